What follows belongs to an exercise in optimizing a design on an open flow for small area; a production flow would make more cautious choices.
The RTL was checked by simulation tests, not by an equivalence proof against the original design.
Runs are listed by start time; runs that overlapped did not see each other's results, and the first one shown may already differ from the original design.
Not every run is shown, and edits may drop behaviour that the tests do not exercise.
Power figures rest on the tool's default switching activity, not on a simulated workload.

[flow/config.mk]
export PLATFORM = sky130hd
export DESIGN_NAME = router_top
export DESIGN_NICKNAME = router_top
export VERILOG_FILES = /design/flow/design.v
export SDC_FILE = /design/flow/constraint.sdc
export NUM_CORES = 4
export LEC_CHECK = 0
export CAP_MARGIN = 20
export CORE_MARGIN = 2
export CORE_UTILIZATION = 40
export SLEW_MARGIN = 20
[flow/constraint.sdc]
create_clock -name core_clock -period 5.0 [get_ports {clock}]
set_input_delay 1.0000 -clock core_clock [delete_from_list [all_inputs] [get_ports {clock}]]
set_output_delay 1.0000 -clock core_clock [all_outputs]
set_load 0.01 [all_outputs]
[flow/design.v]
module router_fsm(input clock, resetn, pkt_valid, parity_done, soft_reset_0, soft_reset_1, soft_reset_2,
                        fifo_full, low_pkt_valid, fifo_empty_0, fifo_empty_1, fifo_empty_2,
                  input [1:0] data_in,
                  output busy, detect_add, ld_state, laf_state, full_state, write_enb_reg, rst_int_reg, lfd_state);
parameter Decode_Address = 3'b000, 
          Load_First_Data = 3'b001,
          Wait_Till_Empty = 3'b010,
          Load_Data = 3'b011,
          Check_Parity_Error = 3'b100,
          Load_Parity = 3'b101,
          Fifo_Full_State = 3'b110,
          Load_After_Full = 3'b111;
reg [2:0] state, next_state;
always @(posedge clock) begin
    if (!resetn) state <= Decode_Address;
    else if((soft_reset_0 && (data_in[1:0] == 0)) | (soft_reset_1 && (data_in[1:0] == 1)) | (soft_reset_2 && (data_in[1:0] == 2))) state <= Decode_Address;
    else state <= next_state; 
end
always @(*) begin
    case(state)
    Decode_Address : begin  
        if(pkt_valid & (data_in[1:0] == 0 & fifo_empty_0 | data_in[1:0] == 1 & fifo_empty_1 | data_in[1:0] == 2 & fifo_empty_2))
        begin
            next_state = Load_First_Data;
        end
        else if(pkt_valid & (data_in[1:0] == 0 & !fifo_empty_0 | data_in[1:0] == 1 & !fifo_empty_1 | data_in[1:0] == 2 & !fifo_empty_2))
        begin
            next_state = Wait_Till_Empty;
        end
        else next_state = Decode_Address;
    end
    Load_First_Data : next_state = Load_Data;  
    Wait_Till_Empty : begin  
        if( (fifo_empty_0 && (data_in[1:0] == 0)) || (fifo_empty_1 && (data_in[1:0] == 1)) || (fifo_empty_2 && (data_in[1:0] == 2)) ) begin
            next_state = Load_First_Data;
        end
        else next_state = Wait_Till_Empty;
    end
    Load_Data : begin  
        if(fifo_full) next_state = Fifo_Full_State;
        else if (!fifo_full & !pkt_valid) next_state = Load_Parity;
        else next_state = Load_Data;
    end
    Fifo_Full_State : begin  
        if(!fifo_full) next_state = Load_After_Full;
        else next_state = Fifo_Full_State;
    end
    Load_Parity : next_state = Check_Parity_Error;  
    Check_Parity_Error : begin  
        if(fifo_full) next_state= Fifo_Full_State;
        else next_state = Decode_Address;
    end
    Load_After_Full : begin  
        if (parity_done) next_state = Decode_Address;
        else if(low_pkt_valid) next_state = Load_Parity;
        else next_state = Load_Data;
    end
    endcase
end
assign detect_add = (state == Decode_Address);
assign lfd_state = (state == Load_First_Data);
assign busy = (state == Load_First_Data) || (state == Load_Parity) || (state == Fifo_Full_State) || (state == Load_After_Full) || (state == Wait_Till_Empty) || (state == Check_Parity_Error);
assign ld_state = (state == Load_Data)||(state == Load_Parity) ;
assign write_enb_reg = (state == Load_First_Data)|(state == Load_Data)||(state == Load_Parity);
assign full_state = (state == Fifo_Full_State);
assign laf_state = (state == Load_After_Full);  
assign rst_int_reg = (state == Check_Parity_Error);
endmodule
module router_reg(input clock, resetn, pkt_valid, fifo_full, rst_int_reg, detect_add, 
                        ld_state, laf_state, full_state, lfd_state, 
                  output reg parity_done, low_pkt_valid, err, 
                  input [7:0] data_in, output reg [7:0] dout);
reg [7:0] a,c,d,e;
reg [8:0] b [31:0];
reg [4:0] count_b,count_a ;
always@(posedge clock) begin
    if(!resetn) begin
        dout <= 8'd0;
        parity_done <= 1'b0;
        low_pkt_valid <= 1'b0;
        err <= 1'b0;
        count_b <= 0;
        count_a <= 0;
        c <= 8'd0;
        d <= 8'd0;
    end
    else begin
    parity_done <= ((ld_state & !fifo_full & !pkt_valid) | (laf_state & low_pkt_valid & !parity_done)) & !detect_add;
    low_pkt_valid <= (ld_state & !pkt_valid);
        if(pkt_valid) begin
            if(detect_add) begin
                dout <= data_in;
                c <= data_in;
            end
            else if(ld_state||lfd_state) begin
                if(full_state) begin
                    b[count_b] <= data_in;
                    count_b <= count_b + 1;
                end
                else if(!full_state) begin
                    if(laf_state) begin
                        dout <= b[count_a];
                        count_a <= count_a + 1;
                    end
                    else begin
                        c <= c^data_in;
                        dout <= data_in;
                    end
                end 
            end 
        end
        else begin
            d <= data_in;
            dout <= data_in;
        end
    end
err <= (c==d) ? 0 : 1 ;
end
endmodule
module router_sync(input detect_add, write_enb_reg, clock, resetn, 
                         read_enb_0, read_enb_1, read_enb_2,
                         empty_0, empty_1, empty_2, 
                         full_0, full_1, full_2, 
                   input [1:0] data_in,
                   output reg vld_out_0, vld_out_1, vld_out_2,
                   output reg soft_reset_0, soft_reset_1, soft_reset_2, 
                   output reg fifo_full,
                   output reg [2:0] write_enb);
reg [1:0] q;
reg [4:0] count0,count1,count2;
always@(posedge clock)begin
    if(detect_add) q <= data_in;
end
always@(*)begin
    vld_out_0 <= !empty_0;
    vld_out_1 <= !empty_1;
    vld_out_2 <= !empty_2;
    case(q)
    2'b00 : begin
            fifo_full = full_0;
            write_enb = {2'b00, write_enb_reg};
            end 
    2'b01 : begin
            fifo_full = full_1;
            write_enb = {1'b0, write_enb_reg,1'b0};
            end
    2'b10 : begin
            fifo_full = full_2;
            write_enb = {write_enb_reg, 2'b00};
            end
    default : begin
                fifo_full = 0;
                write_enb = 3'd0;
    end
    endcase
end
always@(posedge clock) begin
    if(!resetn)begin
        count0<=5'd0;
        count1<=5'd0;
        count2<=5'd0;
        soft_reset_0 <= 1'b0;
        soft_reset_1 <= 1'b0;
        soft_reset_2 <= 1'b0;
    end
    else begin
        soft_reset_0 <= 1'b0;
        soft_reset_1 <= 1'b0;
        soft_reset_2 <= 1'b0;
        if (vld_out_0 && !read_enb_0) begin
            if (count0 == 5'b11101) begin
                soft_reset_0 <= 1'b1;
                count0 <= 5'd0;
            end
            else count0 <= count0 + 1'b1;
        end
        else count0 <= 5'd0;
        if (vld_out_1 && !read_enb_1) begin
            if (count1 == 5'b11101) begin
                soft_reset_1 <= 1'b1;
                count1 <= 5'd0;
            end
            else count1 <= count1 + 1'b1;
        end
        else count1 <= 5'd0;
        if (vld_out_2 && !read_enb_2) begin
            if (count2 == 5'b11101) begin
                soft_reset_2 <= 1'b1;
                count2 <= 5'd0;
            end
            else count2 <= count2 + 1'b1;
        end
        else count2 <= 5'd0;
    end
end
endmodule
module router_fifo(input clock, resetn, write_enb, read_enb, soft_reset, lfd_state,
                   input [7:0] data_in, output full, empty, output [7:0] data_out);
reg [8:0] mem [0:15];
reg [3:0] rd_pointer, wr_pointer;
reg [8:0] packet_out;
wire [8:0]packet;
reg [6:0] length;
reg [4:0] status_count;
assign empty = (status_count == 0 ) ? 1'b1 : 1'b0 ;
assign full = (status_count == 5'd16) ? 1'b1 : 1'b0 ;
assign packet[7:0] = data_in[7:0];
assign packet[8] = lfd_state;
assign data_out = resetn ?  packet_out[7:0] : 8'd0;
always@(posedge clock) begin
    if(!resetn || soft_reset) status_count <= 5'd0;
    else if(full == 1'b0 && write_enb & empty == 1'b0 && read_enb) status_count <= status_count;
    else if (full == 1'b0 && write_enb) status_count <= status_count + 1'b1;
    else if(empty == 1'b0 && read_enb ) status_count <= status_count - 1'b1;
    else status_count <= status_count;
end
always@(posedge clock) begin
    if(!resetn || soft_reset) begin  
        wr_pointer <= 4'd0;
    end
    else if(full == 1'b0 && write_enb) begin  
            mem[wr_pointer[3:0]] <= packet;
            wr_pointer <= wr_pointer + 1'b1;
    end
end
always@(posedge clock) begin
    if(!resetn || soft_reset) begin  
        rd_pointer <= 4'd0;
        packet_out <= 9'd0;
    end
    else begin 
        if(empty == 1'b0 && read_enb ) begin  
                packet_out <= mem[rd_pointer[3:0]];
                rd_pointer <= rd_pointer + 1'b1;
        end
        if (length == 0 && (empty || !mem[rd_pointer[3:0]][8])) packet_out <= 9'd0;
    end
end
always@(posedge clock)begin
    if (!resetn || soft_reset) begin
        length <= 0;
    end
    else if(empty == 1'b0 && read_enb ) begin
        if(mem[rd_pointer[3:0]][8])begin
                length <= mem[rd_pointer[3:0]][7:2] + 1'b1;
        end
        else if (length != 0)  begin
                length <= length - 1'b1;
        end
    end
end
endmodule
module router_top(input clock, resetn, read_enb_0, read_enb_1, read_enb_2, pkt_valid,
                  input [7:0] data_in, output [7:0] data_out_0, data_out_1, data_out_2,
                  output valid_out_0, valid_out_1, valid_out_2, error, busy);
wire parity_done,detect_add;
wire ld_state, laf_state, full_state, write_enb_reg, rst_int_reg, lfd_state;
wire [2:0] fifo_empty, full,w_enb, write_enb, soft_reset_temp;
wire fifo_full,low_pkt_valid,soft_reset_0,soft_reset_1,soft_reset_2;
wire [7:0] dout;
wire read_enb_temp[2:0];
wire [7:0] data_out_temp[2:0];
assign soft_reset_temp[0] = soft_reset_0;
assign soft_reset_temp[1] = soft_reset_1;
assign soft_reset_temp[2] = soft_reset_2;
assign read_enb_temp[0] = read_enb_0;
assign read_enb_temp[1] = read_enb_1;
assign read_enb_temp[2] = read_enb_2;
assign data_out_0 = data_out_temp[0];
assign data_out_1 = data_out_temp[1];
assign data_out_2 = data_out_temp[2];
router_fsm dut1(.clock(clock),
                .resetn(resetn),
                .pkt_valid(pkt_valid),
                .parity_done(parity_done),
                .soft_reset_0(soft_reset_0),
                .soft_reset_1(soft_reset_1),
                .soft_reset_2(soft_reset_2),
                .fifo_full(fifo_full),
                .low_pkt_valid(low_pkt_valid),
                .fifo_empty_0(fifo_empty[0]),
                .fifo_empty_1(fifo_empty[1]),
                .fifo_empty_2(fifo_empty[2]),
                .data_in(data_in[1:0]),
                .busy(busy),
                .detect_add(detect_add),
                .ld_state(ld_state),
                .laf_state(laf_state),
                .full_state(full_state),
                .write_enb_reg(write_enb_reg),
                .rst_int_reg(rst_int_reg),
                .lfd_state(lfd_state));
router_reg dut2(.clock(clock),
                .resetn(resetn),
                .pkt_valid(pkt_valid),
                .fifo_full(fifo_full),
                .detect_add(detect_add),
                .ld_state(ld_state),
                .laf_state(laf_state),
                .full_state(full_state),
                .rst_int_reg(rst_int_reg),
                .lfd_state(lfd_state),
                .parity_done(parity_done),
                .low_pkt_valid(low_pkt_valid),
                .err(error),
                .data_in(data_in),
                .dout(dout));
router_sync dut3(.clock(clock),
                .resetn(resetn),
                .detect_add(detect_add),
                .read_enb_0(read_enb_0),
                .read_enb_1(read_enb_1),
                .read_enb_2(read_enb_2),
                .write_enb_reg(write_enb_reg),
                .empty_0(fifo_empty[0]),
                .empty_1(fifo_empty[1]),
                .empty_2(fifo_empty[2]),
                .full_0(full[0]),
                .full_1(full[1]),
                .full_2(full[2]),
                .data_in(data_in[1:0]),
                .vld_out_0(valid_out_0),
                .vld_out_1(valid_out_1),
                .vld_out_2(valid_out_2),
                .soft_reset_0(soft_reset_0),
                .soft_reset_1(soft_reset_1),
                .soft_reset_2(soft_reset_2),
                .fifo_full(fifo_full),
                .write_enb(w_enb));
genvar x;
generate for (x= 0 ; x<3 ; x = x+1)
begin:fifo
	router_fifo f(.clock(clock),
                  .resetn(resetn), 
                  .soft_reset(soft_reset_temp[x]),
	              .lfd_state(lfd_state),
                  .write_enb(w_enb[x]),
                  .data_in(dout), 
                  .read_enb(read_enb_temp[x]),
	              .full(full[x]), 
                  .empty(fifo_empty[x]), 
                  .data_out(data_out_temp[x]));
end
endgenerate	
endmodule
[flow/run.sh]
#!/bin/bash
# synth_recipe.tcl (not shown) runs the flow's synth.tcl, then flattens the netlist and writes it again
# the make line also repeats each setting of config.mk as NAME=value (left out here)
make -C /OpenROAD-flow-scripts/flow DESIGN_CONFIG=/design/flow/config.mk WORK_HOME=/design/flow/orfs CLKGATE_MAP_FILE= SYNTH_SCRIPT=/design/flow/synth_recipe.tcl finish
==> flow_summary.ini, run 1 <==
[placement]
dp_hpwl_um = 33850
place_congestion = 0.8331
portBuffers = 42
placed_cells = 2343

[sta]
relSlewSlack = 0.2490
finalCriticalPeriod_ns = 3.802
rsz0062_at_grt = false
finClkSkew_ns = 0.02029
period_share = 0.7604
tightest_slew_ns = 1.124
setup-tns-final_ns = 0
hold_viol = 0
setup_viol = 0
fmax_ghz = 0.2630
slew_violations = 0

[floorplan]
dieArea_um2 = 61750
core_um2 = 59020
io_pins = 43
rows = 89
die_w_um = 248.5
initial_core_util = 0.4052
fp.dieH_um = 248.5

[finish]
layout_common_cells = 434 x edfxtp_1, 139 x nor2_1, 138 x nand2_1, 132 x dfxtp_1, 84 x mux4_2
fin_nets = 1686
fin_cells = 2451
area_growth_pct = 13.94
drive_gt1_frac = 0.1436
antenna_cells = 0
mostFrequentLayoutCell = edfxtp_1
fillers = 5095

[global_route]
grt_start_max_net_pins = 50
grt_antenna_before_repair = 3
grt_overflow = 0
track_usage = 0.1706
first_global_vias = 13740
gr-max-usage-layer = met2
grt_first_pass_wirelength_um = 81440
grt_util_met3 = 0.03235
use_met1 = 0.2208
met2_usage = 0.2826

[route]
ant_nets = 0
routedWlPerCell_um = 21.67
drc = 0
dr_total_vias = 13480
vias_per_cell = 5.499
drtPass1Iterations = 7
drtIter0Drc = 1096
totalWireLength_um = 53110

[synth]
syn_avg_cell_area_um2 = 15.27
synth_nets = 1622
syn_inst = 1566
synth_cell_types = 73
ys_warn_count = 5
ys_ff_latch = 578
synthesis.area_um2 = 23910
synth_edf_count = 434
synth-main-ff-cell = edfxtp_1
yosysSeqAreaShare = 0.6656
async_flop_share = 0

[worst_setup_path]
crit_type = reg2reg
required_ns = 5.52
cp_max_fo = 14
crit_path_end_kind = flop
cp-start-kind = flop
worstPathArrival_ns = 4.32
r2r_cells = 9

[flow_run]
drv_cap = 0

[min_path]
hold-path-cell-count = 2
hp-class = reg2reg

[clock_network]
post_cts_resized = 0
htreeDepth = 2
cts_hold_buf = 0
cts_buffers = 58
clk_latency_ns = 0.61
clkSinkCount = 578
cts_tree = done
clk_pin_slew_worst_paths_ns = 0.06
clockBufferDepth = 3
root_buffer = clkbuf_16
post_cts_buffers = 0

[pwr]
powerDensity_nw_per_um2 = 511.2
finalPower_mw = 13.93
p_leak_nw = 9.036
ir_drop_mv = 0.3534

[status]
outcome = no timing/DRC/antenna violations
==> routing by layer <==
layer | vias to the layer above | share of wire | wire length (um)
met3 | 101 | 0.056 | 2964
met1 | 6856 | 0.42 | 22400
met4 | 2 | 0.035 | 1885
met5 | - | 0.00013 | 7
li1 | 6134 | - | -
met2 | 384 | 0.49 | 25850
==> report_power, final <==
| group | internal [mW] | total [mW] | switching (mW) |
|---|---|---|---|
| Combinational | 1.43 | 3.11 | 1.68 |
| Sequential | 5.56 | 6.13 | 0.571 |
| Clock | 2.88 | 4.69 | 1.81 |
==> cell usage after synthesis, drive strengths merged (19+ instances only) <==
master,count,share of area
dfxtp,144,0.12
clkbuf,32,0.0054
a22oi,34,0.011
ha,39,0.020
nor2,139,0.022
xnor2,27,0.0099
a21oi,54,0.011
nor3,20,0.0042
mux4,117,0.12
and2,37,0.0097
nand2,139,0.022
buf,35,0.011
inv,36,0.0057
mux2i,23,0.0098
edfxtp,434,0.54
nand3,40,0.0084
xor2,40,0.015
o21ai,19,0.0040
==> worst max-delay path, cell delays in order (launching register included) <==
cell and delay [ns]:
dfxtp_1 0.59, a21bo_2 0.32, a2111oi_2 1.00, inv_1 0.30, fa_1 0.50, a21o_1 0.18, a21o_1 0.18, or3_1 0.32
and3_1 0.18, nor3_1 0.15
==> cell families after synthesis <==
kind of cell,share of synthesized area
AO/OA/AOI/OAI,0.05039
XOR/XNOR,0.02454
adder cells (fa/ha/maj),0.02292
buffers and inverters,0.02213
flip-flops,0.6656
multiplexers,0.1280
AND/OR/NAND/NOR,0.08649
==> registers in the layout (all words and copies together) (netlist names), 2 cells and up, named ones only <==
| signal | flops |
|---|---|
| dut2.c | 8 |
| fifo.f.rd_pointer | 12 |
| fifo.f.wr_pointer | 12 |
| dut3.count1 | 5 |
| fifo.f.packet_out | 24 |
| fifo.f.length | 21 |
| dut2.d | 8 |
| fifo.f.status_count | 15 |
| fifo.f.mem | 432 |
| dut2.dout | 8 |
| dut3.count2 | 5 |
| dut3.q | 2 |
| dut1.state | 3 |
| dut3.count0 | 5 |
==> layout make-up <==
cell class / count / area [um^2] / area share
flip-flops and latches: 578 / 15950 / 0.5853
multi-input cells: 884 / 7482 / 0.2746
clock buffers: 66 / 1501 / 0.05510
well taps: 773 / 967.2 / 0.03550
repair buffers: 71 / 633.1 / 0.02324
clock inverters: 42 / 576.8 / 0.02117
inverters: 37 / 138.9 / 0.005097
==> path summary, 6_finish.rpt <==
path / startpoint / endpoint / slack [ns]
worst max-delay path: dut1.state[0] / fifo[1].f.status_count[4] / 1.20
worst min-delay path: fifo[2].f.packet_out[4] / fifo[2].f.packet_out[4] / 0.45
worst max register to register: dut1.state[0] / fifo[1].f.status_count[4] / 1.20
worst min register to register: fifo[2].f.packet_out[4] / fifo[2].f.packet_out[4] / 0.45
==> stage by stage <==
step / area (um^2) / utilization / worst slack [ns] / hold WS, ns
floorplan: 23910 / - / 1.998 / 0.4317
global placement: 25150 / 0.4262 / 1.391 / 0.4408
detailed placement: 25150 / 0.4262 / 1.335 / 0.4448
CTS: 27230 / 0.4614 / 1.303 / 0.4533
global route: 27250 / 0.4617 / 1.044 / 0.4658
finish: 27250 / 0.4617 / 1.198 / 0.4510
==> inputs of run 2 (changes only) <==
==> flow/design.v (replaced) <==
module router_fifo(input clock, input [15:0] ld, sh, hd, input [8:0] din_x,
                   output [8:0] row0);
reg [8:0] row [0:15];
assign row0 = row[0];
genvar g;
generate for (g = 0; g < 16; g = g + 1) begin : rows
    wire [8:0] above = (g == 15) ? 9'd0 : row[(g + 1) % 16];
    always @(posedge clock)
        row[g] <= ~((din_x & {9{ld[g]}}) | (above & {9{sh[g]}}) | (row[g] & {9{hd[g]}}));
end endgenerate
endmodule
module router_top(input clock, resetn, read_enb_0, read_enb_1, read_enb_2, pkt_valid,
                  input [7:0] data_in, output [7:0] data_out_0, data_out_1, data_out_2,
                  output valid_out_0, valid_out_1, valid_out_2, error, busy);
localparam Decode_Address     = 3'b000,
           Load_First_Data    = 3'b001,
           Wait_Till_Empty    = 3'b010,
           Load_Data          = 3'b011,
           Check_Parity_Error = 3'b100,
           Load_Parity        = 3'b101,
           Fifo_Full_State    = 3'b110,
           Load_After_Full    = 3'b111;
reg [2:0] state, next_state;
wire [1:0] addr = data_in[1:0];
wire detect_add = (state == Decode_Address);
wire lfd_state  = (state == Load_First_Data);
wire ld_state   = (state == Load_Data) || (state == Load_Parity);
wire laf_state  = (state == Load_After_Full);
wire write_enb_reg = lfd_state || ld_state;
assign busy = !(detect_add || state == Load_Data);
wire [2:0] empty, full;      
assign valid_out_0 = !empty[0];
assign valid_out_1 = !empty[1];
assign valid_out_2 = !empty[2];
reg [1:0] q;
always @(posedge clock) if (detect_add) q <= addr;
wire fifo_full = (q == 2'd0) ? full[0] : (q == 2'd1) ? full[1] : (q == 2'd2) ? full[2] : 1'b0;
wire [2:0] write_enb = {write_enb_reg && q == 2'd2, write_enb_reg && q == 2'd1, write_enb_reg && q == 2'd0};
reg [4:0] cnt0, cnt1, cnt2;
wire soft_reset_0 = (cnt0 == 5'd30);
wire soft_reset_1 = (cnt1 == 5'd30);
wire soft_reset_2 = (cnt2 == 5'd30);
function [4:0] next_count(input [4:0] c, input stall);
    if (!stall) next_count = 5'd0;
    else if (c == 5'd30) next_count = 5'd1;
    else next_count = c + 1'b1;
endfunction
always @(posedge clock) begin
    if (!resetn) begin
        cnt0 <= 5'd0; cnt1 <= 5'd0; cnt2 <= 5'd0;
    end
    else begin
        cnt0 <= next_count(cnt0, !empty[0] && !read_enb_0);
        cnt1 <= next_count(cnt1, !empty[1] && !read_enb_1);
        cnt2 <= next_count(cnt2, !empty[2] && !read_enb_2);
    end
end
reg parity_done, low_pkt_valid;
wire addr_empty = (addr == 2'd0) ? empty[0] : (addr == 2'd1) ? empty[1] : (addr == 2'd2) ? empty[2] : 1'b0;
always @(posedge clock) begin
    if (!resetn) state <= Decode_Address;
    else if ((soft_reset_0 && addr == 2'd0) || (soft_reset_1 && addr == 2'd1) || (soft_reset_2 && addr == 2'd2))
        state <= Decode_Address;
    else state <= next_state;
end
always @(*) begin
    case (state)
    Decode_Address:     next_state = !pkt_valid || addr == 2'd3 ? Decode_Address :
                                     addr_empty ? Load_First_Data : Wait_Till_Empty;
    Load_First_Data:    next_state = Load_Data;
    Wait_Till_Empty:    next_state = addr_empty ? Load_First_Data : Wait_Till_Empty;
    Load_Data:          next_state = fifo_full ? Fifo_Full_State : !pkt_valid ? Load_Parity : Load_Data;
    Fifo_Full_State:    next_state = fifo_full ? Fifo_Full_State : Load_After_Full;
    Load_Parity:        next_state = Check_Parity_Error;
    Check_Parity_Error: next_state = fifo_full ? Fifo_Full_State : Decode_Address;
    default:            next_state = parity_done ? Decode_Address : low_pkt_valid ? Load_Parity : Load_Data;
    endcase
end
reg [7:0] dout, c, d;
reg err;
assign error = err;
always @(posedge clock) begin
    if (!resetn) begin
        parity_done <= 1'b0;
        low_pkt_valid <= 1'b0;
        dout <= 8'd0;
        c <= 8'd0;
        d <= 8'd0;
    end
    else begin
        parity_done <= (ld_state && !fifo_full && !pkt_valid) || (laf_state && low_pkt_valid && !parity_done);
        low_pkt_valid <= ld_state && !pkt_valid;
        if (!pkt_valid || detect_add || write_enb_reg) dout <= data_in;
        if (pkt_valid && detect_add) c <= data_in;
        else if (pkt_valid && write_enb_reg) c <= c ^ data_in;
        if (!pkt_valid) d <= data_in;
    end
    err <= (c != d);
end
reg ph;
always @(posedge clock) begin
    if (!resetn) ph <= 1'b0;
    else ph <= !ph;
end
wire [8:0] din_x = {lfd_state, dout} ^ {9{ph}};
wire [2:0] soft_reset = {soft_reset_2, soft_reset_1, soft_reset_0};
wire [2:0] read_enb = {read_enb_2, read_enb_1, read_enb_0};
wire [7:0] data_out [0:2];
assign data_out_0 = data_out[0];
assign data_out_1 = data_out[1];
assign data_out_2 = data_out[2];
genvar k, g;
generate for (k = 0; k < 3; k = k + 1) begin : fifo
    reg  [4:0] n;            
    assign empty[k] = (n == 5'd0);
    assign full[k] = n[4];
    reg  [7:0] packet_out;
    reg        lz;           
    reg  [5:0] lm;           
    wire rst = !resetn || soft_reset[k];
    wire r = !empty[k] && read_enb[k];
    wire w = !full[k] && write_enb[k];
    wire [8:0] row0;
    wire [8:0] head = row0 ^ {9{ph}};
    wire hdr = head[8];
    wire [4:0] t = n - {4'd0, r};
    wire [15:0] ld, sh, hd;
    for (g = 0; g < 16; g = g + 1) begin : sel
        assign ld[g] = (t == g);
        assign sh[g] = r && !ld[g];
        assign hd[g] = !r && !ld[g];
    end
    router_fifo mem(.clock(clock), .ld(ld), .sh(sh), .hd(hd), .din_x(din_x), .row0(row0));
    assign data_out[k] = resetn ? packet_out : 8'd0;
    always @(posedge clock) begin
        if (rst) n <= 5'd0;
        else if (w && !r) n <= n + 1'b1;
        else if (!w && r) n <= n - 1'b1;
    end
    always @(posedge clock) begin
        if (rst) packet_out <= 8'd0;
        else if (lz && (empty[k] || !hdr)) packet_out <= 8'd0;
        else if (r) packet_out <= head[7:0];
    end
    always @(posedge clock) begin
        if (rst) lz <= 1'b1;
        else if (r) begin
            if (hdr) begin
                lz <= 1'b0;
                lm <= head[7:2];
            end
            else if (!lz) begin
                if (lm == 6'd0) lz <= 1'b1;
                lm <= lm - 1'b1;
            end
        end
    end
end endgenerate
endmodule
--- a/flow/config.mk
+++ b/flow/config.mk
@@ -9,3 +9,4 @@
 export CORE_MARGIN = 2
 export CORE_UTILIZATION = 40
 export SLEW_MARGIN = 20
+export SYNTH_HIERARCHICAL = 1
==> flow_summary.ini, run 2 <==
[sta]
hold_viol = 0
relSlewSlack = 0.3446
slew_violations = 0
rsz0062_at_grt = false
finClkSkew_ns = 0.02833
setup-tns-final_ns = 0
setup_viol = 0
finalCriticalPeriod_ns = 3.933
fmax_ghz = 0.2543
setup_slack_ns = 1.067
period_share = 0.7865
tightest_slew_ns = 0.9771
holdWs_ns = 0.4266

[clock_network]
clkSinkCount = 540
root_buffer = clkbuf_16
cts_buffers = 53
cts_tree = done
clk_pin_slew_worst_paths_ns = 0.06
post_cts_resized = 0
clk_latency_ns = 0.60
clockBufferDepth = 3
htreeDepth = 2
post_cts_buffers = 0
cts_hold_buf = 0

[pwr]
powerDensity_nw_per_um2 = 819.7
p_leak_nw = 8.548
finalPower_mw = 18.95
ir_drop_mv = 0.3611

[worst_setup_path]
reg2reg_from = fifo[0].n[4]
crit_path_end_kind = flop
required_ns = 5.49
cp-startpoint = read_enb_0
crit_type = in2reg
worstPathArrival_ns = 4.42
cp_max_fo = 11
cp-start-kind = input port

[synth]
synthesis.area_um2 = 20690
ys_warn_count = 9
synth_nets = 1967
syn_inst = 1924
syn_avg_cell_area_um2 = 10.76

[finish]
area_growth_pct = 11.71
final_area_um2 = 23120
fillers = 4661
largest_reg_flops = 432
utilization = 0.4515
layout_common_cells = 519 x dfxtp_1, 405 x a222oi_1, 227 x nor2_1, 67 x nand2_1, 55 x clkbuf_16
fin_cells = 2550
drive_gt1_frac = 0.07166
antenna_cells = 0
fin_nets = 1869
mostFrequentLayoutCell = dfxtp_1
multiInputGateArea_um2 = 8687
regArea_um2 = 11010

[floorplan]
dieArea_um2 = 53570
rows = 83
fp.dieH_um = 231.5
die_w_um = 231.5
io_pins = 43
core_um2 = 51200
initial_core_util = 0.4042

[placement]
dp_hpwl_um = 32620
placed_cells = 2451
portBuffers = 42
placed_cell_area_um2 = 21280
post-place-ws_ns = 0.4709
place_congestion = 0.7850

[route]
drtIter0Drc = 2889
routedWlPerCell_um = 19.85
drc = 0
totalWireLength_um = 50610
ant_nets = 0
dr_total_vias = 16100
drtPass1Iterations = 15
vias_per_cell = 6.313

[global_route]
first_global_vias = 15190
track_usage = 0.1807
grt_start_max_net_pins = 54
grt_first_pass_wirelength_um = 81030
grt_antenna_before_repair = 0
grt_overflow = 0

[min_path]
hp-class = reg2reg
worst_hold_startpoint = fifo[0].mem.row[13][8]

[flow_run]
drv_cap = 0

[status]
outcome = no timing/DRC/antenna violations
run 2: area by class of cell:
type | instances | share of cell area
clock buffers | 78 | 0.06760
repair buffers | 66 | 0.02598
well taps | 680 | 0.03680
flip-flops and latches | 540 | 0.4765
clock inverters | 21 | 0.01169
multi-input cells | 1130 | 0.3758
inverters | 35 | 0.005683
run 2: critical path, cell delays in order:
cell and delay [ns]:
clkdlybuf4s50_1 0.54, o31a_1 0.18, ha_1 0.17, ha_1 0.30, nor3b_1 0.27, xnor2_1 0.21
or3b_1 0.50, nor2_1 0.56, nor2_1 0.29, a222oi_1 0.38
run 2: worst paths after layout:
kind / to / cells after the start / slack (ns)
hold / removal: fifo[0].mem.row[12][8] / 1 / 0.43
hold reg to reg: fifo[0].mem.row[12][8] / 1 / 0.43
setup reg to reg: fifo[0].mem.row[11][7] / 10 / 1.17
setup / recovery: fifo[0].mem.row[11][7] / 10 / 1.07
run 2: report_power, final:
group          internal, mW  switching (mW)  total, mW
Clock                  2.39            1.71       4.11
Combinational          2.97            3.80       6.77
Sequential             6.62            1.45       8.07
Total                  12.0            6.96       18.9
run 2: metal layers:
| metal | track usage | part of all wire |
|---|---|---|
| met3 | 0.02264 | 0.065 |
| met1 | 0.2465 | 0.45 |
| met4 | 0.05524 | 0.021 |
| met2 | 0.2981 | 0.47 |
| met5 | 0 | 0 |
==> inputs of run 3 (changes only) <==
--- a/flow/config.mk
+++ b/flow/config.mk
@@ -8,5 +8,7 @@
 export CAP_MARGIN = 20
 export CORE_MARGIN = 2
 export CORE_UTILIZATION = 40
+export CTS_CLUSTER_DIAMETER = 60
+export CTS_CLUSTER_SIZE = 25
 export SLEW_MARGIN = 20
 export SYNTH_HIERARCHICAL = 1
==> flow_summary.ini, run 3 <==
[route]
vias_per_cell = 6.358
routed.top_layer = met4
drtIter0Drc = 2775
wl_met3_um = 3278
drc = 0
route.met2.wl_um = 23250
dr_total_vias = 15950
met1_length_um = 22470
totalWireLength_um = 50040
ant_nets = 0
drtPass1Iterations = 17
routedWlPerCell_um = 19.94

[floorplan]
rows = 83
core_um2 = 51200
dieArea_um2 = 53570
fp.dieH_um = 231.5
die_w_um = 231.5
io_pins = 43
initial_core_util = 0.4042

[synth]
syn_avg_cell_area_um2 = 10.76
ys_warn_count = 9
synthesis.area_um2 = 20690
synth_nets = 1967
syn_inst = 1924

[finish]
regArea_um2 = 11010
multiInputGateArea_um2 = 8687
fin_nets = 1850
mostFrequentLayoutCell = dfxtp_1
drive_gt1_frac = 0.05741
fillers = 4732
utilization = 0.4389
final_area_um2 = 22470
largest_reg_flops = 432
area_growth_pct = 8.592
antenna_cells = 0
layout_common_cells = 519 x dfxtp_1, 405 x a222oi_1, 227 x nor2_1, 67 x nand2_1, 54 x xnor2_1

[status]
outcome = no timing/DRC/antenna violations

[worst_setup_path]
cp_max_fo = 11
required_ns = 5.44
crit_path_cell_trace = clkdlybuf4s50_1, o31a_1, ha_1, ha_1, nor3b_1, xnor2_1, or3b_1, nor2_1, nor2_1, a222oi_1
cp_slowest_stage_delay_ns = 0.56
cp_slowest_cell = nor2_1
crit_family = simple AND/OR/NAND/NOR gates
worstPathArrival_ns = 4.45
crit_buf_inv = 1
crit_type = in2reg
cp-start-kind = input port
crit_path_end_kind = flop

[sta]
tightest_slew_ns = 1.020
fmax_ghz = 0.2495
setup_slack_ns = 0.9927
finClkSkew_ns = 0.02035
finalCriticalPeriod_ns = 4.007
hold_viol = 0
setup-tns-final_ns = 0
relSlewSlack = 0.3156
setup_viol = 0
rsz0062_at_grt = false
holdWs_ns = 0.4389
period_share = 0.8015
slew_violations = 0

[clock_network]
cts_tree = done
cts_hold_buf = 0
clk_latency_ns = 0.55
htreeDepth = 2
root_buffer = clkbuf_16
cts_buffers = 34
post_cts_resized = 0
clk_pin_slew_worst_paths_ns = 0.09
clockBufferDepth = 3
clkSinkCount = 540
post_cts_buffers = 0

[pwr]
p_leak_nw = 8.226
p_comb_frac = 0.378
switching_share = 0.3812
ir_drop_mv = 0.3227
clkPwrFrac = 0.172
pwr-share-seq = 0.450
intPower_mw = 11.08
p_sw_mw = 6.827
powerDensity_nw_per_um2 = 796.9

[global_route]
first_global_vias = 14980
grt_antenna_before_repair = 0
track_usage = 0.1787
grt_first_pass_wirelength_um = 80080
grt_overflow = 0
grt_start_max_net_pins = 54

[placement]
place_congestion = 0.7850
dp_hpwl_um = 32620
post-place-ws_ns = 0.4709
placed_cell_area_um2 = 21280
portBuffers = 42

[min_path]
hp-class = reg2reg

[flow_run]
drv_cap = 0
run 3: cell count changes in the layout (fill, tap and decap cells not counted), moves of 3 or more:
cell       delta
bufinv_16     -3
clkbuf_1     -12
clkbuf_16    -17
clkbuf_8     -10
clkinv_2      -8
inv_6         +3
run 3: power by group through the flow:
stage | clock (mW) | combinational [mW] | sequential [mW]
floorplan | 0 | 5.74 | 7.53
detailed placement | 0 | 6.72 | 8.13
global route | 3.30 | 7.53 | 8.26
global placement | 0 | 6.39 | 8.07
finish | 3.08 | 6.77 | 8.06
CTS | 3.15 | 6.73 | 8.03
run 3: layout make-up:
type,count,share of cell area
timing repair buffer,66,0.02673
sequential,540,0.4901
clock buffer,39,0.04248
multi-input combinational,1130,0.3866
inverter,35,0.005846
tap,680,0.03786
clock inverter,19,0.01036
run 3: worst register-to-register path: cells and delay by family (launching register included):
| kind | cells | cell delay, ns |
|---|---|---|
| AOI/OAI and AO/OA | 2 | 0.65 |
| adders and majority gates | 2 | 0.48 |
| and+or+nand+nor | 5 | 1.96 |
| xor gates and xnor gates | 1 | 0.27 |
| DFF | 1 | 0.39 |
run 3: worst paths after layout:
| kind | start | to | cells after the start | slack, ns |
|---|---|---|---|---|
| hold reg to reg | fifo[0].mem.row[13][8] | fifo[0].mem.row[12][8] | 1 | 0.44 |
| setup / recovery | read_enb_0 | fifo[0].mem.row[11][7] | 10 | 0.99 |
| setup reg to reg | fifo[0].n[4] | fifo[0].mem.row[11][7] | 10 | 1.15 |
| hold / removal | fifo[0].mem.row[13][8] | fifo[0].mem.row[12][8] | 1 | 0.44 |
run 3: stage by stage:
stage / std cells / power (mW)
floorplan: 1924 / 13.27
global placement: 2451 / 14.46
detailed placement: 2451 / 14.84
CTS: 2509 / 17.91
global route: 2509 / 19.09
finish: 2509 / 17.91
run 3: metal layers:
layer | track usage | up-vias
li1 | - | 7486
met1 | 0.2458 | 7827
met2 | 0.2957 | 574
met3 | 0.01981 | 64
met4 | 0.05121 | 0
met5 | 0 | -
==> inputs of run 4 (changes only) <==
--- a/flow/config.mk
+++ b/flow/config.mk
@@ -8,7 +8,7 @@
 export CAP_MARGIN = 20
 export CORE_MARGIN = 2
 export CORE_UTILIZATION = 40
-export CTS_CLUSTER_DIAMETER = 60
-export CTS_CLUSTER_SIZE = 25
+export CTS_CLUSTER_DIAMETER = 80
+export CTS_CLUSTER_SIZE = 30
 export SLEW_MARGIN = 20
 export SYNTH_HIERARCHICAL = 1
==> flow_summary.ini, run 4 <==
[synth]
ys_warn_count = 9
synth_nets = 1967
syn_avg_cell_area_um2 = 10.76
synthesis.area_um2 = 20690
syn_inst = 1924

[clock_network]
cts_tree = done
root_buffer = clkbuf_16
post_cts_resized = 0
clkSinkCount = 540
cts_buffers = 24
clk_pin_slew_worst_paths_ns = 0.11
htreeDepth = 1
clockBufferDepth = 3
cts_hold_buf = 0
post_cts_buffers = 0
clk_latency_ns = 0.57

[route]
routedWlPerCell_um = 19.96
totalWireLength_um = 49680
dr_total_vias = 15950
ant_nets = 0
vias_per_cell = 6.408
drc = 0
drtIter0Drc = 2947
drtPass1Iterations = 14

[floorplan]
fp.dieH_um = 231.5
io_pins = 43
rows = 83
dieArea_um2 = 53570
initial_core_util = 0.4042
die_w_um = 231.5
core_um2 = 51200

[worst_setup_path]
setup.worst_path.end = fifo[0].mem.row[11][7]
r2r_cells = 10
cp_max_fo = 11
crit_path_end_kind = flop
crit_type = in2reg
cp-start-kind = input port
worstPathArrival_ns = 4.46
r2r_setup_slack_ns = 1.13
timing.rr.end = fifo[0].mem.row[11][7]
cp-startpoint = read_enb_0
required_ns = 5.47
reg2reg_from = fifo[0].n[4]

[sta]
relSlewSlack = 0.3446
finClkSkew_ns = 0.02320
slew_violations = 0
hold_viol = 0
fmax_ghz = 0.2506
rsz0062_at_grt = false
holdWs_ns = 0.4338
tightest_slew_ns = 0.9772
finalCriticalPeriod_ns = 3.990
setup_viol = 0
period_share = 0.7980
setup-tns-final_ns = 0

[global_route]
grt_start_max_net_pins = 54
track_usage = 0.1771
grt_overflow = 0
grt_first_pass_wirelength_um = 79740
first_global_vias = 14910
grt_antenna_before_repair = 0

[placement]
place_congestion = 0.7850
portBuffers = 42
placed_cells = 2451
dp_hpwl_um = 32620

[finish]
fin_nets = 1840
fin_cells = 2489
antenna_cells = 0
layout_common_cells = 519 x dfxtp_1, 405 x a222oi_1, 227 x nor2_1, 67 x nand2_1, 54 x xnor2_1
mostFrequentLayoutCell = dfxtp_1
drive_gt1_frac = 0.04643
area_growth_pct = 6.705
largest_reg_flops = 432

[pwr]
p_leak_nw = 8.037
ir_drop_mv = 0.3615
finalPower_mw = 17.25
powerDensity_nw_per_um2 = 781.4

[min_path]
hp-class = reg2reg

[flow_run]
drv_cap = 0

[status]
outcome = no timing/DRC/antenna violations
==> run 4: worst min-delay path by stage <==
stage	depth (start not counted)	end	from	slack [ns]
after floorplan	1	fifo[0].mem.row[15][8]	fifo[0].mem.row[15][8]	0.41
after global placement	1	fifo[2].mem.row[7][8]	fifo[2].mem.row[8][8]	0.43
after detailed placement	1	fifo[2].mem.row[7][8]	fifo[2].mem.row[8][8]	0.43
after CTS	1	fifo[0].mem.row[1][6]	fifo[0].mem.row[2][6]	0.44
after global routing	1	fifo[0].mem.row[1][6]	fifo[0].mem.row[2][6]	0.45
final	1	fifo[0].mem.row[12][3]	fifo[0].mem.row[13][3]	0.43
==> run 4: critical path: stages <==
cell,delay [ns]
clkdlybuf4s50_1,0.55
o31a_1,0.19
ha_1,0.17
ha_1,0.30
nor3b_1,0.27
xnor2_1,0.21
or3b_1,0.50
nor2_1,0.58
nor2_1,0.30
a222oi_1,0.38
==> run 4: layout make-up <==
cell class	count	area [um^2]
clock buffers	30	696.9
clock inverters	8	100.1
fillers	4748	29120
inverters	35	131.4
multi-input cells	1130	8687
flip-flops and latches	540	11010
well taps	680	850.8
repair buffers	66	600.6
==> run 4: where the power goes <==
group | switching [mW] | leakage [nW] | internal, mW
clock | 1.39 | 0.390 | 1.04
sequential | 1.45 | 4.55 | 6.60
combinational | 3.81 | 3.10 | 2.97
==> run 4: metrics by stage <==
| stage | util | area, um^2 | setup slack [ns] |
|---|---|---|---|
| global route | 0.4313 | 22080 | 0.7796 |
| global placement | 0.4157 | 21280 | 0.6404 |
| finish | 0.4313 | 22080 | 1.010 |
| floorplan | - | 20690 | 1.185 |
| detailed placement | 0.4157 | 21280 | 0.4709 |
| CTS | 0.4313 | 22080 | 1.067 |
==> run 4: per-layer routing <==
layer	global-route usage	vias up	wire length (um)
li1	-	7453	-
met1	0.2461	7810	22280
met2	0.2956	632	23150
met3	0.01427	55	3357
met4	0.04758	0	894
met5	0	-	0
==> inputs of run 5 (changes only) <==
==> flow/flow/run.sh (new file) <==
#!/bin/bash
# The standard layout (standard.sh) with three changes:
#  - synthesis maps the logic with an area-oriented ABC script (flow/synth.tcl);
#  - the port buffers are the smallest buffer cell;
#  - clock tree synthesis adds no dummy loads.
set -euo pipefail
here=$(pwd)
export MY_ABC_SCRIPT=$here/flow/abc_area.script
export BUFFER_PORTS_ARGS="-buffer_cell sky130_fd_sc_hd__buf_1"
export CTS_ARGS="-sink_clustering_enable -repair_clock_nets -dont_use_dummy_load -sink_clustering_size 30 -sink_clustering_max_diameter 80"
sed "s|SYNTH_SCRIPT=[^ ]*|SYNTH_SCRIPT=$here/flow/synth.tcl|" standard.sh > my_standard.sh
grep -q "SYNTH_SCRIPT=$here/flow/synth.tcl" my_standard.sh
bash my_standard.sh > standard.log 2>&1
==> flow/flow/abc_area.script (new file) <==
strash
dch -f
&get -n
&nf -R 1000
&put
==> flow/flow/synth.tcl (new file) <==
# The standard synthesis (synth_recipe.tcl), except that ABC maps the logic
# with an area-oriented script (abc_area.script beside this file, named by
# MY_ABC_SCRIPT) instead of ORFS's delay-oriented one.  Everything else,
# including the flip-flop mapping, is ORFS's synth.tcl unchanged.
proc synth {args} { yosys synth -nofsm -noshare {*}$args }
set f [open $::env(SCRIPTS_DIR)/synth.tcl]
set src [read $f]
close $f
set old {log_cmd abc {*}$abc_args}
if {[string first $old $src] < 0} { error "abc call not found in synth.tcl" }
set src [string map [list $old {log_cmd abc {*}[lreplace $abc_args 1 1 $::env(MY_ABC_SCRIPT)]}] $src]
eval $src
# left out here: clear keep_hierarchy, flatten, clean up, hide names made inside functions, write 1_2_yosys.v
==> flow/standard.sh (new file) <==
#!/bin/bash
# synth_recipe.tcl (not shown) runs the flow's synth.tcl, then flattens the netlist and writes it again
# the make line also repeats each setting of config.mk as NAME=value (left out here)
make -C /OpenROAD-flow-scripts/flow DESIGN_CONFIG=/design/flow/config.mk WORK_HOME=/design/flow/orfs CLKGATE_MAP_FILE= SYNTH_SCRIPT=/design/flow/synth_recipe.tcl "${@:-finish}"
removed: flow/run.sh
==> flow_summary.ini, run 5 <==
[finish]
mostFrequentLayoutCell = dfxtp_1
largest_reg_flops = 432
final_area_um2 = 21250
fin_nets = 1808
fin_cells = 2378
drive_gt1_frac = 0.03290
antenna_cells = 0
layout_common_cells = 519 x dfxtp_1, 406 x a222oi_1, 199 x nor2_1, 97 x nand2_1, 62 x a21oi_1
area_growth_pct = 10.28

[pwr]
p_sw_mw = 6.562
finalPower_mw = 16.92
intPower_mw = 10.36
switching_share = 0.3878
ir_drop_mv = 0.3059
pwr-share-seq = 0.469
p_comb_frac = 0.397
p_leak_nw = 7.692
clkPwrFrac = 0.134
powerDensity_nw_per_um2 = 796.3

[clock_network]
cts_buffers = 27
root_buffer = clkbuf_16
clk_latency_ns = 0.60
clk_pin_slew_worst_paths_ns = 0.11
htreeDepth = 1
cts_tree = done
post_cts_resized = 0
cts_hold_buf = 0
post_cts_buffers = 0
clockBufferDepth = 3
clkSinkCount = 540

[route]
drc = 0
dr_total_vias = 15310
vias_per_cell = 6.437
totalWireLength_um = 47490
drtIter0Drc = 2708
drtPass1Iterations = 15
ant_nets = 0
routedWlPerCell_um = 19.97

[placement]
place_congestion = 0.7718
dp_hpwl_um = 31730
post-place-ws_ns = 0.6147
placed_cell_area_um2 = 20530
portBuffers = 42
placed_cells = 2349

[sta]
hold_viol = 0
slew_violations = 0
rsz0062_at_grt = false
setup-tns-final_ns = 0
setup_slack_ns = 0.6303
finalCriticalPeriod_ns = 4.370
fmax_ghz = 0.2288
finClkSkew_ns = 0.06568
period_share = 0.8739
tightest_slew_ns = 1.115
setup_viol = 0
relSlewSlack = 0.2557

[worst_setup_path]
worstPathArrival_ns = 4.87
cp-start-kind = flop
cp_max_fo = 28
required_ns = 5.50
crit_type = reg2reg
crit_path_end_kind = flop

[floorplan]
rows = 80
initial_core_util = 0.4044
dieArea_um2 = 49940
fp.dieH_um = 223.5
die_w_um = 223.5
core_um2 = 47650
io_pins = 43

[min_path]
hp-class = reg2reg

[global_route]
grt_overflow = 0
grt_start_max_net_pins = 49
first_global_vias = 14550
track_usage = 0.1836
grt_antenna_before_repair = 0
grt_first_pass_wirelength_um = 77220

[synth]
synth_nets = 1716
synthesis.area_um2 = 19270
syn_avg_cell_area_um2 = 11.52
ys_warn_count = 9
syn_inst = 1673

[flow_run]
drv_cap = 0

[status]
outcome = no timing/DRC/antenna violations
-- run 5: changes by cell type in the layout (fill, tap and decap cells not counted), sizes merged, moves of 29 or more --
cell | previous run | this run
a21oi | 19 | 62
clkdlybuf4s50 | 42 | 0
buf | 24 | 63
inv | 35 | 0
nand2 | 67 | 97
nor2 | 228 | 199
-- run 5: cell type report --
class | count | area [um^2]
Multi-Input combinational cell | 1103 | 8314
Clock buffer | 27 | 675.6
Tap cell | 615 | 769.5
Inverter | 30 | 112.6
Sequential cell | 540 | 11010
Fill cell | 4443 | 26400
Timing Repair Buffer | 63 | 362.8
-- run 5: per-stage QoR --
step | utilization | hold WS, ns
global route | 0.4460 | 0.3947
global placement | 0.4303 | 0.4277
floorplan | - | 0.4143
detailed placement | 0.4309 | 0.4295
finish | 0.4460 | 0.3738
CTS | 0.4451 | 0.3767
-- run 5: worst max-delay path, stage by stage, from the launching register on --
cell	delay [ns]
dfxtp_1	0.37
or3_1	0.41
or3_1	0.46
and2_0	0.24
clkinv_1	0.05
buf_4	0.32
nor2_1	0.10
ha_1	0.25
nor3b_1	0.17
xnor2_1	0.22
nor2b_1	0.21
nand2_1	0.17
nor2_1	0.65
nor2_1	0.32
a222oi_1	0.36
-- run 5: routing by layer --
metal | wire length, um | GRT usage
met5 | 0 | 0
met2 | 22750 | 0.3196
met1 | 21790 | 0.2496
met3 | 2493 | 0.01910
met4 | 461 | 0.03183
-- run 5: final timing paths --
path / startpoint / to / slack [ns] / cells after the start
worst max register to register: fifo[2].n[0] / fifo[2].mem.row[14][8] / 0.63 / 14
worst min-delay path: fifo[1].mem.row[14][3] / fifo[1].mem.row[13][3] / 0.37 / 1
worst max-delay path: fifo[2].n[0] / fifo[2].mem.row[14][8] / 0.63 / 14
worst min register to register: fifo[1].mem.row[14][3] / fifo[1].mem.row[13][3] / 0.37 / 1
-- run 5: power groups by stage --
stage | clock network (mW) | registers, mW | logic, mW
detailed placement | 0 | 8.01 | 6.67
global route | 2.49 | 8.14 | 7.53
global placement | 0 | 7.97 | 6.40
CTS | 2.34 | 7.91 | 6.69
floorplan | 0 | 7.56 | 5.11
finish | 2.27 | 7.94 | 6.72
==> inputs of run 6 (changes only) <==
--- a/flow/design.v
+++ b/flow/design.v
@@ -37,13 +37,12 @@
 wire fifo_full = (q == 2'd0) ? full[0] : (q == 2'd1) ? full[1] : (q == 2'd2) ? full[2] : 1'b0;
 wire [2:0] write_enb = {write_enb_reg && q == 2'd2, write_enb_reg && q == 2'd1, write_enb_reg && q == 2'd0};
 reg [4:0] cnt0, cnt1, cnt2;
-wire soft_reset_0 = (cnt0 == 5'd30);
-wire soft_reset_1 = (cnt1 == 5'd30);
-wire soft_reset_2 = (cnt2 == 5'd30);
+localparam [31:0] FEEDBACK = 32'b10101000111111110101011100000001;
+wire soft_reset_0 = (cnt0 == 5'b10000);
+wire soft_reset_1 = (cnt1 == 5'b10000);
+wire soft_reset_2 = (cnt2 == 5'b10000);
 function [4:0] next_count(input [4:0] c, input stall);
-    if (!stall) next_count = 5'd0;
-    else if (c == 5'd30) next_count = 5'd1;
-    else next_count = c + 1'b1;
+    next_count = stall ? {c[3:0], FEEDBACK[c]} : 5'd0;
 endfunction
 always @(posedge clock) begin
     if (!resetn) begin
==> flow/flow/abc_area.script (replaced) <==
strash
dch -f
amap
==> flow_summary.ini, run 6 <==
[floorplan]
fp.dieH_um = 222.1
initial_core_util = 0.4068
dieArea_um2 = 49310
rows = 79
die_w_um = 222.1
core_um2 = 46750
io_pins = 43

[route]
drc = 0
routedWlPerCell_um = 20.52
drtIter0Drc = 3073
vias_per_cell = 6.562
ant_nets = 0
dr_total_vias = 15970
drtPass1Iterations = 10
totalWireLength_um = 49920

[finish]
fillers = 4365
regArea_um2 = 11010
layout_common_cells = 519 x dfxtp_1, 405 x a222oi_1, 288 x nor2_1, 92 x clkinv_1, 80 x a21oi_1
drive_gt1_frac = 0.03395
multiInputGateArea_um2 = 7769
utilization = 0.4484
fin_cells = 2433
area_growth_pct = 10.23
antenna_cells = 0
mostFrequentLayoutCell = dfxtp_1
largest_reg_flops = 432
fin_nets = 1865

[placement]
post-place-ws_ns = 0.9164
placed_cells = 2405
dp_hpwl_um = 33070
place_congestion = 0.8009
portBuffers = 42

[clock_network]
clk_pin_slew_worst_paths_ns = 0.12
clk_latency_ns = 0.59
cts_buffers = 27
cts_hold_buf = 0
root_buffer = clkbuf_16
post_cts_resized = 0
clockBufferDepth = 3
cts_tree = done
clkSinkCount = 540
htreeDepth = 1
post_cts_buffers = 0

[global_route]
track_usage = 0.1943
grt_overflow = 0
grt_first_pass_wirelength_um = 80660
first_global_vias = 14800
grt_start_max_net_pins = 49
grt_antenna_before_repair = 0

[min_path]
hold-path-cell-count = 2
hp-class = reg2reg

[worst_setup_path]
cp_max_fo = 11
worstPathArrival_ns = 4.57
crit_type = reg2reg
required_ns = 5.45
r2r_cells = 15
cp-start-kind = flop
crit_path_end_kind = flop

[status]
outcome = no timing/DRC/antenna violations

[sta]
rsz0062_at_grt = false
hold_viol = 0
setup_viol = 0
fmax_ghz = 0.2427
period_share = 0.8241
slew_violations = 0
finClkSkew_ns = 0.06950
relSlewSlack = 0.2965
setup_slack_ns = 0.8797
finalCriticalPeriod_ns = 4.120
tightest_slew_ns = 1.044
setup-tns-final_ns = 0

[synth]
synth_nets = 1769
synthesis.area_um2 = 19020
syn_avg_cell_area_um2 = 10.98
ys_warn_count = 9
syn_inst = 1732

[flow_run]
drv_cap = 0

[pwr]
powerDensity_nw_per_um2 = 819.6
p_leak_nw = 7.837
ir_drop_mv = 0.3225
## run 6: where the power goes
group	switching [mW]	leakage (nW)	internal [mW]	total (mW)
clock network	1.29	0.333	0.961	2.26
logic	4.14	2.95	2.80	6.94
registers	1.37	4.55	6.62	7.99
## run 6: final timing paths
kind,endpoint,slack (ns),from
min reg2reg,cnt0[1],0.40,cnt0[0]
max reg2reg,fifo[0].mem.row[0][0],0.88,fifo[0].n[1]
max,fifo[0].mem.row[0][0],0.88,fifo[0].n[1]
min,cnt0[1],0.40,cnt0[0]
## run 6: cell type report
| class | count | share of cell area |
|---|---|---|
| Sequential cell | 540 | 0.5252 |
| Timing Repair Buffer | 67 | 0.01934 |
| Multi-Input combinational cell | 1100 | 0.3705 |
| Inverter | 92 | 0.01647 |
| Clock buffer | 27 | 0.03223 |
| Tap cell | 607 | 0.03622 |
## run 6: critical path, stage by stage (launching register included)
cell	delay, ns
dfxtp_1	0.38
clkinv_1	0.08
nand3_1	0.10
nor3_1	0.56
clkinv_1	0.28
nand2_1	0.17
nor2_1	0.08
ha_1	0.22
clkinv_1	0.07
nor3_1	0.05
nor2_1	0.09
a21oi_1	0.07
or3_1	0.46
nor2_1	0.64
nor2_1	0.31
a222oi_1	0.42
## run 6: routing by layer
layer  part of all wire  GRT usage  vias to the layer above
met5                  0          0                        -
met4              0.012    0.04403                        0
met3              0.066    0.01908                       34
met2               0.45     0.3145                      609
met1               0.47     0.2802                     7780
li1                   -          -                     7542
## run 6: per-stage QoR
stage,power [mW],instance area [um^2],hold WS [ns]
after floorplan,12.80,19020,0.4130
after global placement,14.56,20210,0.4184
after detailed placement,14.87,20260,0.4247
after CTS,17.18,20940,0.4118
after global routing,18.48,20970,0.4233
final,17.18,20970,0.4050
==> inputs of run 7 (changes only) <==
==> flow/flow/run.sh (replaced) <==
#!/bin/bash
# The standard layout (standard.sh) with three changes:
#  - synthesis maps the logic with an area-oriented ABC script (flow/synth.tcl);
#  - the port buffers are the smallest buffer cell;
#  - clock tree synthesis adds no dummy loads and uses clkbuf_8 for
#    clusters of at most 20 flip-flops.
set -euo pipefail
here=$(pwd)
export MY_ABC_SCRIPT=$here/flow/abc_area.script
export BUFFER_PORTS_ARGS="-buffer_cell sky130_fd_sc_hd__buf_1"
export CTS_ARGS="-sink_clustering_enable -repair_clock_nets -dont_use_dummy_load -sink_clustering_size 20 -sink_clustering_max_diameter 60 -buf_list sky130_fd_sc_hd__clkbuf_8"
sed "s|SYNTH_SCRIPT=[^ ]*|SYNTH_SCRIPT=$here/flow/synth.tcl|" standard.sh > my_standard.sh
grep -q "SYNTH_SCRIPT=$here/flow/synth.tcl" my_standard.sh
bash my_standard.sh > standard.log 2>&1
==> flow_summary.ini, run 7 <==
[status]
outcome = no timing/DRC/antenna violations

[clock_network]
post_cts_buffers = 0
clockBufferDepth = 3
clk_latency_ns = 0.65
cts_hold_buf = 0
cts_buffers = 40
clk_pin_slew_worst_paths_ns = 0.12
root_buffer = clkbuf_8
cts_tree = done
clkSinkCount = 540
htreeDepth = 2
post_cts_resized = 0

[sta]
tightest_slew_ns = 1.049
setup_slack_ns = 0.8993
rsz0062_at_grt = false
relSlewSlack = 0.2934
setup_viol = 0
finalCriticalPeriod_ns = 4.101
fmax_ghz = 0.2439
hold_viol = 0
setup-tns-final_ns = 0
slew_violations = 0
finClkSkew_ns = 0.07810
period_share = 0.8201

[finish]
layout_common_cells = 519 x dfxtp_1, 405 x a222oi_1, 288 x nor2_1, 92 x clkinv_1, 80 x a21oi_1
largest_reg_flops = 432
final_area_um2 = 20840
area_growth_pct = 9.584
fin_nets = 1878
mostFrequentLayoutCell = dfxtp_1
fin_cells = 2447
drive_gt1_frac = 0.04078

[worst_setup_path]
r2r_cells = 15
cp_slowest_cell = nor2_1
crit_type = reg2reg
worstPathArrival_ns = 4.56
critPathMostFrequentCell = nor2_1
crit_path_cell_trace = clkinv_1, nand3_1, nor3_1, clkinv_1, nand2_1, nor2_1, ha_1, clkinv_1, nor3_1, nor2_1, a21oi_1, or3_1, nor2_1, nor2_1, a222oi_1
cp_max_fo = 11
crit_buf_inv = 3
cp.depth = 15
cp-start-kind = flop
required_ns = 5.46
crit_family = simple AND/OR/NAND/NOR gates
crit_path_end_kind = flop
cp_slowest_stage_delay_ns = 0.59

[global_route]
grt_start_max_net_pins = 49
grt_first_pass_wirelength_um = 81460
track_usage = 0.1980
first_global_vias = 14920
grt_antenna_before_repair = 1
grt_overflow = 0

[min_path]
hold-path-cell-count = 1
hp-class = reg2reg

[route]
totalWireLength_um = 50340
vias_per_cell = 6.545
drc = 0
routedWlPerCell_um = 20.57
drtPass1Iterations = 14
ant_nets = 0
dr_total_vias = 16020
drtIter0Drc = 3233

[placement]
place_congestion = 0.8009
placed_cell_area_um2 = 20260
post-place-ws_ns = 0.9164
dp_hpwl_um = 33070
placed_cells = 2405
portBuffers = 42

[pwr]
ir_drop_mv = 0.2398
powerDensity_nw_per_um2 = 813.9
p_leak_nw = 7.791

[synth]
synth_nets = 1769
syn_inst = 1732
synthesis.area_um2 = 19020
ys_warn_count = 9
syn_avg_cell_area_um2 = 10.98

[flow_run]
drv_cap = 0

[floorplan]
core_um2 = 46750
dieArea_um2 = 49310
fp.dieH_um = 222.1
die_w_um = 222.1
io_pins = 43
rows = 79
initial_core_util = 0.4068
run 7: cell type report:
cell class	instances	area [um^2]
fill	4379	25910
sequential	540	11010
multi-input combinational	1100	7769
tap	607	759.5
clock buffer	40	550.5
timing repair buffer	67	405.4
inverter	92	345.3
antenna	1	2.502
run 7: final timing paths:
check / to / slack [ns] / start
worst max register to register: fifo[0].mem.row[8][3] / 0.90 / fifo[0].n[0]
worst min register to register: fifo[1].mem.row[4][6] / 0.42 / fifo[1].mem.row[5][6]
worst min-delay path: fifo[1].mem.row[4][6] / 0.42 / fifo[1].mem.row[5][6]
worst max-delay path: fifo[0].mem.row[8][3] / 0.90 / fifo[0].n[0]
run 7: per-layer routing:
metal  wire, um  vias up  global-route usage
met5          0        -                   0
met4        738        0             0.04599
met3       3110       54             0.02823
met2      22970      538              0.3183
met1      23520     7866              0.2813
li1           -     7558                   -
run 7: metrics by stage:
stage | hold slack [ns] | total power [mW] | util
finish | 0.4184 | 16.96 | 0.4458
global route | 0.4291 | 18.26 | 0.4458
CTS | 0.4154 | 16.96 | 0.4452
detailed placement | 0.4247 | 14.87 | 0.4334
global placement | 0.4184 | 14.56 | 0.4322
floorplan | 0.4130 | 12.80 | -
run 7: worst register-to-register path: stages (launching register included):
cell and delay [ns]:
dfxtp_1 0.40, clkinv_1 0.09, nand3_1 0.09, nor3_1 0.52, clkinv_1 0.27, nand2_1 0.16, nor2_1 0.07, ha_1 0.22
clkinv_1 0.07, nor3_1 0.05, nor2_1 0.09, a21oi_1 0.07, or3_1 0.45, nor2_1 0.59, nor2_1 0.30, a222oi_1 0.46
run 7: power breakdown:
group | total [mW] | internal [mW] | switching (mW)
Sequential | 7.99 | 6.62 | 1.37
Clock | 2.04 | 0.721 | 1.32
Combinational | 6.93 | 2.80 | 4.13
==> inputs of run 8 (changes only) <==
--- a/flow/config.mk
+++ b/flow/config.mk
@@ -8,7 +8,6 @@
 export CAP_MARGIN = 20
 export CORE_MARGIN = 2
 export CORE_UTILIZATION = 40
-export CTS_CLUSTER_DIAMETER = 80
-export CTS_CLUSTER_SIZE = 30
+export PLACE_DENSITY = 0.9
 export SLEW_MARGIN = 20
 export SYNTH_HIERARCHICAL = 1
==> flow_summary.ini, run 8 <==
[clock_network]
post_cts_resized = 0
post_cts_buffers = 0
htreeDepth = 1
cts_hold_buf = 0
clockBufferDepth = 3
clk_latency_ns = 0.65
clkSinkCount = 540
clk_pin_slew_worst_paths_ns = 0.12
cts_tree = done
root_buffer = clkbuf_8
cts_buffers = 31

[route]
routed.top_layer = met4
totalWireLength_um = 50320
dr_total_vias = 16860
ant_nets = 0
routedWlPerCell_um = 20.72
vias_per_cell = 6.943
drtIter0Drc = 4085
drc = 0
drtPass1Iterations = 15
route.met2.wl_um = 23390
met1_length_um = 19800
wl_met3_um = 5485

[sta]
finClkSkew_ns = 0.05428
period_share = 0.8737
setup_viol = 0
slew_violations = 0
finalCriticalPeriod_ns = 4.369
tightest_slew_ns = 1.135
setup-tns-final_ns = 0
holdWs_ns = 0.4057
hold_viol = 0
rsz0062_at_grt = false
fmax_ghz = 0.2289
relSlewSlack = 0.2417

[floorplan]
core_um2 = 46750
initial_core_util = 0.4068
fp.dieH_um = 222.1
die_w_um = 222.1
rows = 79
io_pins = 43
dieArea_um2 = 49310

[finish]
antenna_cells = 0
area_growth_pct = 8.249
largest_reg_flops = 432
mostFrequentLayoutCell = dfxtp_1
fin_nets = 1860
drive_gt1_frac = 0.03130
layout_common_cells = 519 x dfxtp_1, 405 x a222oi_1, 288 x nor2_1, 92 x clkinv_1, 80 x a21oi_1

[worst_setup_path]
crit_path_end_kind = flop
cp_slowest_stage_delay_ns = 0.64
worstPathArrival_ns = 4.90
crit_type = reg2reg
cp_max_fo = 11
required_ns = 5.53
crit_path_cell_trace = clkinv_1, nand3_1, nor3_1, clkinv_1, nand2_1, nor2_1, ha_1, clkinv_1, nor3_1, nor2_1, a21oi_1, or3_1, nor2_1, nor2_1, a222oi_1
cp-start-kind = flop
critPathMostFrequentCell = nor2_1
cp_slowest_cell = nor2_1

[global_route]
grt_start_max_net_pins = 55
grt_overflow = 0
first_global_vias = 15870
grt_first_pass_wirelength_um = 81990
track_usage = 0.1929
grt_antenna_before_repair = 0

[synth]
syn_inst = 1732
synthesis.area_um2 = 19020
syn_avg_cell_area_um2 = 10.98
ys_warn_count = 9
synth_nets = 1769

[min_path]
hp-class = reg2reg

[status]
outcome = no timing/DRC/antenna violations

[placement]
place_congestion = 0.8489
portBuffers = 42
dp_hpwl_um = 32950

[pwr]
powerDensity_nw_per_um2 = 824.0
p_leak_nw = 7.656
ir_drop_mv = 0.2889

[flow_run]
drv_cap = 0
## run 8: cell types whose count changed in the layout (fill, tap and decap cells not counted)
cell	delta
buf_4	-6
buf_16	-3
clkbuf_8	-9
diode_2	-1
o21ai_0	+1
o21ai_1	-1
## run 8: power breakdown
group | switching, mW | leakage (nW) | internal (mW)
clock network | 1.22 | 0.223 | 0.556
registers | 1.46 | 4.55 | 6.62
logic | 4.36 | 2.88 | 2.75
## run 8: cell type report
| class | instances | area, um^2 |
|---|---|---|
| repair buffers | 58 | 277.8 |
| inverters | 92 | 345.3 |
| multi-input cells | 1100 | 7769 |
| well taps | 607 | 759.5 |
| fillers | 4166 | 26160 |
| clock buffers | 31 | 426.7 |
| flip-flops and latches | 540 | 11010 |
## run 8: per-stage QoR
stage	util	instances	power, mW	setup slack (ns)	instance area [um^2]
3_5_place_dp	0.4313	2397	14.95	0.9027	20160
3_3_place_gp	0.4313	2397	14.28	1.111	20160
6_report	0.4404	2428	16.96	0.6315	20590
2_1_floorplan	-	1732	12.80	0.9298	19020
5_1_grt	0.4404	2428	17.96	0.4099	20590
4_1_cts	0.4404	2428	16.71	0.8382	20590
## run 8: critical path, delay by kind of cell, from the launching register on
family,cells,cell delay [ns]
simple gates,9,2.43
buf+inv,3,0.60
compound gates,2,0.59
flops,1,0.40
fa+ha+maj,1,0.22
## run 8: metal layers
metal  up-vias  GRT usage
met1      8096     0.2562
li1       7498          -
met4         0    0.07149
met2      1135     0.3229
met5         -          0
met3       128    0.02266
## run 8: path summary, 6_finish.rpt
kind                                   start                      to  slack (ns)  depth (start not counted)
worst min-delay path                 cnt1[3]                 cnt1[4]        0.41                          2
worst max-delay path            fifo[0].n[0]  fifo[0].mem.row[14][6]        0.63                         15
worst min register to register       cnt1[3]                 cnt1[4]        0.41                          2
worst max register to register  fifo[0].n[0]  fifo[0].mem.row[14][6]        0.63                         15
==> inputs of run 9 (changes only) <==
--- a/flow/design.v
+++ b/flow/design.v
@@ -122,12 +122,15 @@
     wire [8:0] row0;
     wire [8:0] head = row0 ^ {9{ph}};
     wire hdr = head[8];
-    wire [4:0] t = n - {4'd0, r};
+    wire [16:0] e;           
     wire [15:0] ld, sh, hd;
+    for (g = 0; g < 17; g = g + 1) begin : dec
+        assign e[g] = (n == g);
+    end
     for (g = 0; g < 16; g = g + 1) begin : sel
-        assign ld[g] = (t == g);
-        assign sh[g] = r && !ld[g];
-        assign hd[g] = !r && !ld[g];
+        assign sh[g] = r && !e[g + 1];
+        assign hd[g] = !r && !e[g];
+        assign ld[g] = !(sh[g] || hd[g]);
     end
     router_fifo mem(.clock(clock), .ld(ld), .sh(sh), .hd(hd), .din_x(din_x), .row0(row0));
     assign data_out[k] = resetn ? packet_out : 8'd0;
==> flow_summary.ini, run 9 <==
[clock_network]
cts_buffers = 34
clk_pin_slew_worst_paths_ns = 0.12
root_buffer = clkbuf_8
clkSinkCount = 540
clk_latency_ns = 0.62
cts_hold_buf = 0
htreeDepth = 2
post_cts_buffers = 0
clockBufferDepth = 3
post_cts_resized = 0
cts_tree = done

[worst_setup_path]
crit_buf_inv = 4
cp-start-kind = flop
reg2reg_from = fifo[2].n[0]
r2r_cells = 11
r2r_setup_slack_ns = 0.82
cp_max_fo = 29
crit_path_cell_trace = clkinv_1, ha_1, and3_1, nand2_1, clkinv_1, nor2_1, buf_4, clkinv_1, nor2_1, nor2_1, a222oi_1
crit_path_end_kind = flop
crit_family = simple AND/OR/NAND/NOR gates
cp_slowest_stage_delay_ns = 0.77
cp-startpoint = fifo[2].n[0]
timing.rr.end = fifo[2].mem.row[4][5]
required_ns = 5.41
worstPathArrival_ns = 4.59
cp_slowest_cell = nor2_1
crit_type = reg2reg

[global_route]
grt_start_max_net_pins = 57
grt_antenna_before_repair = 1
first_global_vias = 15910
grt_first_pass_wirelength_um = 80580
track_usage = 0.1931
grt_overflow = 0

[route]
dr_total_vias = 16780
drc = 0
drtIter0Drc = 4087
ant_nets = 0
vias_per_cell = 6.865
totalWireLength_um = 50780
drtPass1Iterations = 13
routedWlPerCell_um = 20.77

[floorplan]
initial_core_util = 0.4067
io_pins = 43
die_w_um = 222.0
dieArea_um2 = 49300
core_um2 = 46750
rows = 79
fp.dieH_um = 222.0

[synth]
synth_cell_types = 32
yosysSeqAreaShare = 0.5790
synth.top_cell.area_share = 0.5474
syn_avg_cell_area_um2 = 10.90
synth_edf_count = 20
ys_warn_count = 9
ys_top_cells_by_area = dfxtp_1 55%, a222oi_1 21%, nor2_1 6.3%
netlist_top_cells_count = 520 x dfxtp_1, 405 x a222oi_1, 317 x nor2_1
syn_inst = 1745
synth-main-ff-cell = dfxtp_1
async_flop_share = 0
ys_ff_latch = 540
synth_nets = 1783
yosysMostFrequentCell = dfxtp_1
synthesis.area_um2 = 19020
yosysTopAreaCell = dfxtp_1

[sta]
rsz0062_at_grt = false
hold_viol = 0
fmax_ghz = 0.2391
finalCriticalPeriod_ns = 4.182
setup_slack_ns = 0.8182
setup_viol = 0
finClkSkew_ns = 0.06476
tightest_slew_ns = 1.162
setup-tns-final_ns = 0
relSlewSlack = 0.2238
period_share = 0.8364
slew_violations = 0

[placement]
placed_cell_area_um2 = 20170
place_congestion = 0.8543
dp_hpwl_um = 33290
post-place-ws_ns = 1.014
portBuffers = 42

[finish]
utilization = 0.4413
drive_gt1_frac = 0.03319
largest_reg_flops = 432
area_growth_pct = 8.507
fin_nets = 1878
mostFrequentLayoutCell = dfxtp_1
antenna_cells = 0
final_area_um2 = 20630
layout_common_cells = 519 x dfxtp_1, 405 x a222oi_1, 317 x nor2_1, 80 x clkinv_1, 73 x a21oi_1

[flow_run]
drv_cap = 0

[pwr]
powerDensity_nw_per_um2 = 811.3
p_leak_nw = 7.775
ir_drop_mv = 0.3116

[min_path]
worst_hold_startpoint = cnt1[4]
hold-path-cell-count = 2
hp-class = reg2reg
worst_hold_path.endpoint = cnt1[0]

[status]
outcome = no timing/DRC/antenna violations
-- run 9: tightest hold or removal path: cells and delay by family, from the launching register on --
family,cells,cell delay (ns)
flip-flops,1,0.30
buffers and inverters,1,0.08
AO/OA/AOI/OAI,1,0.08
-- run 9: metrics by stage --
step | power (mW) | cells | hold slack (ns)
6_report | 16.74 | 2445 | 0.4401
5_1_grt | 17.71 | 2445 | 0.4567
4_1_cts | 16.51 | 2445 | 0.4355
3_5_place_dp | 14.68 | 2411 | 0.4284
3_3_place_gp | 14.10 | 2411 | 0.4188
2_1_floorplan | 12.61 | 1745 | 0.4130
-- run 9: modules after synthesis (local to each module, per instance) --
module,times used,flip-flops and latches,cells inside
router_top,1,108,881
router_fifo,3,144,288
-- run 9: layer usage --
metal  track usage  vias up  wire, um  share of wire
li1              -     7514         -              -
met1        0.2468     8124     19980           0.39
met2        0.3245     1006     24150           0.48
met3       0.03260      140      5088           0.10
met4       0.07759        0      1563          0.031
met5             0        -         0              0
-- run 9: how the worst max path moves through the flow --
stage                                        to  cells after the start
after global routing      fifo[2].mem.row[4][5]                     11
after detailed placement  fifo[2].mem.row[2][3]                     11
after CTS                 fifo[2].mem.row[4][5]                     11
final                     fifo[2].mem.row[4][5]                     11
after floorplan           fifo[0].mem.row[0][8]                      3
after global placement    fifo[2].mem.row[1][2]                     11
-- run 9: logic make-up (layout without fill, tap and decap cells) --
logic type | Yosys count | in the layout | synth area share
AO/OA/AOI/OAI | 637 | 637 | 0.2889
flip-flops | 540 | 540 | 0.5790
AND/OR/NAND/NOR | 459 | 459 | 0.09824
buffers and inverters | 80 | 173 | 0.01579
adder cells (fa/ha/maj) | 24 | 24 | 0.01579
XOR/XNOR | 5 | 5 | 0.002303
-- run 9: cell type report --
type / instances / area, um^2
inverters: 80 / 300.3
fillers: 4167 / 26120
flip-flops and latches: 540 / 11010
multi-input cells: 1125 / 7809
well taps: 607 / 759.5
repair buffers: 59 / 285.3
clock buffers: 34 / 467.9
-- run 9: where the power goes --
part / switching, mW / internal [mW]
combinational: 4.20 / 2.61
sequential: 1.45 / 6.62
clock: 1.25 / 0.619
total: 6.90 / 9.84

-- afterwards: timing with drivers on the ports --
How much do the figures lean on ideal ports? The routed layouts below were timed once more, with nothing changed but the port constraints. Step 1 assumes that a clkbuf_16 drives the clock port and a buf_2 every other input. Step 2 times the ports against the registers' clock, not the clock port: input delays grow and output delays shrink by t, the midpoint of the rising clock arrivals with the driver on. a / b / c = ideal ports / drivers / drivers and shift; a / b = the first two.
| run | shift t [ns] | setup slack, ns | latest minus earliest clock arrival (ns) | worst register clock-pin slew, ns |
|---|---|---|---|---|
| run 1 | 0.659 | 1.198 / 1.198 / 1.198 | 0.023 / 0.023 | 0.06 / 0.06 |
| run 2 | 0.645 | 1.067 / 1.085 / 0.440 | 0.031 / 0.031 | 0.07 / 0.07 |
| run 3 | 0.597 | 0.993 / 1.009 / 0.412 | 0.029 / 0.028 | 0.09 / 0.09 |
| run 4 | 0.621 | 1.010 / 1.024 / 0.404 | 0.028 / 0.027 | 0.11 / 0.11 |
| run 5 | 0.623 | 0.630 / 0.630 / 0.630 | 0.067 / 0.067 | 0.11 / 0.11 |
| run 6 | 0.611 | 0.880 / 0.880 / 0.880 | 0.071 / 0.071 | 0.12 / 0.12 |
| run 7 | 0.664 | 0.899 / 0.899 / 0.887 | 0.078 / 0.078 | 0.12 / 0.12 |
| run 8 | 0.663 | 0.631 / 0.631 / 0.631 | 0.055 / 0.056 | 0.12 / 0.12 |
| run 9 | 0.623 | 0.818 / 0.818 / 0.818 | 0.090 / 0.090 | 0.12 / 0.12 |
After both steps every run listed still meets setup and hold. For run 2, which loses most, drivers alone change the setup slack by +0.018 ns; drivers and shift together by -0.627 ns.
